Context: an optimization exercise on an open-source flow, tuned for small area and a short achievable clock period. The choices shown serve that exercise and are no tape-out recipe. At most, simulation tests tie the RTL to the original design; equivalence was not proved. Runs are listed by start time; runs that overlapped did not see each other's results, and the first one shown may already differ from the original design. The series may have gaps, and a smaller design here may also do less where the tests do not look. For run 1, only the layout was checked, not whether the RTL still works. Power is estimated from default activity; no workload was simulated.

$ cat config.mk
export PLATFORM = sky130hd
export DESIGN_NAME = mac
export DESIGN_NICKNAME = mac
export VERILOG_FILES = /design/flow/design.v
export SDC_FILE = /design/flow/constraint.sdc
export NUM_CORES = 4
export LEC_CHECK = 0
export CAP_MARGIN = 20
export CORE_MARGIN = 2
export CORE_UTILIZATION = 60
export CTS_BUF_LIST = sky130_fd_sc_hd__clkbuf_4 sky130_fd_sc_hd__clkbuf_8
export SLEW_MARGIN = 20
export SYNTH_HIERARCHICAL = 1
$ cat constraint.sdc
create_clock -name core_clock -period 12.5 [get_ports {clk}]
set_input_delay 2.5000 -clock core_clock [delete_from_list [all_inputs] [get_ports {clk}]]
set_output_delay 2.5000 -clock core_clock [all_outputs]
set_load 0.01 [all_outputs]
$ cat design.v
`timescale 1ns / 1ps
module full_adder(
    input a_in,
    input b_in,
    input c_in,
    output sum,
    output carry
    );
    assign sum=a_in^b_in^c_in;
    assign carry=(a_in & b_in)|(b_in & c_in)|(a_in & c_in);
endmodule
`timescale 1ns / 1ps
module genericadder(a_in, b_in, c_in, sum, carry);
    parameter width=24;
    input [width-1:0] a_in, b_in;
    input c_in;
    output [width-1:0] sum;
    output carry;
    wire[width:0] c;
    genvar i;
    assign c[0] = c_in;
    generate
    for(i=0; i<width; i=i+1)
    begin : Adder_gen
    full_adder dut(a_in[i],b_in[i],c[i],sum[i],c[i+1]);
    end
    endgenerate
    assign carry = c[width];
    endmodule
`timescale 1ns / 1ps
module multiplier(a_in, b_in, prod);
    parameter width = 12;
    input [width-1:0] a_in;
    input [width-1:0] b_in;
    output [2*width-1:0] prod;
    assign prod = a_in * b_in;
endmodule
module mac(
     input [11:0] Ain,
     input [11:0] Bin,
     input clk,reset,
     output [24:0] Mac_out
);
    reg [24:0] acc_s;
    reg [24:4] acc_c;
    wire pp0_0 = ~(Ain[0] & Bin[0]);
    wire pp0_1 = ~(Ain[0] & Bin[1]);
    wire pp0_2 = ~(Ain[0] & Bin[2]);
    wire pp0_3 = ~(Ain[0] & Bin[3]);
    wire pp0_4 = ~(Ain[0] & Bin[4]);
    wire pp0_5 = ~(Ain[0] & Bin[5]);
    wire pp0_6 = ~(Ain[0] & Bin[6]);
    wire pp0_7 = ~(Ain[0] & Bin[7]);
    wire pp0_8 = ~(Ain[0] & Bin[8]);
    wire pp0_9 = ~(Ain[0] & Bin[9]);
    wire pp0_10 = ~(Ain[0] & Bin[10]);
    wire pp0_11 = ~(Ain[0] & Bin[11]);
    wire pp1_0 = ~(Ain[1] & Bin[0]);
    wire pp1_1 = ~(Ain[1] & Bin[1]);
    wire pp1_2 = ~(Ain[1] & Bin[2]);
    wire pp1_3 = ~(Ain[1] & Bin[3]);
    wire pp1_4 = ~(Ain[1] & Bin[4]);
    wire pp1_5 = ~(Ain[1] & Bin[5]);
    wire pp1_6 = ~(Ain[1] & Bin[6]);
    wire pp1_7 = ~(Ain[1] & Bin[7]);
    wire pp1_8 = ~(Ain[1] & Bin[8]);
    wire pp1_9 = ~(Ain[1] & Bin[9]);
    wire pp1_10 = ~(Ain[1] & Bin[10]);
    wire pp1_11 = ~(Ain[1] & Bin[11]);
    wire pp2_0 = ~(Ain[2] & Bin[0]);
    wire pp2_1 = ~(Ain[2] & Bin[1]);
    wire pp2_2 = ~(Ain[2] & Bin[2]);
    wire pp2_3 = ~(Ain[2] & Bin[3]);
    wire pp2_4 = ~(Ain[2] & Bin[4]);
    wire pp2_5 = ~(Ain[2] & Bin[5]);
    wire pp2_6 = ~(Ain[2] & Bin[6]);
    wire pp2_7 = ~(Ain[2] & Bin[7]);
    wire pp2_8 = ~(Ain[2] & Bin[8]);
    wire pp2_9 = ~(Ain[2] & Bin[9]);
    wire pp2_10 = ~(Ain[2] & Bin[10]);
    wire pp2_11 = ~(Ain[2] & Bin[11]);
    wire pp3_0 = ~(Ain[3] & Bin[0]);
    wire pp3_1 = ~(Ain[3] & Bin[1]);
    wire pp3_2 = ~(Ain[3] & Bin[2]);
    wire pp3_3 = ~(Ain[3] & Bin[3]);
    wire pp3_4 = ~(Ain[3] & Bin[4]);
    wire pp3_5 = ~(Ain[3] & Bin[5]);
    wire pp3_6 = ~(Ain[3] & Bin[6]);
    wire pp3_7 = ~(Ain[3] & Bin[7]);
    wire pp3_8 = ~(Ain[3] & Bin[8]);
    wire pp3_9 = ~(Ain[3] & Bin[9]);
    wire pp3_10 = ~(Ain[3] & Bin[10]);
    wire pp3_11 = ~(Ain[3] & Bin[11]);
    wire pp4_0 = ~(Ain[4] & Bin[0]);
    wire pp4_1 = ~(Ain[4] & Bin[1]);
    wire pp4_2 = ~(Ain[4] & Bin[2]);
    wire pp4_3 = ~(Ain[4] & Bin[3]);
    wire pp4_4 = ~(Ain[4] & Bin[4]);
    wire pp4_5 = ~(Ain[4] & Bin[5]);
    wire pp4_6 = ~(Ain[4] & Bin[6]);
    wire pp4_7 = ~(Ain[4] & Bin[7]);
    wire pp4_8 = ~(Ain[4] & Bin[8]);
    wire pp4_9 = ~(Ain[4] & Bin[9]);
    wire pp4_10 = ~(Ain[4] & Bin[10]);
    wire pp4_11 = ~(Ain[4] & Bin[11]);
    wire pp5_0 = ~(Ain[5] & Bin[0]);
    wire pp5_1 = ~(Ain[5] & Bin[1]);
    wire pp5_2 = ~(Ain[5] & Bin[2]);
    wire pp5_3 = ~(Ain[5] & Bin[3]);
    wire pp5_4 = ~(Ain[5] & Bin[4]);
    wire pp5_5 = ~(Ain[5] & Bin[5]);
    wire pp5_6 = ~(Ain[5] & Bin[6]);
    wire pp5_7 = ~(Ain[5] & Bin[7]);
    wire pp5_8 = ~(Ain[5] & Bin[8]);
    wire pp5_9 = ~(Ain[5] & Bin[9]);
    wire pp5_10 = ~(Ain[5] & Bin[10]);
    wire pp5_11 = ~(Ain[5] & Bin[11]);
    wire pp6_0 = ~(Ain[6] & Bin[0]);
    wire pp6_1 = ~(Ain[6] & Bin[1]);
    wire pp6_2 = ~(Ain[6] & Bin[2]);
    wire pp6_3 = ~(Ain[6] & Bin[3]);
    wire pp6_4 = ~(Ain[6] & Bin[4]);
    wire pp6_5 = ~(Ain[6] & Bin[5]);
    wire pp6_6 = ~(Ain[6] & Bin[6]);
    wire pp6_7 = ~(Ain[6] & Bin[7]);
    wire pp6_8 = ~(Ain[6] & Bin[8]);
    wire pp6_9 = ~(Ain[6] & Bin[9]);
    wire pp6_10 = ~(Ain[6] & Bin[10]);
    wire pp6_11 = ~(Ain[6] & Bin[11]);
    wire pp7_0 = ~(Ain[7] & Bin[0]);
    wire pp7_1 = ~(Ain[7] & Bin[1]);
    wire pp7_2 = ~(Ain[7] & Bin[2]);
    wire pp7_3 = ~(Ain[7] & Bin[3]);
    wire pp7_4 = ~(Ain[7] & Bin[4]);
    wire pp7_5 = ~(Ain[7] & Bin[5]);
    wire pp7_6 = ~(Ain[7] & Bin[6]);
    wire pp7_7 = ~(Ain[7] & Bin[7]);
    wire pp7_8 = ~(Ain[7] & Bin[8]);
    wire pp7_9 = ~(Ain[7] & Bin[9]);
    wire pp7_10 = ~(Ain[7] & Bin[10]);
    wire pp7_11 = ~(Ain[7] & Bin[11]);
    wire pp8_0 = ~(Ain[8] & Bin[0]);
    wire pp8_1 = ~(Ain[8] & Bin[1]);
    wire pp8_2 = ~(Ain[8] & Bin[2]);
    wire pp8_3 = ~(Ain[8] & Bin[3]);
    wire pp8_4 = ~(Ain[8] & Bin[4]);
    wire pp8_5 = ~(Ain[8] & Bin[5]);
    wire pp8_6 = ~(Ain[8] & Bin[6]);
    wire pp8_7 = ~(Ain[8] & Bin[7]);
    wire pp8_8 = ~(Ain[8] & Bin[8]);
    wire pp8_9 = ~(Ain[8] & Bin[9]);
    wire pp8_10 = ~(Ain[8] & Bin[10]);
    wire pp8_11 = ~(Ain[8] & Bin[11]);
    wire pp9_0 = ~(Ain[9] & Bin[0]);
    wire pp9_1 = ~(Ain[9] & Bin[1]);
    wire pp9_2 = ~(Ain[9] & Bin[2]);
    wire pp9_3 = ~(Ain[9] & Bin[3]);
    wire pp9_4 = ~(Ain[9] & Bin[4]);
    wire pp9_5 = ~(Ain[9] & Bin[5]);
    wire pp9_6 = ~(Ain[9] & Bin[6]);
    wire pp9_7 = ~(Ain[9] & Bin[7]);
    wire pp9_8 = ~(Ain[9] & Bin[8]);
    wire pp9_9 = ~(Ain[9] & Bin[9]);
    wire pp9_10 = ~(Ain[9] & Bin[10]);
    wire pp9_11 = ~(Ain[9] & Bin[11]);
    wire pp10_0 = ~(Ain[10] & Bin[0]);
    wire pp10_1 = ~(Ain[10] & Bin[1]);
    wire pp10_2 = ~(Ain[10] & Bin[2]);
    wire pp10_3 = ~(Ain[10] & Bin[3]);
    wire pp10_4 = ~(Ain[10] & Bin[4]);
    wire pp10_5 = ~(Ain[10] & Bin[5]);
    wire pp10_6 = ~(Ain[10] & Bin[6]);
    wire pp10_7 = ~(Ain[10] & Bin[7]);
    wire pp10_8 = ~(Ain[10] & Bin[8]);
    wire pp10_9 = ~(Ain[10] & Bin[9]);
    wire pp10_10 = ~(Ain[10] & Bin[10]);
    wire pp10_11 = ~(Ain[10] & Bin[11]);
    wire pp11_0 = ~(Ain[11] & Bin[0]);
    wire pp11_1 = ~(Ain[11] & Bin[1]);
    wire pp11_2 = ~(Ain[11] & Bin[2]);
    wire pp11_3 = ~(Ain[11] & Bin[3]);
    wire pp11_4 = ~(Ain[11] & Bin[4]);
    wire pp11_5 = ~(Ain[11] & Bin[5]);
    wire pp11_6 = ~(Ain[11] & Bin[6]);
    wire pp11_7 = ~(Ain[11] & Bin[7]);
    wire pp11_8 = ~(Ain[11] & Bin[8]);
    wire pp11_9 = ~(Ain[11] & Bin[9]);
    wire pp11_10 = ~(Ain[11] & Bin[10]);
    wire pp11_11 = ~(Ain[11] & Bin[11]);
    wire na_s0 = ~acc_s[0];
    wire na_s1 = ~acc_s[1];
    wire na_s2 = ~acc_s[2];
    wire na_s3 = ~acc_s[3];
    wire na_s4 = ~acc_s[4];
    wire na_s5 = ~acc_s[5];
    wire na_s6 = ~acc_s[6];
    wire na_c6 = ~acc_c[6];
    wire na_s7 = ~acc_s[7];
    wire na_s8 = ~acc_s[8];
    wire na_c8 = ~acc_c[8];
    wire na_s9 = ~acc_s[9];
    wire na_c9 = ~acc_c[9];
    wire na_s10 = ~acc_s[10];
    wire na_c10 = ~acc_c[10];
    wire na_s11 = ~acc_s[11];
    wire na_c11 = ~acc_c[11];
    wire na_s12 = ~acc_s[12];
    wire na_c12 = ~acc_c[12];
    wire na_s13 = ~acc_s[13];
    wire na_c13 = ~acc_c[13];
    wire na_s14 = ~acc_s[14];
    wire na_c14 = ~acc_c[14];
    wire na_s15 = ~acc_s[15];
    wire na_c15 = ~acc_c[15];
    wire na_s16 = ~acc_s[16];
    wire na_c16 = ~acc_c[16];
    wire na_s17 = ~acc_s[17];
    wire na_c17 = ~acc_c[17];
    wire na_s18 = ~acc_s[18];
    wire na_c18 = ~acc_c[18];
    wire na_s19 = ~acc_s[19];
    wire na_c19 = ~acc_c[19];
    wire na_s20 = ~acc_s[20];
    wire na_c20 = ~acc_c[20];
    wire na_s21 = ~acc_s[21];
    wire na_s22 = ~acc_s[22];
    wire na_c22 = ~acc_c[22];
    wire na_s23 = ~acc_s[23];
    wire na_s24 = ~acc_s[24];
    wire s1, c2;
    wire s3, c4;
    wire s5, c6;
    wire s7, c8;
    wire s9, c10;
    wire s11, c12;
    wire s13, c14;
    wire s15, c16;
    wire s17, c18;
    wire s19, c20;
    wire s21, c22;
    wire s23, c24;
    wire s25, c26;
    wire s27, c28;
    wire s29, c30;
    wire s31, c32;
    wire s33, c34;
    wire s35, c36;
    wire s37, c38;
    wire s39, c40;
    wire s41, c42;
    wire s43, c44;
    wire s45, c46;
    wire s47, c48;
    wire s49, c50;
    wire s51, c52;
    wire s53, c54;
    wire s55, c56;
    wire s57, c58;
    wire s59, c60;
    wire s61, c62;
    wire s63, c64;
    wire s65, c66;
    wire s67, c68;
    wire s69, c70;
    wire s71, c72;
    wire s73, c74;
    wire s75, c76;
    wire s77, c78;
    wire s79, c80;
    wire s81, c82;
    wire s83, c84;
    wire s85, c86;
    wire s87, c88;
    wire s89, c90;
    wire s91, c92;
    wire s93, c94;
    wire s95, c96;
    wire s97, c98;
    wire s99, c100;
    wire s101, c102;
    wire s103, c104;
    wire s105, c106;
    wire s107, c108;
    wire s109, c110;
    wire s111, c112;
    wire s113, c114;
    wire s115, c116;
    wire s117, c118;
    wire s119, c120;
    wire s121, c122;
    wire s123, c124;
    wire s125, c126;
    wire s127, c128;
    wire s129, c130;
    wire s131, c132;
    wire s133, c134;
    wire s135, c136;
    wire s137, c138;
    wire s139, c140;
    wire s141, c142;
    wire s143, c144;
    wire s145, c146;
    wire s147, c148;
    wire s149, c150;
    wire s151, c152;
    wire s153, c154;
    wire s155, c156;
    wire s157, c158;
    wire s159, c160;
    wire s161, c162;
    wire s163, c164;
    wire s165, c166;
    wire s167, c168;
    wire s169, c170;
    wire s171, c172;
    wire s173, c174;
    wire s175, c176;
    wire s177, c178;
    wire s179, c180;
    wire s181, c182;
    wire s183, c184;
    wire s185, c186;
    wire s187, c188;
    wire s189, c190;
    wire s191, c192;
    wire s193, c194;
    wire s195, c196;
    wire s197, c198;
    wire s199, c200;
    wire s201, c202;
    wire s203, c204;
    wire s205, c206;
    wire s207, c208;
    wire s209, c210;
    wire s211, c212;
    wire s213, c214;
    wire s215, c216;
    wire s217, c218;
    wire s219, c220;
    wire s221, c222;
    wire s223, c224;
    wire s225, c226;
    wire s227, c228;
    wire s229, c230;
    wire s231, c232;
    wire s233, c234;
    wire s235, c236;
    wire s237, c238;
    wire s239, c240;
    wire s241, c242;
    wire s243, c244;
    wire s245, c246;
    wire s247, c248;
    wire s249, c250;
    wire s251, c252;
    wire s253, c254;
    wire s255, c256;
    wire s257, c258;
    wire s259, c260;
    wire s261, c262;
    wire s263, c264;
    wire s265, c266;
    wire s267, c268;
    wire s269, c270;
    wire s271, c272;
    wire s273, c274;
    wire s275, c276;
    wire s277, c278;
    wire s279, c280;
    wire s281, c282;
    wire s283, c284;
    wire s285, c286;
    wire s287, c288;
    wire s289, c290;
    wire s291, c292;
    wire s293, c294;
    wire s295, c296;
    wire s297, c298;
    wire s299, c300;
    wire s301, c302;
    wire s303, c304;
    wire s305, c306;
    wire s307, c308;
    wire s309, c310;
    wire s311, c312;
    wire s313, c314;
    xor2m h0s (acc_s[0], pp0_0, s1);
    nand3m h0c (acc_s[0], Ain[0], Bin[0], c2);
    xor2m h1s (acc_s[1], pp0_1, s3);
    nand3m h1c (acc_s[1], Ain[0], Bin[1], c4);
    full_adder f2 (pp1_0, s3, c2, s5, c6);
    xor2m h3s (acc_s[2], pp0_2, s7);
    nand3m h3c (acc_s[2], Ain[0], Bin[2], c8);
    full_adder f4 (pp1_1, pp2_0, s7, s9, c10);
    full_adder f5 (c4, s9, c6, s11, c12);
    xor2m h6s (acc_s[3], pp0_3, s13);
    nand3m h6c (acc_s[3], Ain[0], Bin[3], c14);
    full_adder f7 (pp1_2, pp2_1, pp3_0, s15, c16);
    full_adder f8 (s13, c8, s15, s17, c18);
    full_adder f9 (c10, s17, c12, s19, c20);
    xor2m h10s (acc_s[4], pp0_4, s21);
    nand3m h10c (acc_s[4], Ain[0], Bin[4], c22);
    full_adder f11 (pp1_3, pp2_2, pp3_1, s23, c24);
    full_adder f12 (pp4_0, s21, c14, s25, c26);
    full_adder f13 (c16, s23, s25, s27, c28);
    full_adder f14 (c18, s27, c20, s29, c30);
    xor2m h15s (acc_s[5], pp0_5, s31);
    nand3m h15c (acc_s[5], Ain[0], Bin[5], c32);
    full_adder f16 (pp1_4, pp2_3, pp3_2, s33, c34);
    full_adder f17 (pp4_1, pp5_0, s31, s35, c36);
    full_adder f18 (c22, c24, s33, s37, c38);
    full_adder f19 (s35, c26, s37, s39, c40);
    full_adder f20 (c28, s39, c30, s41, c42);
    xnor2m h21s (acc_s[6], acc_c[6], s43);
    nand2m h21c (acc_s[6], acc_c[6], c44);
    full_adder f22 (s43, pp0_6, pp1_5, s45, c46);
    full_adder f23 (pp2_4, pp3_3, pp4_2, s47, c48);
    full_adder f24 (pp5_1, pp6_0, c32, s49, c50);
    full_adder f25 (c34, s45, s47, s51, c52);
    full_adder f26 (c36, s49, c38, s53, c54);
    full_adder f27 (s51, c40, s53, s55, c56);
    xor2m h28s (acc_s[7], c44, s57);
    ornm h28c (c44, acc_s[7], c58);
    full_adder f29 (s57, pp0_7, pp1_6, s59, c60);
    full_adder f30 (pp2_5, pp3_4, pp4_3, s61, c62);
    full_adder f31 (pp5_2, pp6_1, pp7_0, s63, c64);
    full_adder f32 (c46, c48, s59, s65, c66);
    full_adder f33 (s61, s63, c50, s67, c68);
    full_adder f34 (c52, s65, s67, s69, c70);
    full_adder f35 (c54, s69, c56, s71, c72);
    xnor2m h36s (acc_s[8], acc_c[8], s73);
    nand2m h36c (acc_s[8], acc_c[8], c74);
    full_adder f37 (s73, c58, pp0_8, s75, c76);
    full_adder f38 (pp1_7, pp2_6, pp3_5, s77, c78);
    full_adder f39 (pp4_4, pp5_3, pp6_2, s79, c80);
    full_adder f40 (pp7_1, pp8_0, c60, s81, c82);
    full_adder f41 (c62, c64, s75, s83, c84);
    full_adder f42 (s77, s79, s81, s85, c86);
    full_adder f43 (c66, s83, c68, s87, c88);
    full_adder f44 (s85, c70, s87, s89, c90);
    xnor2m h45s (acc_s[9], acc_c[9], s91);
    nand2m h45c (acc_s[9], acc_c[9], c92);
    full_adder f46 (s91, c74, pp0_9, s93, c94);
    full_adder f47 (pp1_8, pp2_7, pp3_6, s95, c96);
    full_adder f48 (pp4_5, pp5_4, pp6_3, s97, c98);
    full_adder f49 (pp7_2, pp8_1, pp9_0, s99, c100);
    full_adder f50 (c76, c78, c80, s101, c102);
    full_adder f51 (s93, s95, s97, s103, c104);
    full_adder f52 (s99, c82, c84, s105, c106);
    full_adder f53 (s101, s103, c86, s107, c108);
    full_adder f54 (s105, c88, s107, s109, c110);
    xnor2m h55s (acc_s[10], acc_c[10], s111);
    nand2m h55c (acc_s[10], acc_c[10], c112);
    full_adder f56 (s111, c92, pp0_10, s113, c114);
    full_adder f57 (pp1_9, pp2_8, pp3_7, s115, c116);
    full_adder f58 (pp4_6, pp5_5, pp6_4, s117, c118);
    full_adder f59 (pp7_3, pp8_2, pp9_1, s119, c120);
    full_adder f60 (pp10_0, c94, c96, s121, c122);
    full_adder f61 (c98, c100, s113, s123, c124);
    full_adder f62 (s115, s117, s119, s125, c126);
    full_adder f63 (c102, s121, c104, s127, c128);
    full_adder f64 (s123, s125, c106, s129, c130);
    full_adder f65 (s127, c108, s129, s131, c132);
    xnor2m h66s (acc_s[11], acc_c[11], s133);
    nand2m h66c (acc_s[11], acc_c[11], c134);
    full_adder f67 (s133, c112, pp0_11, s135, c136);
    full_adder f68 (pp1_10, pp2_9, pp3_8, s137, c138);
    full_adder f69 (pp4_7, pp5_6, pp6_5, s139, c140);
    full_adder f70 (pp7_4, pp8_3, pp9_2, s141, c142);
    full_adder f71 (pp10_1, pp11_0, c114, s143, c144);
    full_adder f72 (c116, c118, c120, s145, c146);
    full_adder f73 (s135, s137, s139, s147, c148);
    full_adder f74 (s141, c122, c124, s149, c150);
    full_adder f75 (s143, c126, s145, s151, c152);
    full_adder f76 (s147, c128, s149, s153, c154);
    full_adder f77 (s151, c130, s153, s155, c156);
    xnor2m h78s (acc_s[12], acc_c[12], s157);
    nand2m h78c (acc_s[12], acc_c[12], c158);
    full_adder f79 (s157, c134, pp1_11, s159, c160);
    full_adder f80 (pp2_10, pp3_9, pp4_8, s161, c162);
    full_adder f81 (pp5_7, pp6_6, pp7_5, s163, c164);
    full_adder f82 (pp8_4, pp9_3, pp10_2, s165, c166);
    full_adder f83 (pp11_1, c136, c138, s167, c168);
    full_adder f84 (c140, c142, s159, s169, c170);
    full_adder f85 (s161, s163, s165, s171, c172);
    full_adder f86 (c144, c146, s167, s173, c174);
    full_adder f87 (c148, s169, s171, s175, c176);
    full_adder f88 (c150, c152, s173, s177, c178);
    full_adder f89 (s175, c154, s177, s179, c180);
    full_adder f90 (na_s13, na_c13, c158, s181, c182);
    full_adder f91 (s181, pp2_11, pp3_10, s183, c184);
    full_adder f92 (pp4_9, pp5_8, pp6_7, s185, c186);
    full_adder f93 (pp7_6, pp8_5, pp9_4, s187, c188);
    full_adder f94 (pp10_3, pp11_2, c160, s189, c190);
    full_adder f95 (c162, c164, c166, s191, c192);
    full_adder f96 (s183, s185, s187, s193, c194);
    full_adder f97 (c168, c170, s189, s195, c196);
    full_adder f98 (c172, s191, s193, s197, c198);
    full_adder f99 (c174, s195, c176, s199, c200);
    full_adder f100 (s197, c178, s199, s201, c202);
    full_adder f101 (na_s14, na_c14, c182, s203, c204);
    full_adder f102 (s203, pp3_11, pp4_10, s205, c206);
    full_adder f103 (pp5_9, pp6_8, pp7_7, s207, c208);
    full_adder f104 (pp8_6, pp9_5, pp10_4, s209, c210);
    full_adder f105 (pp11_3, c184, c186, s211, c212);
    full_adder f106 (c188, s205, s207, s213, c214);
    full_adder f107 (s209, c190, c192, s215, c216);
    full_adder f108 (s211, c194, s213, s217, c218);
    full_adder f109 (c196, s215, c198, s219, c220);
    full_adder f110 (s217, c200, s219, s221, c222);
    full_adder f111 (na_s15, na_c15, c204, s223, c224);
    full_adder f112 (s223, pp4_11, pp5_10, s225, c226);
    full_adder f113 (pp6_9, pp7_8, pp8_7, s227, c228);
    full_adder f114 (pp9_6, pp10_5, pp11_4, s229, c230);
    full_adder f115 (c206, c208, c210, s231, c232);
    full_adder f116 (s225, s227, s229, s233, c234);
    full_adder f117 (c212, c214, s231, s235, c236);
    full_adder f118 (s233, c216, c218, s237, c238);
    full_adder f119 (s235, c220, s237, s239, c240);
    full_adder f120 (na_s16, na_c16, c224, s241, c242);
    full_adder f121 (pp5_11, pp6_10, pp7_9, s243, c244);
    full_adder f122 (pp8_8, pp9_7, pp10_6, s245, c246);
    full_adder f123 (pp11_5, s241, c226, s247, c248);
    full_adder f124 (c228, c230, s243, s249, c250);
    full_adder f125 (s245, c232, s247, s251, c252);
    full_adder f126 (c234, s249, c236, s253, c254);
    full_adder f127 (s251, s253, c238, s255, c256);
    full_adder f128 (na_s17, na_c17, pp6_11, s257, c258);
    full_adder f129 (pp7_10, pp8_9, pp9_8, s259, c260);
    full_adder f130 (pp10_7, pp11_6, c242, s261, c262);
    full_adder f131 (c244, c246, s257, s263, c264);
    full_adder f132 (s259, s261, c248, s265, c266);
    full_adder f133 (c250, s263, c252, s267, c268);
    full_adder f134 (s265, c254, s267, s269, c270);
    full_adder f135 (na_s18, na_c18, pp7_11, s271, c272);
    full_adder f136 (pp8_10, pp9_9, pp10_8, s273, c274);
    full_adder f137 (pp11_7, c258, c260, s275, c276);
    full_adder f138 (c262, s271, s273, s277, c278);
    full_adder f139 (c264, s275, s277, s279, c280);
    full_adder f140 (c266, s279, c268, s281, c282);
    full_adder f141 (na_s19, na_c19, pp8_11, s283, c284);
    full_adder f142 (pp9_10, pp10_9, pp11_8, s285, c286);
    full_adder f143 (c272, c274, s283, s287, c288);
    full_adder f144 (s285, c276, c278, s289, c290);
    full_adder f145 (s287, c280, s289, s291, c292);
    full_adder f146 (na_s20, na_c20, pp9_11, s293, c294);
    full_adder f147 (pp10_10, pp11_9, c284, s295, c296);
    full_adder f148 (c286, s293, c288, s297, c298);
    full_adder f149 (s295, c290, s297, s299, c300);
    full_adder f150 (na_s21, pp10_11, pp11_10, s301, c302);
    full_adder f151 (c294, s301, c296, s303, c304);
    full_adder f152 (c298, s303, c300, s305, c306);
    full_adder f153 (na_s22, na_c22, pp11_11, s307, c308);
    full_adder f154 (c302, s307, c304, s309, c310);
    full_adder f155 (na_s23, c308, c310, s311, c312);
    xor2m h156s (acc_s[24], c312, s313);
    ornm h156c (c312, acc_s[24], c314);
    wire [24:0] ns = {s313, s311, s309, s305, c292, s291, c270, c256, c240, c222, c202, c180, c156, c132, c110, c90, s89, s71, s55, s41, s29, s19, s11, s5, s1};
    wire [24:4] nc = {1'b1, 1'b1, c306, 1'b1, s299, c282, s281, s269, s255, s239, s221, s201, s179, s155, s131, s109, c72, 1'b1, c42, 1'b1, 1'b1};
    always @(posedge clk) begin
        acc_s <= ~(ns | {25{reset}});
        acc_c <= ~(nc | {21{reset}});
    end
    out_adder oa (acc_s, {acc_c[22], acc_c[20], acc_c[19], acc_c[18], acc_c[17], acc_c[16], acc_c[15], acc_c[14], acc_c[13], acc_c[12], acc_c[11], acc_c[10], acc_c[9], acc_c[8], acc_c[6]}, Mac_out);
endmodule
module out_adder(input [24:0] s, input [14:0] c, output [24:0] y);
    assign y[0] = s[0];
    assign y[1] = s[1];
    assign y[2] = s[2];
    assign y[3] = s[3];
    assign y[4] = s[4];
    assign y[5] = s[5];
    wire g6_6 = s[6] & c[0];
    wire p6_6 = s[6] ^ c[0];
    wire g7_7 = 1'b0;
    wire p7_7 = s[7];
    wire g8_8 = s[8] & c[1];
    wire p8_8 = s[8] ^ c[1];
    wire g9_9 = s[9] & c[2];
    wire p9_9 = s[9] ^ c[2];
    wire g10_10 = s[10] & c[3];
    wire p10_10 = s[10] ^ c[3];
    wire g11_11 = s[11] & c[4];
    wire p11_11 = s[11] ^ c[4];
    wire g12_12 = s[12] & c[5];
    wire p12_12 = s[12] ^ c[5];
    wire g13_13 = s[13] & c[6];
    wire p13_13 = s[13] ^ c[6];
    wire g14_14 = s[14] & c[7];
    wire p14_14 = s[14] ^ c[7];
    wire g15_15 = s[15] & c[8];
    wire p15_15 = s[15] ^ c[8];
    wire g16_16 = s[16] & c[9];
    wire p16_16 = s[16] ^ c[9];
    wire g17_17 = s[17] & c[10];
    wire p17_17 = s[17] ^ c[10];
    wire g18_18 = s[18] & c[11];
    wire p18_18 = s[18] ^ c[11];
    wire g19_19 = s[19] & c[12];
    wire p19_19 = s[19] ^ c[12];
    wire g20_20 = s[20] & c[13];
    wire p20_20 = s[20] ^ c[13];
    wire g21_21 = 1'b0;
    wire p21_21 = s[21];
    wire g22_22 = s[22] & c[14];
    wire p22_22 = s[22] ^ c[14];
    wire g23_23 = 1'b0;
    wire p23_23 = s[23];
    wire g24_24 = 1'b0;
    wire p24_24 = s[24];
    wire g7_6 = g7_7 | (p7_7 & g6_6);
    wire g9_8 = g9_9 | (p9_9 & g8_8);
    wire p9_8 = p9_9 & p8_8;
    wire g11_10 = g11_11 | (p11_11 & g10_10);
    wire p11_10 = p11_11 & p10_10;
    wire g13_12 = g13_13 | (p13_13 & g12_12);
    wire p13_12 = p13_13 & p12_12;
    wire g15_14 = g15_15 | (p15_15 & g14_14);
    wire p15_14 = p15_15 & p14_14;
    wire g17_16 = g17_17 | (p17_17 & g16_16);
    wire p17_16 = p17_17 & p16_16;
    wire g19_18 = g19_19 | (p19_19 & g18_18);
    wire p19_18 = p19_19 & p18_18;
    wire g21_20 = g21_21 | (p21_21 & g20_20);
    wire p21_20 = p21_21 & p20_20;
    wire g23_22 = g23_23 | (p23_23 & g22_22);
    wire p23_22 = p23_23 & p22_22;
    wire g9_6 = g9_8 | (p9_8 & g7_6);
    wire g13_10 = g13_12 | (p13_12 & g11_10);
    wire p13_10 = p13_12 & p11_10;
    wire g17_14 = g17_16 | (p17_16 & g15_14);
    wire p17_14 = p17_16 & p15_14;
    wire g21_18 = g21_20 | (p21_20 & g19_18);
    wire p21_18 = p21_20 & p19_18;
    wire g13_6 = g13_10 | (p13_10 & g9_6);
    wire g21_14 = g21_18 | (p21_18 & g17_14);
    wire p21_14 = p21_18 & p17_14;
    wire g21_6 = g21_14 | (p21_14 & g13_6);
    wire g17_6 = g17_14 | (p17_14 & g13_6);
    wire g11_6 = g11_10 | (p11_10 & g9_6);
    wire g15_6 = g15_14 | (p15_14 & g13_6);
    wire g19_6 = g19_18 | (p19_18 & g17_6);
    wire g23_6 = g23_22 | (p23_22 & g21_6);
    wire g8_6 = g8_8 | (p8_8 & g7_6);
    wire g10_6 = g10_10 | (p10_10 & g9_6);
    wire g12_6 = g12_12 | (p12_12 & g11_6);
    wire g14_6 = g14_14 | (p14_14 & g13_6);
    wire g16_6 = g16_16 | (p16_16 & g15_6);
    wire g18_6 = g18_18 | (p18_18 & g17_6);
    wire g20_6 = g20_20 | (p20_20 & g19_6);
    wire g22_6 = g22_22 | (p22_22 & g21_6);
    wire g24_6 = g24_24 | (p24_24 & g23_6);
    assign y[6] = p6_6;
    assign y[7] = p7_7 ^ g6_6;
    assign y[8] = p8_8 ^ g7_6;
    assign y[9] = p9_9 ^ g8_6;
    assign y[10] = p10_10 ^ g9_6;
    assign y[11] = p11_11 ^ g10_6;
    assign y[12] = p12_12 ^ g11_6;
    assign y[13] = p13_13 ^ g12_6;
    assign y[14] = p14_14 ^ g13_6;
    assign y[15] = p15_15 ^ g14_6;
    assign y[16] = p16_16 ^ g15_6;
    assign y[17] = p17_17 ^ g16_6;
    assign y[18] = p18_18 ^ g17_6;
    assign y[19] = p19_19 ^ g18_6;
    assign y[20] = p20_20 ^ g19_6;
    assign y[21] = p21_21 ^ g20_6;
    assign y[22] = p22_22 ^ g21_6;
    assign y[23] = p23_23 ^ g22_6;
    assign y[24] = p24_24 ^ g23_6;
endmodule
module fa_fast(input a, input b, input c, output sum, output carry);
    wire ab;
    xor2m x1 (a, b, ab);
    xor2m x2 (ab, c, sum);
    maj3m m1 (a, b, c, carry);
endmodule
module xor2m(input a, input b, output y);
    assign y = a ^ b;
endmodule
module xnor2m(input a, input b, output y);
    assign y = ~(a ^ b);
endmodule
module or2m(input a, input b, output y);
    assign y = a | b;
endmodule
module nand2m(input a, input b, output y);
    assign y = ~(a & b);
endmodule
module nand3m(input a, input b, input c, output y);
    assign y = ~(a & b & c);
endmodule
module ornm(input a, input bn, output y);
    assign y = a | ~bn;
endmodule
module maj3m(input a, input b, input c, output y);
    assign y = (a & b) | (a & c) | (b & c);
endmodule
$ cat flow/run.sh
#!/bin/bash
# The standard layout (standard.sh, standard synthesis unchanged), with
# two options: the port buffers are buf_1 cells, and the setup repair aims at
# a slack margin of 7.25 ns.  ORFS keeps each step's log in orfs/logs; the make
# output goes to standard.log.
set -o pipefail
bash standard.sh BUFFER_PORTS_ARGS="-buffer_cell sky130_fd_sc_hd__buf_1" SETUP_SLACK_MARGIN=7.25 finish > standard.log 2>&1
$ cat standard.sh
#!/bin/bash
# synth_recipe.tcl (not shown) runs the flow's synth.tcl, then flattens the netlist and writes it again
# the make line also repeats each setting of config.mk as NAME=value (left out here)
make -C /OpenROAD-flow-scripts/flow DESIGN_CONFIG=/design/flow/config.mk WORK_HOME=/design/flow/orfs CLKGATE_MAP_FILE= SYNTH_SCRIPT=/design/flow/synth_recipe.tcl "${@:-finish}"
==> results.txt, run 1 <==
* Status: timing/DRC/antenna clean
* Power per Cell Area at around 220 nW/um^2
* Worst skew pair latency at roughly 0.3 ns
* # rows at 35
* CP startpoint: acc_c[2]$_DFF_P_
* Min-Delay Path Class: register to register
* Setup Total Neg Slack at 0 ns
* Req. time, crit path at about 10 ns
* Netlist cell types at 30
* WL per Instance at 19.1 um
* Maxcap violations at 0
* CTS tree: done
* Routability Congestion at around 0.86
* Met1 usage at roughly 37%
* Final setup violation count at 0
* Pins Over Slew Limit at 0
* Nets at 748
* Synth Cell Area at roughly 5500 um^2
* Post-Syn Area per Cell at roughly 10 um^2
* Die Footprint at about 10,000 um^2
* Fmax at 192 MHz
* Total Routing Usage GR at 28.5%
* Fin. Hold Viols at 0
* Post-DRT Antenna Nets at 0
* Number of placed I/O pins at roughly 50
* Critical Path End: Mac_out[18]
* Worst r2r path cells at 11
* Leak Pwr at 2.22 nW
* Crit. End Element: primary output
* Fillers at 765
* Peak VDD IR at approximately 0.00015 V
* Initial antenna violation count at 0
* CTS clock-pin slew for the worst setup and hold paths at ~0.09 ns
* Clock Tree Root: clkbuf_8
* H-Tree Depth at 2
* Final Util at 65.6%
* RSZ-0062 raised after global routing: true
* # port buffers at 50
* Worst setup SP type: register
* CP arrival at 2.71 ns
* Main area contributors after synthesis: fa_1 55%, dfxtp_1 14%, nand2_1 11%
* Clock sink count at 40
* Worst-Margin Slew at about 0.91 ns
* Vias at between 3,000 and 4,000
* Fraction of layout cells with a size suffix above 1 at a little under an eighth
* Antenna Cells at 0
* Hold path depth at 2
* FF-to-FF End: acc_s[21]$_DFF_P_
* Asr flop ratio synth at 0%
* Fin crit period at 5.21 ns
* Iter 0 DRT Violations at 143
* Most Crowded Layer GR: met2
* Chip width at between 100 and 150 um
* Setup CP Type: register to primary output
* Mapped Cells at between 500 and 600
* Syn_nets at 722
* Total power at between 1 and 1.5 mW
* Remaining routing DRC violations at 0
* Worst R2R Setup Slack at ~8 ns
* Core area at 9110 um^2
* Placed Area at about 5700 um^2
* Initial Util at between 60% and 70%
* Largest net degree at the start of global routing at slightly above 40
* Max reg flops at 25
* R2r startpoint: acc_c[8]$_DFF_P_
* Clk_skew at ~0.0046 ns
* Synth warn at 7
* Sequential fraction of the synthesis area at approximately 14%
* Vias in the first global route at between 4,000 and 5,000
* Post-synthesis sequential element count at 40
* Biggest area consumer among synthesized cells: fa_1
* Post-route cell area at roughly 6000 um^2
* Ys flop type: dfxtp_1
* Die Ht at approximately 100 um
* Slew margin rel. at between 30% and 40%
* TritonCTS Buffers at 5
* Area grow syn2layout at 7.71%
* DR pass1 iterations at 4
* Grt met3 use at 3.76%
* DR vias/cell at 5.58
* Crit path max fanout at 2
* Overflow after GRT at 0
* Clk buf depth at 2
* Dpl hpwl at slightly above 10 mm
* EDFF count, synth at 0
* Top-area cell type share of the netlist area at between 50% and 60%
* Final period utilization at between 40% and 50%
* First-pass GRT wire length at between 20 and 25 mm
* Met2 Use GR at about half
* Final wirelength at approximately 13 mm
[critical path, cell delays in order, from the launching register on]
cell and delay (ns):
dfxtp_4 0.37, ha_4 0.16, ha_4 0.16, a211o_4 0.34, a211oi_4 0.31, o31ai_2 0.14
a31oi_2 0.19, inv_1 0.10, fa_2 0.54, buf_6 0.10
[modules after synthesis (local to each module, per instance), excerpt]
module / cells inside / flops+latches / cell area [um^2] / copies in the design
out_adder: 87 / 0 / 771 / 1
nand2m: 1 / 0 / 3.75 / 6
nand3m: 1 / 0 / 5.00 / 6
ornm: 1 / 0 / 6.26 / 1
full_adder: 1 / 0 / 20.0 / 143
xnor2m: 1 / 0 / 8.76 / 6
[where the power goes]
| group | internal, mW | leakage (nW) | switching [mW] |
|---|---|---|---|
| Sequential | 0.186 | 0.333 | 0.0506 |
| Combinational | 0.459 | 1.82 | 0.533 |
| Clock | 0.0616 | 0.0586 | 0.0518 |
| Total | 0.706 | 2.22 | 0.636 |
[through the flow]
stage	worst slack, ns	std cells	hold WS [ns]
after floorplan	7.28	529	0.500
after global placement	6.52	655	0.519
after detailed placement	6.54	655	0.539
after CTS	7.24	667	0.564
after global routing	7.18	667	0.594
final	7.29	667	0.556
[layout by cell type, fill, tap and decap left out, types with 2 or more instances in the layout]
cell type  synthesis  routed
a21o_2             3       3
a21oi_1            4       4
buf_1              0      20
buf_2             24      12
buf_4              7       4
buf_6              4       2
clkbuf_4           0      16
clkbuf_8           0       5
dfxtp_1           40      36
dfxtp_2            0       3
fa_1             151     148
fa_2               0       3
ha_1              16      13
ha_4               0       3
inv_1             34      34
nand2_1          156     155
nand2b_1           2       2
nand3_1            7       7
nor2_1            42      42
xnor2_1            9       9
xor2_1            13      13
[layout make-up]
class | instances | area [um^2] | area share, %
sequential | 40 | 808 | 13.5
multi-input combinational | 420 | 4480 | 75.0
clock buffer | 6 | 76.3 | 1.28
timing repair buffer | 54 | 305 | 5.11
inverter | 34 | 128 | 2.14
clock inverter | 2 | 35.0 | 0.586
tap | 111 | 139 | 2.32
[what timing repair did]
item | 4_1_cts | 5_1_grt
pin swaps | 4 | 1
hold buffers | 0 | 0
setup buffers | 4 | 0
resized for setup | 49 | 22
setup endpoints to repair | 29 | 11
[metal layers]
| metal | wire (um) | vias up |
|---|---|---|
| li1 | - | 1636 |
| met1 | 4790 | 1926 |
| met2 | 6830 | 127 |
| met3 | 700 | 31 |
| met4 | 444 | 0 |
| met5 | 0 | - |
[Yosys cell counts (2+ instances only)]
library cell and number:
ha_1 16, buf_6 4, o21ai_0 2, buf_2 24, dfxtp_1 40, a31oi_1 2
nor2_1 42, nand3_1 7, buf_4 7, nand2b_1 2, inv_1 34, xnor2_1 9
a21oi_1 4, a21o_2 3, xor2_1 13, nand2_1 156, fa_1 151
[worst min-delay path by stage]
stage | start | end | slack [ns]
floorplan | acc_s[0]$_DFF_P_ | acc_s[0]$_DFF_P_ | 0.50
global placement | acc_s[0]$_DFF_P_ | acc_s[0]$_DFF_P_ | 0.52
detailed placement | acc_s[0]$_DFF_P_ | acc_s[0]$_DFF_P_ | 0.54
CTS | acc_s[0]$_DFF_P_ | acc_s[0]$_DFF_P_ | 0.56
global route | acc_s[0]$_DFF_P_ | acc_s[0]$_DFF_P_ | 0.59
finish | acc_s[0]$_DFF_P_ | acc_s[0]$_DFF_P_ | 0.56
[cells by family after synthesis]
kind of cell	Yosys count	synth area share, %
DFF	40	14.4
AOI/OAI and AO/OA	22	3.14
xor gates and xnor gates	22	3.47
buffers and inverters	69	6.23
and+or+nand+nor	209	14.6
adders and majority gates	167	58.1
==> run 2, diff against run 1 <==
--- a/design.v
+++ b/design.v
@@ -384,43 +384,43 @@
     wire s309, c310;
     wire s311, c312;
     wire s313, c314;
-    xor2m h0s (acc_s[0], pp0_0, s1);
-    nand3m h0c (acc_s[0], Ain[0], Bin[0], c2);
-    xor2m h1s (acc_s[1], pp0_1, s3);
-    nand3m h1c (acc_s[1], Ain[0], Bin[1], c4);
+    xnor2m h0s (na_s0, pp0_0, s1);
+    or2m h0c (na_s0, pp0_0, c2);
+    xnor2m h1s (na_s1, pp0_1, s3);
+    or2m h1c (na_s1, pp0_1, c4);
     full_adder f2 (pp1_0, s3, c2, s5, c6);
-    xor2m h3s (acc_s[2], pp0_2, s7);
-    nand3m h3c (acc_s[2], Ain[0], Bin[2], c8);
+    xnor2m h3s (na_s2, pp0_2, s7);
+    or2m h3c (na_s2, pp0_2, c8);
     full_adder f4 (pp1_1, pp2_0, s7, s9, c10);
     full_adder f5 (c4, s9, c6, s11, c12);
-    xor2m h6s (acc_s[3], pp0_3, s13);
-    nand3m h6c (acc_s[3], Ain[0], Bin[3], c14);
+    xnor2m h6s (na_s3, pp0_3, s13);
+    or2m h6c (na_s3, pp0_3, c14);
     full_adder f7 (pp1_2, pp2_1, pp3_0, s15, c16);
     full_adder f8 (s13, c8, s15, s17, c18);
     full_adder f9 (c10, s17, c12, s19, c20);
-    xor2m h10s (acc_s[4], pp0_4, s21);
-    nand3m h10c (acc_s[4], Ain[0], Bin[4], c22);
+    xnor2m h10s (na_s4, pp0_4, s21);
+    or2m h10c (na_s4, pp0_4, c22);
     full_adder f11 (pp1_3, pp2_2, pp3_1, s23, c24);
     full_adder f12 (pp4_0, s21, c14, s25, c26);
     full_adder f13 (c16, s23, s25, s27, c28);
     full_adder f14 (c18, s27, c20, s29, c30);
-    xor2m h15s (acc_s[5], pp0_5, s31);
-    nand3m h15c (acc_s[5], Ain[0], Bin[5], c32);
+    xnor2m h15s (na_s5, pp0_5, s31);
+    or2m h15c (na_s5, pp0_5, c32);
     full_adder f16 (pp1_4, pp2_3, pp3_2, s33, c34);
     full_adder f17 (pp4_1, pp5_0, s31, s35, c36);
     full_adder f18 (c22, c24, s33, s37, c38);
     full_adder f19 (s35, c26, s37, s39, c40);
     full_adder f20 (c28, s39, c30, s41, c42);
-    xnor2m h21s (acc_s[6], acc_c[6], s43);
-    nand2m h21c (acc_s[6], acc_c[6], c44);
+    xnor2m h21s (na_s6, na_c6, s43);
+    or2m h21c (na_s6, na_c6, c44);
     full_adder f22 (s43, pp0_6, pp1_5, s45, c46);
     full_adder f23 (pp2_4, pp3_3, pp4_2, s47, c48);
     full_adder f24 (pp5_1, pp6_0, c32, s49, c50);
     full_adder f25 (c34, s45, s47, s51, c52);
     full_adder f26 (c36, s49, c38, s53, c54);
     full_adder f27 (s51, c40, s53, s55, c56);
-    xor2m h28s (acc_s[7], c44, s57);
-    ornm h28c (c44, acc_s[7], c58);
+    xnor2m h28s (na_s7, c44, s57);
+    or2m h28c (na_s7, c44, c58);
     full_adder f29 (s57, pp0_7, pp1_6, s59, c60);
     full_adder f30 (pp2_5, pp3_4, pp4_3, s61, c62);
     full_adder f31 (pp5_2, pp6_1, pp7_0, s63, c64);
@@ -428,8 +428,8 @@
     full_adder f33 (s61, s63, c50, s67, c68);
     full_adder f34 (c52, s65, s67, s69, c70);
     full_adder f35 (c54, s69, c56, s71, c72);
-    xnor2m h36s (acc_s[8], acc_c[8], s73);
-    nand2m h36c (acc_s[8], acc_c[8], c74);
+    xnor2m h36s (na_s8, na_c8, s73);
+    or2m h36c (na_s8, na_c8, c74);
     full_adder f37 (s73, c58, pp0_8, s75, c76);
     full_adder f38 (pp1_7, pp2_6, pp3_5, s77, c78);
     full_adder f39 (pp4_4, pp5_3, pp6_2, s79, c80);
@@ -438,8 +438,8 @@
     full_adder f42 (s77, s79, s81, s85, c86);
     full_adder f43 (c66, s83, c68, s87, c88);
     full_adder f44 (s85, c70, s87, s89, c90);
-    xnor2m h45s (acc_s[9], acc_c[9], s91);
-    nand2m h45c (acc_s[9], acc_c[9], c92);
+    xnor2m h45s (na_s9, na_c9, s91);
+    or2m h45c (na_s9, na_c9, c92);
     full_adder f46 (s91, c74, pp0_9, s93, c94);
     full_adder f47 (pp1_8, pp2_7, pp3_6, s95, c96);
     full_adder f48 (pp4_5, pp5_4, pp6_3, s97, c98);
@@ -449,8 +449,8 @@
     full_adder f52 (s99, c82, c84, s105, c106);
     full_adder f53 (s101, s103, c86, s107, c108);
     full_adder f54 (s105, c88, s107, s109, c110);
-    xnor2m h55s (acc_s[10], acc_c[10], s111);
-    nand2m h55c (acc_s[10], acc_c[10], c112);
+    xnor2m h55s (na_s10, na_c10, s111);
+    or2m h55c (na_s10, na_c10, c112);
     full_adder f56 (s111, c92, pp0_10, s113, c114);
     full_adder f57 (pp1_9, pp2_8, pp3_7, s115, c116);
     full_adder f58 (pp4_6, pp5_5, pp6_4, s117, c118);
@@ -461,8 +461,8 @@
     full_adder f63 (c102, s121, c104, s127, c128);
     full_adder f64 (s123, s125, c106, s129, c130);
     full_adder f65 (s127, c108, s129, s131, c132);
-    xnor2m h66s (acc_s[11], acc_c[11], s133);
-    nand2m h66c (acc_s[11], acc_c[11], c134);
+    xnor2m h66s (na_s11, na_c11, s133);
+    or2m h66c (na_s11, na_c11, c134);
     full_adder f67 (s133, c112, pp0_11, s135, c136);
     full_adder f68 (pp1_10, pp2_9, pp3_8, s137, c138);
     full_adder f69 (pp4_7, pp5_6, pp6_5, s139, c140);
@@ -474,8 +474,8 @@
     full_adder f75 (s143, c126, s145, s151, c152);
     full_adder f76 (s147, c128, s149, s153, c154);
     full_adder f77 (s151, c130, s153, s155, c156);
-    xnor2m h78s (acc_s[12], acc_c[12], s157);
-    nand2m h78c (acc_s[12], acc_c[12], c158);
+    xnor2m h78s (na_s12, na_c12, s157);
+    or2m h78c (na_s12, na_c12, c158);
     full_adder f79 (s157, c134, pp1_11, s159, c160);
     full_adder f80 (pp2_10, pp3_9, pp4_8, s161, c162);
     full_adder f81 (pp5_7, pp6_6, pp7_5, s163, c164);
@@ -553,122 +553,15 @@
     full_adder f153 (na_s22, na_c22, pp11_11, s307, c308);
     full_adder f154 (c302, s307, c304, s309, c310);
     full_adder f155 (na_s23, c308, c310, s311, c312);
-    xor2m h156s (acc_s[24], c312, s313);
-    ornm h156c (c312, acc_s[24], c314);
+    xnor2m h156s (na_s24, c312, s313);
+    or2m h156c (na_s24, c312, c314);
     wire [24:0] ns = {s313, s311, s309, s305, c292, s291, c270, c256, c240, c222, c202, c180, c156, c132, c110, c90, s89, s71, s55, s41, s29, s19, s11, s5, s1};
     wire [24:4] nc = {1'b1, 1'b1, c306, 1'b1, s299, c282, s281, s269, s255, s239, s221, s201, s179, s155, s131, s109, c72, 1'b1, c42, 1'b1, 1'b1};
     always @(posedge clk) begin
         acc_s <= ~(ns | {25{reset}});
         acc_c <= ~(nc | {21{reset}});
     end
-    out_adder oa (acc_s, {acc_c[22], acc_c[20], acc_c[19], acc_c[18], acc_c[17], acc_c[16], acc_c[15], acc_c[14], acc_c[13], acc_c[12], acc_c[11], acc_c[10], acc_c[9], acc_c[8], acc_c[6]}, Mac_out);
-endmodule
-module out_adder(input [24:0] s, input [14:0] c, output [24:0] y);
-    assign y[0] = s[0];
-    assign y[1] = s[1];
-    assign y[2] = s[2];
-    assign y[3] = s[3];
-    assign y[4] = s[4];
-    assign y[5] = s[5];
-    wire g6_6 = s[6] & c[0];
-    wire p6_6 = s[6] ^ c[0];
-    wire g7_7 = 1'b0;
-    wire p7_7 = s[7];
-    wire g8_8 = s[8] & c[1];
-    wire p8_8 = s[8] ^ c[1];
-    wire g9_9 = s[9] & c[2];
-    wire p9_9 = s[9] ^ c[2];
-    wire g10_10 = s[10] & c[3];
-    wire p10_10 = s[10] ^ c[3];
-    wire g11_11 = s[11] & c[4];
-    wire p11_11 = s[11] ^ c[4];
-    wire g12_12 = s[12] & c[5];
-    wire p12_12 = s[12] ^ c[5];
-    wire g13_13 = s[13] & c[6];
-    wire p13_13 = s[13] ^ c[6];
-    wire g14_14 = s[14] & c[7];
-    wire p14_14 = s[14] ^ c[7];
-    wire g15_15 = s[15] & c[8];
-    wire p15_15 = s[15] ^ c[8];
-    wire g16_16 = s[16] & c[9];
-    wire p16_16 = s[16] ^ c[9];
-    wire g17_17 = s[17] & c[10];
-    wire p17_17 = s[17] ^ c[10];
-    wire g18_18 = s[18] & c[11];
-    wire p18_18 = s[18] ^ c[11];
-    wire g19_19 = s[19] & c[12];
-    wire p19_19 = s[19] ^ c[12];
-    wire g20_20 = s[20] & c[13];
-    wire p20_20 = s[20] ^ c[13];
-    wire g21_21 = 1'b0;
-    wire p21_21 = s[21];
-    wire g22_22 = s[22] & c[14];
-    wire p22_22 = s[22] ^ c[14];
-    wire g23_23 = 1'b0;
-    wire p23_23 = s[23];
-    wire g24_24 = 1'b0;
-    wire p24_24 = s[24];
-    wire g7_6 = g7_7 | (p7_7 & g6_6);
-    wire g9_8 = g9_9 | (p9_9 & g8_8);
-    wire p9_8 = p9_9 & p8_8;
-    wire g11_10 = g11_11 | (p11_11 & g10_10);
-    wire p11_10 = p11_11 & p10_10;
-    wire g13_12 = g13_13 | (p13_13 & g12_12);
-    wire p13_12 = p13_13 & p12_12;
-    wire g15_14 = g15_15 | (p15_15 & g14_14);
-    wire p15_14 = p15_15 & p14_14;
-    wire g17_16 = g17_17 | (p17_17 & g16_16);
-    wire p17_16 = p17_17 & p16_16;
-    wire g19_18 = g19_19 | (p19_19 & g18_18);
-    wire p19_18 = p19_19 & p18_18;
-    wire g21_20 = g21_21 | (p21_21 & g20_20);
-    wire p21_20 = p21_21 & p20_20;
-    wire g23_22 = g23_23 | (p23_23 & g22_22);
-    wire p23_22 = p23_23 & p22_22;
-    wire g9_6 = g9_8 | (p9_8 & g7_6);
-    wire g13_10 = g13_12 | (p13_12 & g11_10);
-    wire p13_10 = p13_12 & p11_10;
-    wire g17_14 = g17_16 | (p17_16 & g15_14);
-    wire p17_14 = p17_16 & p15_14;
-    wire g21_18 = g21_20 | (p21_20 & g19_18);
-    wire p21_18 = p21_20 & p19_18;
-    wire g13_6 = g13_10 | (p13_10 & g9_6);
-    wire g21_14 = g21_18 | (p21_18 & g17_14);
-    wire p21_14 = p21_18 & p17_14;
-    wire g21_6 = g21_14 | (p21_14 & g13_6);
-    wire g17_6 = g17_14 | (p17_14 & g13_6);
-    wire g11_6 = g11_10 | (p11_10 & g9_6);
-    wire g15_6 = g15_14 | (p15_14 & g13_6);
-    wire g19_6 = g19_18 | (p19_18 & g17_6);
-    wire g23_6 = g23_22 | (p23_22 & g21_6);
-    wire g8_6 = g8_8 | (p8_8 & g7_6);
-    wire g10_6 = g10_10 | (p10_10 & g9_6);
-    wire g12_6 = g12_12 | (p12_12 & g11_6);
-    wire g14_6 = g14_14 | (p14_14 & g13_6);
-    wire g16_6 = g16_16 | (p16_16 & g15_6);
-    wire g18_6 = g18_18 | (p18_18 & g17_6);
-    wire g20_6 = g20_20 | (p20_20 & g19_6);
-    wire g22_6 = g22_22 | (p22_22 & g21_6);
-    wire g24_6 = g24_24 | (p24_24 & g23_6);
-    assign y[6] = p6_6;
-    assign y[7] = p7_7 ^ g6_6;
-    assign y[8] = p8_8 ^ g7_6;
-    assign y[9] = p9_9 ^ g8_6;
-    assign y[10] = p10_10 ^ g9_6;
-    assign y[11] = p11_11 ^ g10_6;
-    assign y[12] = p12_12 ^ g11_6;
-    assign y[13] = p13_13 ^ g12_6;
-    assign y[14] = p14_14 ^ g13_6;
-    assign y[15] = p15_15 ^ g14_6;
-    assign y[16] = p16_16 ^ g15_6;
-    assign y[17] = p17_17 ^ g16_6;
-    assign y[18] = p18_18 ^ g17_6;
-    assign y[19] = p19_19 ^ g18_6;
-    assign y[20] = p20_20 ^ g19_6;
-    assign y[21] = p21_21 ^ g20_6;
-    assign y[22] = p22_22 ^ g21_6;
-    assign y[23] = p23_23 ^ g22_6;
-    assign y[24] = p24_24 ^ g23_6;
+    assign Mac_out = acc_s + {acc_c, 4'd0};
 endmodule
 module fa_fast(input a, input b, input c, output sum, output carry);
     wire ab;
@@ -685,15 +578,6 @@
 module or2m(input a, input b, output y);
     assign y = a | b;
 endmodule
-module nand2m(input a, input b, output y);
-    assign y = ~(a & b);
-endmodule
-module nand3m(input a, input b, input c, output y);
-    assign y = ~(a & b & c);
-endmodule
-module ornm(input a, input bn, output y);
-    assign y = a | ~bn;
-endmodule
 module maj3m(input a, input b, input c, output y);
     assign y = (a & b) | (a & c) | (b & c);
 endmodule
==> run 2 against run 1 <==
  * Still clean on timing, DRC and antenna
  * Synthesized cell count increased by 8.7%
  * Flip-flop and latch count unchanged
  * Critical endpoint is now acc_c[13]$_DFF_P_
  * Clock skew increased by 0.0082 ns
==> results.txt, run 2 <==
* Crit. End Element: register
* CTS clock-pin slew for the worst setup and hold paths at 0.09 ns (about the same)
* Commonest non-fill, non-tap cell in the layout: nand2_1
* # rows at 35 (unchanged)
* Total setup buffers inserted after CTS at 0 (-4)
* Number of placed I/O pins at 51 (unchanged)
* Pins Over Slew Limit at 0 (unchanged)
* Overflow after GRT at 0 (unchanged)
* Post-placement cell count at 700 (+6.9%)
* Worst R2R Setup Slack at 7.90 ns (-0.06 ns)
* Slew margin rel. at 36.9% (-2.3 points)
* Hold Path End: acc_s[24]$_DFF_P_
* # port buffers at 50 (unchanged)
* Pre-CTS setup slack at 6.60 ns (+0.0554 ns)
* Final hold slack at 0.543 ns (-0.0132 ns)
* Status: timing/DRC/antenna clean
* Dpl hpwl at 10.3 mm (+1.1%)
* EDFF count, synth at 0 (unchanged)
* R2r startpoint: acc_c[12]$_DFF_P_
* TritonCTS Buffers at 5 (unchanged)
* Setup Total Neg Slack at 0 ns (unchanged)
* Crit path max fanout at 12 (+10)
* Fin crit period at 5.17 ns (-0.0410 ns)
* Post-route cell area at 6020 um^2 (+0.69%)
* Power per Cell Area at 225 nW/um^2 (+0.36%)
* Maxcap violations at 0 (unchanged)
* Die Footprint at 10,300 um^2 (+2.2%)
* Clock sink count at 40 (unchanged)
* Synth warn at 7 (unchanged)
* Iter 0 DRT Violations at 116 (-19%)
* Final period utilization at 41.4% (-0.33 points)
* Hold path depth at 3 (+1)
* Final worst setup slack at 7.33 ns (+0.0410 ns)
* Syn_nets at 760 (+5.3%)
* DR pass1 iterations at 7 (+3)
* Area grow syn2layout at 6.02%
* CTS tree: done
* Peak VDD IR at 0.000155 V (+6.9%)
* Worst setup SP type: primary input
* Remaining routing DRC violations at 0 (unchanged)
* Placed Area at 5840 um^2 (+3.2%)
* Ys flop type: dfxtp_1
* Worst r2r path cells at 12 (+1)
* Sequential fraction of the synthesis area at 14.1% (-0.32 points)
* Setup CP Type: primary input to register
* Final setup violation count at 0 (unchanged)
* H-Tree Depth at 2 (unchanged)
* Netlist cell types at 40 (+33%)
* Clk_skew at 0.0128 ns (+0.00819 ns)
* Non-Filler Instances at 708 (+6.1%)
* Most instantiated library cell after synthesis: nand2_1
* Worst Min Path Start: acc_s[24]$_DFF_P_
* Antenna Cells at 0 (unchanged)
* Top-area cell type share of the netlist area at 50.5% (-4.0 points)
* First-pass GRT wire length at 21.8 mm (+1.8%)
* Vias at 4,012 (+7.8%)
* Initial antenna violation count at 0 (unchanged)
* Synth Cell Area at 5670 um^2 (+2.3%)
* Chip width at 101 um (+1.1%)
* Worst path cell trace: buf_2 > nand2_1 > fa_1 > fa_1 > fa_1 > fa_1 > fa_1 > nor2_1
* Post-DRT Antenna Nets at 0 (unchanged)
* Leak Pwr at 2.18 nW (-1.7%)
* Final wirelength at 13.0 mm (+2.1%)
* Core area at 9200 um^2 (+0.96%)
* Fin. Hold Viols at 0 (unchanged)
* Routability Congestion at 0.865 (+0.84%)
* Slowest cell delay on critical path at 0.57 ns (+0.03 ns)
* Main area contributors after synthesis: fa_1 50%, dfxtp_1 14%, nand2_1 10%
* Max reg flops at 25 (unchanged)
* Biggest area consumer among synthesized cells: fa_1
* FF-to-FF End: acc_s[21]$_DFF_P_
* Most frequent cells in the layout: 152 x nand2_1, 143 x fa_1, 44 x nor2_1
* Post-synthesis sequential element count at 40 (unchanged)
* DR vias/cell at 5.67 (+1.6%)
* Asr flop ratio synth at 0% (unchanged)
* Fraction of layout cells with a size suffix above 1 at 7.20% (-4.1 points)
* Nets at 781 (+4.4%)
* Cell mode on critical path: fa_1
* Vias in the first global route at 4,303 (+4.2%)
* RSZ-0062 raised after global routing: true
* Total Routing Usage GR at 28.4% (-0.16 points)
* Post-synth top cells: 152 x nand2_1, 143 x fa_1, 44 x nor2_1, 42 x inv_1, 40 x dfxtp_1
* Post-Syn Area per Cell at 9.87 um^2 (-5.9%)
* Largest net degree at the start of global routing at 41 (unchanged)
* Die Ht at 101 um (+1.1%)
* Clk buf depth at 2 (unchanged)
* Min-Delay Path Class: register to register
* Req. time, crit path at 12.66 ns (+2.66 ns)
* Initial Util at 61.7% (+0.81 points)
* CP arrival at 5.33 ns (+2.62 ns)
* WL per Instance at 18.4 um (-3.8%)
* Clock Tree Root: clkbuf_8
* Worst-Margin Slew at 0.947 ns (+0.0340 ns)
* Fmax at 193 MHz (+0.79%)
* Mapped Cells at 575 (+8.7%)
* Worst skew pair latency at 0.30 ns (about the same)
* Max stage delay cell, worst path: fa_1
## run 2: cell count changes after synthesis, moves of 4 or more
cell,before,now
a21oi_1,4,12
buf_2,24,0
buf_6,4,0
clkbuf_1,0,28
fa_1,151,143
inv_1,34,42
nand2_1,156,152
or2_1,0,13
xnor2_1,9,26
xor2_1,13,3
## run 2: cell families (layout without fill, tap and decap cells)
logic type / after synthesis / after routing / synth area share (%)
adder cells (fa/ha/maj): 159 / 159 / 54.0
flip-flops: 40 / 40 / 14.1
AND/OR/NAND/NOR: 222 / 222 / 15.9
XOR/XNOR: 29 / 29 / 4.48
AO/OA/AOI/OAI: 47 / 47 / 5.87
buffers and inverters: 78 / 100 / 5.69
## run 2: area by class of cell
class,instances,area (um^2)
clock buffers,7,96.3
clock inverters,1,30.0
fillers,818,3180
inverters,42,158
multi-input cells,457,4550
flip-flops and latches,40,801
well taps,111,139
repair buffers,50,241
## run 2: worst max path at each step
stage,depth (start not counted),slack [ns],endpoint,from
detailed placement,8,6.60,acc_c[13]$_DFF_P_,Bin[10]
global route,8,7.23,acc_c[11]$_DFF_P_,Bin[5]
floorplan,9,7.25,acc_s[5]$_DFF_P_,Bin[0]
finish,8,7.33,acc_c[13]$_DFF_P_,Ain[5]
CTS,9,7.29,acc_s[5]$_DFF_P_,Ain[0]
global placement,8,6.62,acc_c[13]$_DFF_P_,Bin[10]
## run 2: critical path: cells and delay by family
kind | cells | cell delay, ns
fa+ha+maj | 5 | 2.39
buf+inv | 1 | 0.27
simple gates | 2 | 0.17
## run 2: modules after synthesis (local to each module, per instance)
module	cell area (um^2)	cells inside
xnor2m	8.76	1
full_adder	20.0	1
or2m	6.26	1
mac	2610	405
## run 2: metrics by stage
| step | utilization (%) | power, mW |
|---|---|---|
| floorplan | - | 1.01 |
| global placement | 63.5 | 1.24 |
| detailed placement | 63.5 | 1.25 |
| CTS | 65.2 | 1.39 |
| global route | 65.4 | 1.54 |
| finish | 65.4 | 1.36 |
## run 2: timing repair
item | CTS | global route
setup endpoints to repair | 23 | 6
gates resized for setup | 24 | 9
hold buffers | 0 | 0
hold endpoints to repair | 0 | 0
## run 2: layer usage
metal | up-vias | wire (um) | track usage [%]
met5 | - | 0 | 0
met4 | 0 | 206 | 6.76
met3 | 20 | 897 | 4.14
met2 | 137 | 6840 | 49.4
met1 | 2065 | 5080 | 38.0
li1 | 1790 | - | -
## run 2: power breakdown
group / internal (mW) / switching [mW] / leakage (nW) / total [mW]
Clock: 0.0706 / 0.0520 / 0.0645 / 0.123
Sequential: 0.184 / 0.0311 / 0.332 / 0.215
Combinational: 0.457 / 0.561 / 1.78 / 1.02
==> run 3, diff against run 2 <==
==> flow/run.sh (replaced) <==
#!/bin/bash
# The standard layout (standard.sh, standard synthesis unchanged), with
# two options: the port buffers are buf_1 cells, and the setup repair aims at
# a slack margin of 7.1 ns.  ORFS keeps each step's log in orfs/logs; the make
# output goes to standard.log.
set -o pipefail
bash standard.sh BUFFER_PORTS_ARGS="-buffer_cell sky130_fd_sc_hd__buf_1" SETUP_SLACK_MARGIN=7.1 finish > standard.log 2>&1
==> run 3 against run 2 <==
  * Highest routed layer unchanged
  * Sequential share of layout area about the same
  * Largest power group unchanged
  * Synthesized cell count unchanged
  * Critical endpoint unchanged
  * Area after synthesis unchanged
  * Die area unchanged
  * Still clean on timing, DRC and antenna
  * Flip-flop and latch count unchanged
  * Wire length up 1.4%
  * Critical path type unchanged
==> results.txt, run 3 <==
* Slew margin rel. at 38.4% (+1.5 points)
* Critical Path End: acc_c[13]$_DFF_P_
* Worst-Margin Slew at 0.924 ns (-0.0226 ns)
* Worst r2r path cells at 12 (unchanged)
* EDFF count, synth at 0 (unchanged)
* Sequential fraction of the synthesis area at 14.1% (unchanged)
* Pins Over Slew Limit at 0 (unchanged)
* Final setup violation count at 0 (unchanged)
* Most frequent cells in the layout: 152 x nand2_1, 143 x fa_1, 44 x nor2_1
* Crit. End Element: register
* Core area at 9200 um^2 (unchanged)
* Setup Total Neg Slack at 0 ns (unchanged)
* Fillers at 775 (-5.3%)
* Leak Pwr at 2.17 nW (-0.22%)
* Iter 0 DRT Violations at 177 (+53%)
* Worst R2R Setup Slack at 7.89 ns (about the same)
* H-Tree Depth at 2 (unchanged)
* Ys flop type: dfxtp_1
* Die Footprint at 10,300 um^2 (unchanged)
* Post-DRT Antenna Nets at 0 (unchanged)
* Setup CP Type: primary input to register
* Main area contributors after synthesis: fa_1 50%, dfxtp_1 14%, nand2_1 10%
* Fin crit period at 5.27 ns (+0.100 ns)
* Nets at 781 (unchanged)
* DR vias/cell at 5.76 (+1.7%)
* Vias at 4,073 (+1.5%)
* Peak VDD IR at 0.000118 V (-24%)
* Req. time, crit path at 12.66 ns (about the same)
* Routability Congestion at 0.884 (+2.1%)
* Fmax at 190 MHz (-1.9%)
* Clk_skew at 0.00501 ns (-0.00779 ns)
* Final period utilization at 42.2% (+0.80 points)
* WL per Instance at 18.7 um (+1.6%)
* R2r startpoint: acc_c[12]$_DFF_P_
* Clock sink count at 40 (unchanged)
* Mapped Cells at 575 (unchanged)
* Fraction of layout cells with a size suffix above 1 at 7.05% (-0.16 points)
* Max reg flops at 25 (unchanged)
* Final wirelength at 13.2 mm (+1.4%)
* RSZ-0062 raised after global routing: false
* Antenna Cells at 0 (unchanged)
* Syn_nets at 760 (unchanged)
* CTS clock-pin slew for the worst setup and hold paths at 0.08 ns (about the same)
* Maxcap violations at 0 (unchanged)
* Area grow syn2layout at 5.67%
* Crit path max fanout at 12 (unchanged)
* Total Routing Usage GR at 28.5% (+0.072 points)
* CTS tree: done
* Post-synth top cells: 152 x nand2_1, 143 x fa_1, 44 x nor2_1, 42 x inv_1, 40 x dfxtp_1
* Overflow after GRT at 0 (unchanged)
* Min-Delay Path Class: register to register
* Power per Cell Area at 229 nW/um^2 (+1.5%)
* Synth warn at 7 (unchanged)
* Total power at 1.37 mW (+1.2%)
* Biggest area consumer among synthesized cells: fa_1
* Largest net degree at the start of global routing at 41 (unchanged)
* DR pass1 iterations at 4 (-3)
* First-pass GRT wire length at 21.9 mm (+0.35%)
* Post-Syn Area per Cell at 9.87 um^2 (unchanged)
* # port buffers at 50 (unchanged)
* Asr flop ratio synth at 0% (unchanged)
* Remaining routing DRC violations at 0 (unchanged)
* Final hold slack at 0.545 ns (+0.00267 ns)
* Most instantiated library cell after synthesis: nand2_1
* Vias in the first global route at 4,264 (-0.91%)
* Clk buf depth at 2 (unchanged)
* Worst skew pair latency at 0.30 ns (about the same)
* Initial antenna violation count at 0 (unchanged)
* TritonCTS Buffers at 5 (unchanged)
* Initial Util at 61.7% (unchanged)
* Chip width at 101 um (unchanged)
* Fin. Hold Viols at 0 (unchanged)
* Commonest non-fill, non-tap cell in the layout: nand2_1
* Status: timing/DRC/antenna clean
* Post-synthesis sequential element count at 40 (unchanged)
* FF-to-FF End: acc_s[21]$_DFF_P_
* Top-area cell type share of the netlist area at 50.5% (unchanged)
* Dpl hpwl at 10.4 mm (+0.81%)
* Worst setup SP type: primary input
* Final Util at 65.2% (-0.22 points)
* Die Ht at 101 um (unchanged)
* CP arrival at 5.43 ns (+0.10 ns)
* Clock Tree Root: clkbuf_8
* # rows at 35 (unchanged)
* CP startpoint: Bin[10]
* Synth Cell Area at 5670 um^2 (unchanged)
* Total setup buffers inserted after CTS at 0 (unchanged)
* Netlist cell types at 40 (unchanged)
* Number of placed I/O pins at 51 (unchanged)
run 3: cell counts after synthesis:
No cell type changed its count.
run 3: cells by family (layout without fill, tap and decap cells):
family	Yosys count	after routing	synth area share, %
AND/OR/NAND/NOR	222	222	15.9
adder cells (fa/ha/maj)	159	159	54.0
buffers and inverters	78	99	5.69
AO/OA/AOI/OAI	47	47	5.87
flip-flops	40	40	14.1
XOR/XNOR	29	29	4.48
run 3: power breakdown:
part	switching (mW)	internal (mW)	leakage, nW
registers	0.0303	0.184	0.332
logic	0.569	0.459	1.78
clock network	0.0513	0.0787	0.0642
total	0.651	0.721	2.17
run 3: metrics by stage:
step,worst slack (ns),area (um^2),cells
after global placement,6.61,5840,700
after global routing,7.16,6000,707
after floorplan,7.13,5670,575
after CTS,7.06,5990,707
after detailed placement,6.55,5840,700
final,7.23,6000,707
run 3: cell type report:
class / instances / area, um^2 / share of cell area (%)
Clock inverter: 2 / 60.1 / 1.00
Multi-Input combinational cell: 457 / 4550 / 75.9
Tap cell: 111 / 139 / 2.32
Sequential cell: 40 / 801 / 13.4
Inverter: 42 / 158 / 2.63
Clock buffer: 5 / 68.8 / 1.15
Timing Repair Buffer: 50 / 219 / 3.65
run 3: worst min-delay path by stage:
stage	from	endpoint	cells past startpoint	slack, ns
2_1_floorplan	acc_s[24]$_DFF_P_	acc_s[24]$_DFF_P_	3	0.50
3_3_place_gp	acc_s[24]$_DFF_P_	acc_s[24]$_DFF_P_	3	0.52
3_5_place_dp	acc_s[24]$_DFF_P_	acc_s[24]$_DFF_P_	3	0.53
4_1_cts	acc_s[24]$_DFF_P_	acc_s[24]$_DFF_P_	3	0.56
5_1_grt	acc_s[0]$_DFF_P_	acc_s[0]$_DFF_P_	3	0.59
6_report	acc_s[24]$_DFF_P_	acc_s[24]$_DFF_P_	3	0.55
run 3: what timing repair did:
action,4_1_cts,5_1_grt
pin swaps,0,0
setup endpoints to repair,14,16
hold buffers,0,0
gates resized for setup,17,7
run 3: per-module statistics from Yosys (local to each module, per instance):
module | times used | area, um^2 | flops+latches
full_adder | 143 | 20.0 | 0
mac | 1 | 2610 | 40
or2m | 13 | 6.26 | 0
xnor2m | 14 | 8.76 | 0
run 3: per-layer routing:
layer / global-route usage (%) / vias up / part of all wire (%)
met5: 0 / - / 0
met4: 5.82 / 0 / 1.4
met3: 3.04 / 18 / 6.2
met2: 50.1 / 162 / 54
met1: 38.7 / 2100 / 38
li1: - / 1793 / -
run 3: worst max-delay path, cell delays in order:
cell	delay, ns
buf_2	0.29
nand2_1	0.13
fa_1	0.53
fa_1	0.55
fa_1	0.41
fa_1	0.47
fa_1	0.51
nor2_1	0.04
==> run 4, diff against run 3 <==
==> flow/run.sh (replaced) <==
#!/bin/bash
# The standard layout (standard.sh, standard synthesis unchanged), with
# two options: the port buffers are buf_1 cells, and the setup repair aims at
# a slack margin of 7.4 ns.  ORFS keeps each step's log in orfs/logs; the make
# output goes to standard.log.
set -o pipefail
bash standard.sh BUFFER_PORTS_ARGS="-buffer_cell sky130_fd_sc_hd__buf_1" SETUP_SLACK_MARGIN=7.4 finish > standard.log 2>&1
==> run 4 against run 3 <==
  * Sequential power barely moved
  * Highest routed layer unchanged
  * Utilization rose by 1.6 points
  * Die area did not move
  * Register-to-register slack barely moved
  * Final area rose by 2.5%
  * Total power rose by 0.45%
  * Flip-flop and latch count did not move
  * Critical path depth did not move
  * Non-clock buffer count rose by 1
  * Via count fell by 1.5%
  * Worst setup slack improved by 0.22 ns
==> results.txt, run 4 <==
* Status: timing/DRC/antenna clean
* Worst path cell trace: clkbuf_4 > nand2_1 > fa_2 > fa_2 > fa_2 > fa_1 > fa_1 > nor2_1
* Fraction of layout cells with a size suffix above 1 at 13.7% (+6.7 points)
* Most frequent cells in the layout: 147 x nand2_1, 113 x fa_1, 44 x nor2_1
* Crit path max fanout at 12 (unchanged)
* Crit. End Element: register
* Hold buffers post-CTS at 0 (unchanged)
* Dpl hpwl at 10.5 mm (+1.3%)
* Worst Min Path Start: acc_s[24]$_DFF_P_
* Die Ht at 101 um (unchanged)
* Syn_nets at 760 (unchanged)
* R2r startpoint: acc_c[12]$_DFF_P_
* Min-Delay Path Class: register to register
* Remaining routing DRC violations at 0 (unchanged)
* Final period utilization at 40.4% (-1.7 points)
* Post-synthesis sequential element count at 40 (unchanged)
* Fillers at 773 (-0.26%)
* CP startpoint: Bin[10]
* Clock sink count at 40 (unchanged)
* Max reg flops at 25 (unchanged)
* Area grow syn2layout at 8.27%
* Initial Util at 61.7% (unchanged)
* Slowest cell delay on critical path at 0.56 ns (about the same)
* WP buf/inv at 1 (unchanged)
* Number of placed I/O pins at 51 (unchanged)
* Core area at 9200 um^2 (unchanged)
* Slew margin rel. at 41.1% (+2.7 points)
* Largest net degree at the start of global routing at 41 (unchanged)
* Req. time, crit path at 12.66 ns (about the same)
* CTS clock-pin slew for the worst setup and hold paths at 0.08 ns (about the same)
* DR vias/cell at 5.66 (-1.8%)
* Commonest non-fill, non-tap cell in the layout: nand2_1
* Final setup violation count at 0 (unchanged)
* Pins Over Slew Limit at 0 (unchanged)
* EDFF count, synth at 0 (unchanged)
* DR pass1 iterations at 7 (+3)
* Ys flop type: dfxtp_1
* Synth warn at 7 (unchanged)
* CTS tree: done
* Most instantiated library cell after synthesis: nand2_1
* Setup CP Type: primary input to register
* Post-synth top cells: 152 x nand2_1, 143 x fa_1, 44 x nor2_1, 42 x inv_1, 40 x dfxtp_1
* Worst-Margin Slew at 0.883 ns (-0.0411 ns)
* Iter 0 DRT Violations at 210 (+19%)
* # rows at 35 (unchanged)
* Fmax at 198 MHz (+4.3%)
* Clk buf depth at 2 (unchanged)
* Sequential fraction of the synthesis area at 14.1% (unchanged)
* Vias at 4,010 (-1.5%)
* Leak Pwr at 2.18 nW (+0.46%)
* Main area contributors after synthesis: fa_1 50%, dfxtp_1 14%, nand2_1 10%
* Mapped Cells at 575 (unchanged)
* Overflow after GRT at 0 (unchanged)
* Chip width at 101 um (unchanged)
* Synth Cell Area at 5670 um^2 (unchanged)
* Nets at 782 (+0.13%)
* Netlist cell types at 40 (unchanged)
* Worst skew pair latency at 0.31 ns (about the same)
* Worst setup SP type: primary input
* Clock Tree Root: clkbuf_8
* Maxcap violations at 0 (unchanged)
* TritonCTS Buffers at 5 (unchanged)
* RSZ-0062 raised after global routing: false
* Total power at 1.38 mW (+0.45%)
* Vias in the first global route at 4,383 (+2.8%)
* Total Routing Usage GR at 28.6% (+0.12 points)
* WL per Instance at 18.4 um (-1.6%)
* Max stage delay cell, worst path: fa_2
* Asr flop ratio synth at 0% (unchanged)
* # port buffers at 50 (unchanged)
* Cell mode on critical path: fa_2
* Fin. Hold Viols at 0 (unchanged)
* Antenna Cells at 0 (unchanged)
* H-Tree Depth at 2 (unchanged)
* Clk_skew at 0.0111 ns (+0.00604 ns)
* Initial antenna violation count at 0 (unchanged)
* Top-area cell type share of the netlist area at 50.5% (unchanged)
* Biggest area consumer among synthesized cells: fa_1
* Post-Syn Area per Cell at 9.87 um^2 (unchanged)
* Fin crit period at 5.05 ns (-0.216 ns)
* Post-DRT Antenna Nets at 0 (unchanged)
* Final wirelength at 13.0 mm (-1.4%)
* Cell family with most CP delay: adder cells
* Peak VDD IR at 0.000110 V (-6.0%)
* CP arrival at 5.21 ns (-0.22 ns)
* First-pass GRT wire length at 22.0 mm (+0.60%)
* Die Footprint at 10,300 um^2 (unchanged)
* Routability Congestion at 0.836 (-5.4%)
* Power per Cell Area at 224 nW/um^2 (-2.0%)
* Setup Total Neg Slack at 0 ns (unchanged)
==> run 4: changes by cell type in the layout (fill, tap and decap cells not counted), moves of 5 or more <==
cell      change
nand2_2       +5
clkbuf_4     +10
buf_4        +12
nand2_1       -5
clkbuf_2      -6
fa_1         -30
buf_2        -14
fa_2         +30
==> run 4: kinds of logic (layout without fill, tap and decap cells) <==
kind of cell               Yosys count  after routing  synth area share, %
buffers and inverters               78            101                 5.69
xor gates and xnor gates            29             29                 4.48
adders and majority gates          159            159                 54.0
AOI/OAI and AO/OA                   47             47                 5.87
and+or+nand+nor                    222            222                 15.9
DFF                                 40             40                 14.1
==> run 4: power breakdown <==
part | switching (mW) | internal [mW]
Sequential | 0.0310 | 0.184
Clock | 0.0547 | 0.0603
Combinational | 0.571 | 0.477
==> run 4: routing by layer <==
layer	routed length, um	track usage (%)	up-vias	part of all wire [%]
met5	0	0	-	0
met4	246	6.86	0	1.9
met3	534	3.93	25	4.1
met2	7010	50.3	114	54
met1	5240	37.9	2073	40
li1	-	-	1798	-
==> run 4: path summary, 6_finish.rpt <==
kind                                     endpoint  slack, ns  cells after the start
worst max-delay path            acc_c[13]$_DFF_P_       7.45                      8
worst min-delay path            acc_s[24]$_DFF_P_       0.54                      3
worst min register to register  acc_s[24]$_DFF_P_       0.54                      3
worst max register to register  acc_s[21]$_DFF_P_       7.90                     12
==> run 4: worst reg2reg max path, stage by stage, from the launching register on <==
cell and delay (ns):
dfxtp_1 0.34, inv_1 0.06, or2_1 0.24, fa_1 0.39
fa_1 0.41, fa_1 0.39, fa_1 0.40, fa_1 0.41
fa_1 0.45, fa_1 0.42, fa_1 0.42, fa_1 0.48
nor2_1 0.04
==> run 4: area by class of cell <==
class	instances	area, um^2	area share [%]
Clock inverter	3	46.3	0.754
Timing Repair Buffer	51	280	4.56
Multi-Input combinational cell	457	4650	75.7
Inverter	42	158	2.57
Tap cell	111	139	2.26
Clock buffer	5	68.8	1.12
Sequential cell	40	801	13.0
==> run 4: Yosys stat by module, one instance, submodules excluded <==
module	area [um^2]	times used	flip-flops and latches	cells inside
mac	2610	1	40	405
full_adder	20.0	143	0	1
xnor2m	8.76	14	0	1
or2m	6.26	13	0	1
==> run 4: repair_timing <==
action                                  in CTS  in global routing
cloned                                       0                  0
buffers inserted                             0                  1
endpoints found under the hold margin        0                  0
pin swaps                                    0                  3
endpoints found under the setup margin      29                 15
gates resized for setup                     32                 19
==> run 4: stage by stage <==
| stage | setup WS [ns] | cell area [um^2] | hold slack (ns) | std cells | util (%) |
|---|---|---|---|---|---|
| detailed placement | 6.71 | 5930 | 0.528 | 700 | 64.5 |
| CTS | 7.38 | 6090 | 0.549 | 708 | 66.3 |
| global route | 7.39 | 6140 | 0.577 | 709 | 66.8 |
| floorplan | 7.34 | 5890 | 0.504 | 575 | - |
| finish | 7.45 | 6140 | 0.542 | 709 | 66.8 |
| global placement | 6.70 | 5930 | 0.520 | 700 | 64.5 |
==> run 5, diff against run 4 <==
==> flow/run.sh (replaced) <==
#!/bin/bash
# The standard layout (standard.sh, standard synthesis unchanged), with
# two options: the port buffers are buf_1 cells, and the setup repair aims at
# a slack margin of 7.25 ns.  ORFS keeps each step's log in orfs/logs; the make
# output goes to standard.log.
set -o pipefail
bash standard.sh BUFFER_PORTS_ARGS="-buffer_cell sky130_fd_sc_hd__buf_1" SETUP_SLACK_MARGIN=7.25 finish > standard.log 2>&1
--- a/config.mk
+++ b/config.mk
@@ -8,6 +8,6 @@
 export CAP_MARGIN = 20
 export CORE_MARGIN = 2
 export CORE_UTILIZATION = 60
-export CTS_BUF_LIST = sky130_fd_sc_hd__clkbuf_4 sky130_fd_sc_hd__clkbuf_8
+export CTS_BUF_LIST = sky130_fd_sc_hd__clkbuf_16
 export SLEW_MARGIN = 20
 export SYNTH_HIERARCHICAL = 1
==> run 5 against run 4 <==
  * Still clean
  * Final area shrank 1.2%
  * Final cell count down 0.14%
  * Critical path depth unchanged
  * Maximum frequency is 2.5% lower
  * Total power is 0.43% higher
  * Register-to-register slack hardly changed
  * Wire length rose by 1.8%
  * Hold slack lost 0.0047 ns
  * Sequential power is essentially flat
  * Clock-buffer cell count unchanged
  * Flip-flop and latch count is the same
  * Via count grew 0.72%
  * Largest power group unchanged
  * Highest routed layer unchanged
==> results.txt, run 5 <==
* Fmax at 193 MHz (-2.5%)
* Overflow after GRT at 0 (unchanged)
* Post-CTS Resized at 25 (-22%)
* Nets at 781 (-0.13%)
* Pins Over Slew Limit at 0 (unchanged)
* Cell mode on critical path: fa_1
* Worst setup SP type: primary input
* Leak Pwr at 2.20 nW (+0.62%)
* Maxcap violations at 0 (unchanged)
* Req. time, crit path at 12.64 ns (-0.02 ns)
* Netlist cell types at 40 (unchanged)
* Total Routing Usage GR at 28.6% (+0.040 points)
* Iter 0 DRT Violations at 131 (-38%)
* Mapped Cells at 575 (unchanged)
* Most instantiated library cell after synthesis: nand2_1
* Post-route cell area at 6070 um^2 (-1.2%)
* Core area at 9200 um^2 (unchanged)
* Vias at 4,039 (+0.72%)
* CTS clock-pin slew for the worst setup and hold paths at 0.07 ns (about the same)
* Die Ht at 101 um (unchanged)
* Area of the multi-input gates at 4550 um^2 (-2.2%)
* Biggest area consumer among synthesized cells: fa_1
* H-Tree Depth at 2 (unchanged)
* Synth Cell Area at 5670 um^2 (unchanged)
* Post-synthesis sequential element count at 40 (unchanged)
* Setup CP Type: primary input to register
* Final wirelength at 13.3 mm (+1.8%)
* Clock Tree Root: clkbuf_16
* Largest net degree at the start of global routing at 41 (unchanged)
* Final setup violation count at 0 (unchanged)
* Clk buf depth at 2 (unchanged)
* Fillers at 807 (+4.4%)
* EDFF count, synth at 0 (unchanged)
* Main area contributors after synthesis: fa_1 50%, dfxtp_1 14%, nand2_1 10%
* Top-area cell type share of the netlist area at 50.5% (unchanged)
* Worst skew pair latency at 0.29 ns (-0.02 ns)
* Worst-Margin Slew at 0.965 ns (+0.0814 ns)
* Setup Total Neg Slack at 0 ns (unchanged)
* Post-synth top cells: 152 x nand2_1, 143 x fa_1, 44 x nor2_1, 42 x inv_1, 40 x dfxtp_1
* Number of placed I/O pins at 51 (unchanged)
* Initial Util at 61.7% (unchanged)
* Synth warn at 7 (unchanged)
* Syn_nets at 760 (unchanged)
* Post-DRT Antenna Nets at 0 (unchanged)
* Slew margin rel. at 35.7% (-5.4 points)
* Max reg flops at 25 (unchanged)
* Status: timing/DRC/antenna clean
* Chip width at 101 um (unchanged)
* WL per Instance at 18.7 um (+2.0%)
* CTS tree: done
* Crit. End Element: register
* # rows at 35 (unchanged)
* Total setup buffers inserted after CTS at 0 (unchanged)
* Commonest non-fill, non-tap cell in the layout: nand2_1
* Antenna Cells at 0 (unchanged)
* Asr flop ratio synth at 0% (unchanged)
* Placed Area at 5840 um^2 (-1.6%)
* RSZ-0062 raised after global routing: false
* Sequential fraction of the synthesis area at 14.1% (unchanged)
* Min-Delay Path Class: register to register
* Crit path max fanout at 12 (unchanged)
* Vias in the first global route at 4,350 (-0.75%)
* TritonCTS Buffers at 5 (unchanged)
* Routability Congestion at 0.865 (+3.5%)
* # port buffers at 50 (unchanged)
* Register area at 801 um^2 (unchanged)
* Power per Cell Area at 228 nW/um^2 (+1.7%)
* Slowest cell delay on critical path at 0.57 ns (about the same)
* Dpl hpwl at 10.3 mm (-2.1%)
* Die Footprint at 10,300 um^2 (unchanged)
* DR pass1 iterations at 4 (-3)
* First-pass GRT wire length at 21.9 mm (-0.47%)
* CP arrival at 5.32 ns (+0.11 ns)
* Worst path cell trace: buf_2 > nand2_1 > fa_1 > fa_1 > fa_1 > fa_1 > fa_1 > nor2_1
* Fin crit period at 5.18 ns (+0.128 ns)
* Post-Syn Area per Cell at 9.87 um^2 (unchanged)
* Area grow syn2layout at 6.92%
* Ys flop type: dfxtp_1
* Peak VDD IR at 0.000119 V (+7.4%)
* Max stage delay cell, worst path: fa_1
* Final period utilization at 41.5% (+1.0 points)
* Initial antenna violation count at 0 (unchanged)
* DR vias/cell at 5.70 (+0.87%)
* Fraction of layout cells with a size suffix above 1 at 6.87% (-6.8 points)
* Remaining routing DRC violations at 0 (unchanged)
* Most frequent cells in the layout: 152 x nand2_1, 143 x fa_1, 44 x nor2_1
* Clock sink count at 40 (unchanged)
* Fin. Hold Viols at 0 (unchanged)
* Hold buffers post-CTS at 0 (unchanged)
* Clk_skew at 0.00828 ns (-0.00278 ns)
[run 5: cell counts after synthesis]
No cell type changed its count.
[run 5: final timing paths]
| kind | start | endpoint | slack, ns | depth (start not counted) |
|---|---|---|---|---|
| max | Ain[5] | acc_c[13]$_DFF_P_ | 7.32 | 8 |
| min | acc_s[24]$_DFF_P_ | acc_s[24]$_DFF_P_ | 0.54 | 3 |
| max reg2reg | acc_c[12]$_DFF_P_ | acc_s[21]$_DFF_P_ | 7.89 | 12 |
| min reg2reg | acc_s[24]$_DFF_P_ | acc_s[24]$_DFF_P_ | 0.54 | 3 |
[run 5: area by class of cell]
| class | instances | area share [%] |
|---|---|---|
| multi-input cells | 457 | 75.0 |
| flip-flops and latches | 40 | 13.2 |
| repair buffers | 50 | 4.23 |
| inverters | 42 | 2.60 |
| well taps | 111 | 2.29 |
| clock buffers | 5 | 2.06 |
| clock inverters | 3 | 0.619 |
[run 5: modules after synthesis, one instance, submodules excluded]
module | cells | cell area, um^2
mac | 405 | 2610
full_adder | 1 | 20.0
xnor2m | 1 | 8.76
or2m | 1 | 6.26
[run 5: metal layers]
metal | vias to the layer above | track usage, % | share of wire [%]
li1 | 1793 | - | -
met1 | 2081 | 38.0 | 39
met2 | 145 | 49.7 | 53
met3 | 20 | 4.00 | 6.2
met4 | 0 | 7.80 | 1.7
met5 | - | 0 | 0
[run 5: stage by stage]
step	hold WS, ns	total power [mW]	utilization [%]	instances	worst slack, ns
4_1_cts	0.546	1.41	65.6	708	7.25
5_1_grt	0.580	1.57	66.0	708	7.25
6_report	0.537	1.38	66.0	708	7.32
3_3_place_gp	0.521	1.24	63.5	700	6.62
2_1_floorplan	0.504	1.01	-	575	7.25
3_5_place_dp	0.532	1.25	63.5	700	6.60
[run 5: power by group]
part | leakage [nW] | switching [mW] | internal (mW)
logic | 1.79 | 0.562 | 0.458
clock network | 0.0789 | 0.0559 | 0.0930
registers | 0.332 | 0.0310 | 0.184
total | 2.20 | 0.649 | 0.735
[run 5: critical path, delay by kind of cell]
family / cells / cell delay, ns
adder cells (fa/ha/maj): 5 / 2.39
AND/OR/NAND/NOR: 2 / 0.17
buffers and inverters: 1 / 0.26
[run 5: cells by family after synthesis]
kind of cell | Yosys count | synth area share (%)
compound gates | 47 | 5.87
simple gates | 222 | 15.9
xor+xnor | 29 | 4.48
buf+inv | 78 | 5.69
fa+ha+maj | 159 | 54.0
flops | 40 | 14.1

[what the ideal ports hide]
No port has a modelled driver above. Below, the same layouts with a new extraction and two added sets of constraints.
Step 1: set_driving_cell puts a clkbuf_16 on clk and a buf_2 on each other input, an assumption about the parent block.
Step 2, shift: input delay + t, output delay - t, t = (earliest + latest rising clock arrival at the registers) / 2. This alone moves slack from input paths to output paths.
Three values: no drivers, after step 1, after step 2; two values: the first two.
run | shift t [ns] | slack for setup (ns) | cell pins on the clock port's net
run 1 | 0.338 | 7.288 / 7.253 / 7.020 | 1
run 2 | 0.332 | 7.329 / 7.344 / 7.013 | 1
run 3 | 0.332 | 7.229 / 7.240 / 6.908 | 1
run 4 | 0.335 | 7.446 / 7.451 / 7.116 | 1
run 5 | 0.322 | 7.318 / 7.336 / 7.014 | 1
After both steps every run listed still meets setup and hold. The setup slack of run 4, which loses most, moves by +0.005 ns with the drivers and by -0.330 ns with both steps.
